What follows belongs to an exercise in optimizing a design on an open flow for small area; a production flow would make more cautious choices.
Function was checked by simulation only, so behaviour that the tests miss may differ from the original.
Order is by start time. A run may have started before the one above it ended, and the first run may already hold edits.
Some runs may be left out. An edit can pass the tests and still lose a function that they never use.
No activity file was given, so power comes from the tool's default toggle rates.

### flow/run.sh
#!/bin/bash
# synth_recipe.tcl (not shown) runs the flow's synth.tcl, then flattens the netlist and writes it again
# the make line also repeats each setting of config.mk as NAME=value (left out here)
make -C /OpenROAD-flow-scripts/flow DESIGN_CONFIG=/design/flow/config.mk WORK_HOME=/design/flow/orfs CLKGATE_MAP_FILE= SYNTH_SCRIPT=/design/flow/synth_recipe.tcl finish
### flow/config.mk
export PLATFORM = sky130hd
export DESIGN_NAME = regfile
export DESIGN_NICKNAME = regfile
export VERILOG_FILES = /design/flow/design.v
export SDC_FILE = /design/flow/constraint.sdc
export NUM_CORES = 8
export LEC_CHECK = 0
export CAP_MARGIN = 20
export CORE_MARGIN = 2
export CORE_UTILIZATION = 40
export SETUP_SLACK_MARGIN = 0.4
export SLEW_MARGIN = 20
### flow/design.v
module regfile(
    input clk,  
    input rst_n,  
    input [4:0] rs1_id,  
    input [4:0] rs2_id,  
    output wire [31:0] rs1_data,  
    output wire [31:0] rs2_data,  
    input [4:0] rd_id,  
    input [31:0] rd_data  
    );
    reg [31:0] data[31:1];
    always @(posedge clk or negedge rst_n) begin
        if (!rst_n) begin
            for (int c = 1; c < 32; c++) begin
                data[c] <= 0;
            end
        end else begin
            if (rd_id != 0) begin
                data[rd_id] <= rd_data;
            end
        end
    end
    assign rs1_data = rs1_id == 0 ? 0 : data[rs1_id];
    assign rs2_data = rs2_id == 0 ? 0 : data[rs2_id];
endmodule
### flow/constraint.sdc
create_clock -name core_clock -period 6.0 [get_ports {clk}]
set_input_delay 1.2000 -clock core_clock [delete_from_list [all_inputs] [get_ports {clk}]]
set_output_delay 1.2000 -clock core_clock [all_outputs]
set_load 0.01 [all_outputs]
==> results of run 1 <==
-- layout make-up --
cell class,instances,area [sq um]
Antenna cell,23,57.56
Clock inverter,46,658.1
Fill cell,11600,67440
Inverter,11,41.29
Multi-Input combinational cell,2870,24690
Tap cell,1662,2079
Timing Repair Buffer,455,4369
Sequential cell,992,24820
Clock buffer,157,3193
-- routing by layer --
layer	part of all wire	wire [um]	GRT usage
met5	0.00043	125	0.002960
met4	0.093	26670	0.3084
met3	0.16	44960	0.1945
met2	0.39	110800	0.5684
met1	0.37	105200	0.5465
-- stage by stage --
step	util	cells	instance area [sq um]	total power, W
after floorplan	-	4293	51250	0.01154
after global placement	0.4395	5987	55980	0.01350
after detailed placement	0.4395	5987	55980	0.01359
after CTS	0.4701	6192	59860	0.02091
after global routing	0.4700	6194	59860	0.02166
final	0.4705	6216	59920	0.02114
-- cells by family (layout without fill, tap and decap cells) --
kind of cell,after synthesis,in the layout,synth area share
simple gates,656,656,0.07124
compound gates,1088,1088,0.1568
buf+inv,431,669,0.04243
other cells,0,23,0
mux,1126,1126,0.2451
flops,992,992,0.4844
-- cell usage in the layout (no fill, tap or decap), drive strengths merged, types with 13 or more instances in the layout --
cell / Yosys / layout
a2111oi: 13 / 13
a211oi: 13 / 13
a21oi: 136 / 136
a221oi: 63 / 63
a222oi: 27 / 27
a22o: 84 / 84
a22oi: 553 / 553
a31oi: 52 / 52
a32oi: 27 / 27
and3: 36 / 36
and4: 13 / 13
buf: 274 / 362
bufinv: 0 / 15
clkbuf: 146 / 158
clkdlybuf4s50: 0 / 92
clkinv: 0 / 21
dfrtp: 992 / 992
diode: 0 / 23
inv: 11 / 15
mux2: 1023 / 1023
mux2i: 102 / 102
nand2: 167 / 167
nand2b: 16 / 16
nand3: 36 / 36
nand3b: 13 / 13
nand4: 75 / 75
nor2: 148 / 148
nor2b: 25 / 25
nor3: 72 / 72
nor4: 20 / 20
o21ai: 44 / 44
o22ai: 18 / 18
-- where the power goes --
group | internal (W) | leakage (nW) | switching, W
combinational | 0.00190 | 10.8 | 0.00185
clock | 0.00434 | 1.88 | 0.00308
sequential | 0.00826 | 12.2 | 0.00172
total | 0.0145 | 24.9 | 0.00664
-- final timing paths --
check	start	to	slack (ns)	cells past startpoint
worst min-delay path	rst_n	data[1][24]	0.47	1
worst min register to register	data[20][19]	data[20][19]	0.52	1
max in group asynchronous	rst_n	data[21][17]	4.00	2
worst max-delay path	rs2_id[4]	rs2_data[27]	0.23	9
min in group core_clock	data[20][19]	data[20][19]	0.52	1
worst max register to register	data[28][27]	data[28][27]	5.08	1
-- repair_timing --
item | in CTS | in global routing
buffers inserted | 2 | 0
pin swaps | 1 | 0
gates resized for setup | 2 | 6
setup endpoints to repair | 6 | 9
==> flow_metrics.env, run 1 <==
export IMPL_cts_htree_levels=3
export IMPL_dpl_hpwl_um=182200
export IMPL_grt_pass1_vias=44090
export IMPL_final_nets=4489
export IMPL_clkLatencyLatePin_ns=0.77
export IMPL_via_per_inst=7.592
export IMPL_setup_viol=0
export IMPL_startpoint_type="primary input"
export IMPL_p_leak_nw=24.86
export IMPL_yosys_cell_types_count=77
export IMPL_path_buf_inv=4
export IMPL_pin_count=113
export IMPL_core_region_area_sq_mm=0.1274
export IMPL_clk_pin_slew_ns=0.06
export IMPL_fin_crit_sh=0.9620
export IMPL_yosysTopAreaCellShare=0.4844
export IMPL_slew_viol_final=0
export IMPL_rsz0062_at_grt="yes"
export IMPL_cp_required_ns=4.80
export IMPL_finClkSkew_ns=0
export IMPL_yosysMostFrequentCell="mux2_2"
export IMPL_syn_area_sq_mm=0.05125
export IMPL_first_pass_iters=8
export IMPL_grt_pass1_wl_um=385000
export IMPL_fin_crit_ns=5.772
export IMPL_wl_per_cell_um=46.29
export IMPL_rows=131
export IMPL_clock_sinks=992
export IMPL_slew_headroom=0.1698
export IMPL_largest_reg_flops=992
export IMPL_drtIter0Drc=8610
export IMPL_drc=0
export IMPL_worstPathArrival_ns=4.57
export IMPL_chipHeight_um=361.9
export IMPL_initial_core_util=0.4024
export IMPL_cpMaxStageDelayCell="o21ai_1"
export IMPL_gr_usage_all_layers=0.4290
export IMPL_outcome="timing/DRC/antenna clean"
export IMPL_setup_ws_ns=0.2280
export IMPL_antenna_found_initial=21
export IMPL_syn_inst=4293
export IMPL_seq_area_frac_synth=0.4844
export IMPL_clock_fmax_mhz=173.3
export IMPL_gp_congestion=1.072
export IMPL_cts_hold_buf=0
export IMPL_maxCapViolations=0
export IMPL_dr_total_vias=47190
export IMPL_area_delta_synth_final_pct=16.91
export IMPL_io_buffers=112
export IMPL_path_cells="clkbuf_4 > buf_4 > nor2b_2 > buf_4 > a22oi_1 > o21ai_1 > nor4_1 > a31oi_1 > clkdlybuf4s50_1"
export IMPL_largestRegisters="data (992)"
export IMPL_ant_nets=0
export IMPL_grt_ovfl_total=0
export IMPL_hold_class="primary input to async pin"
export IMPL_cts_buffers=110
export IMPL_synth_edff_count=0
export IMPL_crit_path_frequent_cell="buf_4"
export IMPL_hold_viol=0
export IMPL_clk_path_buf_depth=3
export IMPL_cts_tree="yes"
export IMPL_tns_ns=0
export IMPL_dpl_worst_slack_ns=0.2645
export IMPL_clockRootBuffer="clkbuf_16"
export IMPL_crit_path_end_kind="primary output"
export IMPL_synthFlopType="dfrtp_1"
export IMPL_top_register="data"
export IMPL_yosysTopAreaCell="dfrtp_1"
export IMPL_die_w_um=361.9
export IMPL_max_stage_delay_ns=0.64
export IMPL_whs_ns=0.4699
export IMPL_yosysWarningCount=2
export IMPL_drive_gt1_frac=0.3728
export IMPL_grt_max_degree=155
export IMPL_cp_max_fo=21
export IMPL_tightest_slew_ns=1.242
export IMPL_syn_avg_cell_area_sq_um=11.94
export IMPL_power_density_mw_per_mm2=352.9
export IMPL_synth_area_leaders="dfrtp_1, mux2_2, a22oi_1"
export IMPL_die_area_sq_mm=0.1310
export IMPL_synth_seq_cells=992
export IMPL_synth_common_cells="mux2_2, dfrtp_1, a22oi_1"
export IMPL_wirelength_um=287800
export IMPL_synthesis_nets=4342
export IMPL_async_reset_ff_frac=1.000
export IMPL_worst_path_dominant_cell_family="buffers and inverters"
export IMPL_ir_drop_mv=0.2386
export IMPL_path_class="primary input to primary output"
==> inputs of run 2 (changes only) <==
==> flow/design.v (replaced) <==
module regfile_aoi222(
    input a1, input a2, input b1, input b2, input c1, input c2,
    output y
    );
    assign y = ~((a1 & a2) | (b1 & b2) | (c1 & c2));
endmodule
module regfile_hold(
    input q, input keep, input we, input d,
    output y
    );
    assign y = (q & keep) | (we & d);
endmodule
module regfile_rdmux(
    input [31:1] sel,
    input [31:1] d,
    output y
    );
    wire [9:0] g;
    genvar j;
    generate
        for (j = 0; j < 10; j = j + 1) begin : g_grp
            regfile_aoi222 u(
                .a1(sel[3*j+1]), .a2(d[3*j+1]),
                .b1(sel[3*j+2]), .b2(d[3*j+2]),
                .c1(sel[3*j+3]), .c2(d[3*j+3]),
                .y(g[j]));
        end
    endgenerate
    wire g10 = ~(sel[31] & d[31]);
    assign y = ~(&{g, g10});
endmodule
module regfile(
    input clk,  
    input rst_n,  
    input [4:0] rs1_id,  
    input [4:0] rs2_id,  
    output wire [31:0] rs1_data,  
    output wire [31:0] rs2_data,  
    input [4:0] rd_id,  
    input [31:0] rd_data  
    );
    reg [31:0] data[31:1];
    reg [31:1] valid;
    wire [31:1] we, keep;
    genvar i, b;
    generate
        for (i = 1; i < 32; i = i + 1) begin : g_reg
            assign we[i] = (rd_id == i);
            assign keep[i] = (rd_id != i);
            wire [31:0] nxt;
            for (b = 0; b < 32; b = b + 1) begin : g_bit
                regfile_hold u(.q(data[i][b]), .keep(keep[i]), .we(we[i]),
                               .d(rd_data[b]), .y(nxt[b]));
            end
            always @(posedge clk) begin
                data[i] <= nxt;
            end
            always @(posedge clk or negedge rst_n) begin
                if (!rst_n)
                    valid[i] <= 1'b0;
                else if (we[i])
                    valid[i] <= 1'b1;
            end
        end
    endgenerate
    wire [31:1] sel1, sel2;
    generate
        for (i = 1; i < 32; i = i + 1) begin : g_sel
            assign sel1[i] = (rs1_id == i) & valid[i];
            assign sel2[i] = (rs2_id == i) & valid[i];
        end
    endgenerate
    generate
        for (b = 0; b < 32; b = b + 1) begin : g_rd
            wire [31:1] col;
            for (i = 1; i < 32; i = i + 1) begin : g_col
                assign col[i] = data[i][b];
            end
            regfile_rdmux u1(.sel(sel1), .d(col), .y(rs1_data[b]));
            regfile_rdmux u2(.sel(sel2), .d(col), .y(rs2_data[b]));
        end
    endgenerate
endmodule
--- a/flow/config.mk
+++ b/flow/config.mk
@@ -10,3 +10,4 @@
 export CORE_UTILIZATION = 40
 export SETUP_SLACK_MARGIN = 0.4
 export SLEW_MARGIN = 20
+export SYNTH_HIERARCHICAL = 1
==> flow_metrics.env, run 2 <==
export IMPL_wl_met3_um=36280
export IMPL_path_buf_inv=3
export IMPL_startpoint_type="primary input"
export IMPL_power_switching_w=0.005397
export IMPL_yosysTopAreaCellShare=0.5110
export IMPL_grt_pass1_vias=38790
export IMPL_final_cell_area_sq_mm=0.04748
export IMPL_tightest_slew_ns=1.234
export IMPL_cts_htree_levels=3
export IMPL_p_int_w=0.01418
export IMPL_synth_area_leaders="dfxtp_1, a22o_1, a222oi_1"
export IMPL_clock_fmax_mhz=182.2
export IMPL_rrSetupSlack_ns=5.25
export IMPL_cts_hold_buf=0
export IMPL_rows=114
export IMPL_synth_seq_cells=1023
export IMPL_combPwrFrac=0.149
export IMPL_top_register="data"
export IMPL_dr_max_layer_used="met5"
export IMPL_placed_area_sq_mm=0.04368
export IMPL_dpl_hpwl_um=112400
export IMPL_largestRegisters="data (992), valid (31)"
export IMPL_die_area_sq_mm=0.09967
export IMPL_grt_max_degree=33
export IMPL_met2_length_um=80010
export IMPL_worstPathArrival_ns=4.29
export IMPL_ir_drop_mv=0.2566
export IMPL_synth_edff_count=0
export IMPL_io_buffers=112
export IMPL_finClkSkew_ns=0
export IMPL_gr_usage_all_layers=0.3831
export IMPL_synth_common_cells="a22o_1, dfxtp_1, a222oi_1"
export IMPL_p_leak_nw=18.47
export IMPL_clk_path_buf_depth=3
export IMPL_path_cells="dlymetal6s2s_1 > nor3b_1 > and3_1 > buf_4 > a222oi_1 > nand4_1 > a2111o_1 > clkdlybuf4s50_1"
export IMPL_cp_max_fo=22
export IMPL_grt_pass1_wl_um=279000
export IMPL_drive_gt1_frac=0.1158
export IMPL_met1_length_um=70810
export IMPL_hold_path_end="valid[15]"
export IMPL_cts_tree="yes"
export IMPL_fin_crit_ns=5.489
export IMPL_cpMaxStageDelayCell="a2111o_1"
export IMPL_wirelength_um=200200
export IMPL_hold_class="register to register"
export IMPL_path_class="primary input to primary output"
export IMPL_yosysTopAreaCell="dfxtp_1"
export IMPL_cts_buffers=105
export IMPL_maxCapViolations=0
export IMPL_wl_per_cell_um=40.85
export IMPL_crit_path_end_kind="primary output"
export IMPL_chipHeight_um=315.7
export IMPL_clkPwrFrac=0.364
export IMPL_pin_count=113
export IMPL_slew_headroom=0.1757
export IMPL_initial_core_util=0.4031
export IMPL_swShare=0.2757
export IMPL_fin_crit_sh=0.9148
export IMPL_clock_sinks=1023
export IMPL_final_nets=3579
export IMPL_die_w_um=315.7
export IMPL_setup_viol=0
export IMPL_syn_area_sq_mm=0.03886
export IMPL_ant_nets=0
export IMPL_max_stage_delay_ns=0.57
export IMPL_grt_ovfl_total=0
export IMPL_drc=0
export IMPL_syn_inst=3135
export IMPL_largest_reg_flops=992
export IMPL_min_from="valid[15]"
export IMPL_gp_congestion=0.9385
export IMPL_ff2ff_path_depth=1
export IMPL_antenna_found_initial=17
export IMPL_area_delta_synth_final_pct=22.18
export IMPL_hold_viol=0
export IMPL_p_seq_frac=0.487
export IMPL_core_region_area_sq_mm=0.09642
export IMPL_r2r_end="data[31][13]"
export IMPL_dpl_worst_slack_ns=0.2642
export IMPL_layout_common_cells="a22o_1, dfxtp_1, a222oi_1, buf_4, nand4_1"
export IMPL_worst_path_dominant_cell_family="buffers and inverters"
export IMPL_clockRootBuffer="clkbuf_16"
export IMPL_holdPathStages=1
export IMPL_dr_total_vias=40470
export IMPL_setup_ws_ns=0.5114
export IMPL_first_pass_iters=14
export IMPL_outcome="timing/DRC/antenna clean"
export IMPL_fin_util=0.4925
export IMPL_drtIter0Drc=10010
export IMPL_cp_required_ns=4.80
export IMPL_tns_ns=0
export IMPL_clkLatencyLatePin_ns=0.68
export IMPL_synthesis_nets=3184
export IMPL_yosysWarningCount=9
export IMPL_async_reset_ff_frac=0.03030
export IMPL_slew_viol_final=0
export IMPL_synthFlopType="dfxtp_1"
export IMPL_clk_pin_slew_ns=0.06
export IMPL_yosys_cell_types_count=31
export IMPL_rsz0062_at_grt="no"
export IMPL_power_density_mw_per_mm2=412.2
export IMPL_syn_avg_cell_area_sq_um=12.40
export IMPL_rr_startpoint="data[31][13]"
export IMPL_fillers=8547
export IMPL_via_per_inst=8.257
export IMPL_seq_area_frac_synth=0.5310
==> run 2: timing repair <==
action	4_1_cts	5_1_grt
buffers inserted	0	0
pin swaps	10	11
resized for setup	7	16
endpoints found under the setup margin	23	34
==> run 2: per-stage QoR <==
step | total power [W] | std cells | hold slack, ns
global route | 0.02011 | 4895 | 0.4881
detailed placement | 0.01241 | 4698 | 0.4651
finish | 0.01958 | 4901 | 0.4751
global placement | 0.01218 | 4693 | 0.4490
floorplan | 0.01105 | 3135 | 0.4332
CTS | 0.01940 | 4894 | 0.4772
==> run 2: layout make-up <==
class | instances | area, sq um | area share
Sequential cell | 1023 | 20630 | 0.4346
Multi-Input combinational cell | 2095 | 18370 | 0.3868
Timing Repair Buffer | 305 | 3133 | 0.06598
Clock buffer | 150 | 3038 | 0.06398
Tap cell | 1276 | 1597 | 0.03362
Clock inverter | 46 | 701.9 | 0.01478
Antenna cell | 6 | 15.01 | 0.0003162
==> run 2: worst max-delay path by stage <==
stage              start      endpoint  slack (ns)  cells past startpoint
2_1_floorplan  rs2_id[2]   rs2_data[0]        2.06                      5
3_3_place_gp   rs2_id[0]  rs2_data[23]        0.29                      9
3_5_place_dp   rs1_id[1]  rs1_data[15]        0.26                      8
4_1_cts        rs1_id[2]  rs1_data[15]        0.38                      8
5_1_grt        rs1_id[2]  rs1_data[15]        0.43                      8
6_report       rs1_id[1]  rs1_data[15]        0.51                      8
==> run 2: modules after synthesis, one instance, submodules excluded <==
module          cell area [sq um]  flops+latches  times used  cells
regfile_aoi222              10.01              0         640      1
regfile_rdmux               27.53              0          64      4
regfile                     22010           1023           1   1247
regfile_hold                8.758              0         992      1
==> run 2: metal layers <==
metal / global-route usage / vias up
met5: 0.007576 / -
li1: - / 15490
met4: 0.1936 / 16
met2: 0.5406 / 4177
met3: 0.1801 / 1019
met1: 0.4862 / 19760
==> run 2: power by group through the flow <==
stage | registers, W | logic [W] | clock network (W)
global route | 0.00967 | 0.00304 | 0.00741
floorplan | 0.00922 | 0.00182 | 0
detailed placement | 0.00958 | 0.00283 | 0
CTS | 0.00945 | 0.00284 | 0.00711
global placement | 0.00946 | 0.00273 | 0
finish | 0.00953 | 0.00293 | 0.00712
==> run 2: logic make-up (layout without fill, tap and decap cells) <==
logic type / after synthesis / after routing / share of synthesized area
AOI/OAI and AO/OA: 1727 / 1727 / 0.4129
other: 0 / 6 / 0
buffers and inverters: 17 / 501 / 0.002672
and+or+nand+nor: 368 / 368 / 0.05344
DFF: 1023 / 1023 / 0.5310
==> inputs of run 3 (changes only) <==
--- a/flow/design.v
+++ b/flow/design.v
@@ -4,15 +4,28 @@
     );
     assign y = ~((a1 & a2) | (b1 & b2) | (c1 & c2));
 endmodule
-module regfile_hold(
-    input q, input keep, input we, input d,
+module regfile_ao2111(
+    input a1, input a2, input b1, input c1, input d1,
     output y
     );
-    assign y = (q & keep) | (we & d);
+    assign y = (a1 & a2) | b1 | c1 | d1;
+endmodule
+module regfile_xor(
+    input a, input b,
+    output y
+    );
+    assign y = a ^ b;
+endmodule
+module regfile_hold(
+    input q, input we, input dn, input keep,
+    output y
+    );
+    assign y = ~((q | we) & (dn | keep));
 endmodule
 module regfile_rdmux(
     input [31:1] sel,
     input [31:1] d,
+    input flip,
     output y
     );
     wire [9:0] g;
@@ -26,8 +39,12 @@
                 .y(g[j]));
         end
     endgenerate
-    wire g10 = ~(sel[31] & d[31]);
-    assign y = ~(&{g, g10});
+    wire h0 = ~(&g[3:0]);
+    wire h1 = ~(&g[7:4]);
+    wire h2 = ~(&g[9:8]);
+    wire m;
+    regfile_ao2111 u_or(.a1(sel[31]), .a2(d[31]), .b1(h0), .c1(h1), .d1(h2), .y(m));
+    regfile_xor u_x(.a(m), .b(flip), .y(y));
 endmodule
 module regfile(
     input clk,  
@@ -41,6 +58,14 @@
     );
     reg [31:0] data[31:1];
     reg [31:1] valid;
+    reg phase;
+    always @(posedge clk or negedge rst_n) begin
+        if (!rst_n)
+            phase <= 1'b0;
+        else
+            phase <= ~phase;
+    end
+    wire [31:0] dn = rd_data ^ {32{phase}};
     wire [31:1] we, keep;
     genvar i, b;
     generate
@@ -49,8 +74,8 @@
             assign keep[i] = (rd_id != i);
             wire [31:0] nxt;
             for (b = 0; b < 32; b = b + 1) begin : g_bit
-                regfile_hold u(.q(data[i][b]), .keep(keep[i]), .we(we[i]),
-                               .d(rd_data[b]), .y(nxt[b]));
+                regfile_hold u(.q(data[i][b]), .we(we[i]), .dn(dn[b]),
+                               .keep(keep[i]), .y(nxt[b]));
             end
             always @(posedge clk) begin
                 data[i] <= nxt;
@@ -70,14 +95,16 @@
             assign sel2[i] = (rs2_id == i) & valid[i];
         end
     endgenerate
+    wire flip1 = phase & (|sel1);
+    wire flip2 = phase & (|sel2);
     generate
         for (b = 0; b < 32; b = b + 1) begin : g_rd
             wire [31:1] col;
             for (i = 1; i < 32; i = i + 1) begin : g_col
                 assign col[i] = data[i][b];
             end
-            regfile_rdmux u1(.sel(sel1), .d(col), .y(rs1_data[b]));
-            regfile_rdmux u2(.sel(sel2), .d(col), .y(rs2_data[b]));
+            regfile_rdmux u1(.sel(sel1), .d(col), .flip(flip1), .y(rs1_data[b]));
+            regfile_rdmux u2(.sel(sel2), .d(col), .flip(flip2), .y(rs2_data[b]));
         end
     endgenerate
 endmodule
==> flow/flow/run.sh (new file) <==
#!/bin/bash
# The standard layout (standard.sh) with extra ORFS variables:
# - CTS without dummy loads, clkbuf_8 leaf buffers in clusters of up to 16 sinks
# - the smallest buffer cell for the port buffers
export CTS_ARGS="-sink_clustering_enable -repair_clock_nets -dont_use_dummy_load -buf_list sky130_fd_sc_hd__clkbuf_8 -sink_clustering_size 16 -sink_clustering_max_diameter 60"
export BUFFER_PORTS_ARGS="-buffer_cell sky130_fd_sc_hd__buf_1"
bash standard.sh > standard.log 2>&1
==> flow/standard.sh (new file) <==
#!/bin/bash
# synth_recipe.tcl (not shown) runs the flow's synth.tcl, then flattens the netlist and writes it again
# the make line also repeats each setting of config.mk as NAME=value (left out here)
make -C /OpenROAD-flow-scripts/flow DESIGN_CONFIG=/design/flow/config.mk WORK_HOME=/design/flow/orfs CLKGATE_MAP_FILE= SYNTH_SCRIPT=/design/flow/synth_recipe.tcl "${@:-finish}"
==> flow/config.mk (replaced) <==
export PLATFORM = sky130hd
export DESIGN_NAME = regfile
export DESIGN_NICKNAME = regfile
export VERILOG_FILES = /design/flow/design.v
export SDC_FILE = /design/flow/constraint.sdc
export NUM_CORES = 8
export LEC_CHECK = 0
export CAP_MARGIN = 10
export CORE_MARGIN = 2
export CORE_UTILIZATION = 45
export SETUP_SLACK_MARGIN = 0
export SLEW_MARGIN = 10
export SYNTH_HIERARCHICAL = 1
removed: flow/run.sh
==> flow_metrics.env, run 3 <==
export IMPL_cp_required_ns=4.80
export IMPL_io_buffers=112
export IMPL_initial_core_util=0.4560
export IMPL_top_register="data"
export IMPL_fillers=7286
export IMPL_chipHeight_um=292.7
export IMPL_clk_pin_slew_ns=0.06
export IMPL_post_cts_setup_buffer_count=0
export IMPL_clockRootBuffer="clkbuf_8"
export IMPL_outcome="timing/DRC/antenna clean"
export IMPL_grt_ovfl_total=0
export IMPL_synth_seq_cells=1024
export IMPL_rr_startpoint="phase"
export IMPL_tightest_slew_ns=1.157
export IMPL_gr_usage_all_layers=0.3997
export IMPL_finClkSkew_ns=0.08039
export IMPL_synthesis_nets=3331
export IMPL_hold_class="register to register"
export IMPL_startpoint="rs1_id[1]"
export IMPL_async_reset_ff_frac=0.03125
export IMPL_slew_viol_final=0
export IMPL_seq_area_sq_mm=0.02066
export IMPL_layout_common_cells="o22ai_1, dfxtp_1, a222oi_1, buf_4, nand4_1"
export IMPL_die_w_um=292.7
export IMPL_fin_crit_sh=0.9546
export IMPL_ant_nets=0
export IMPL_clkLatencyLatePin_ns=0.75
export IMPL_rsz0062_at_grt="no"
export IMPL_final_cell_area_sq_mm=0.04229
export IMPL_slew_headroom=0.2287
export IMPL_cts_tree="yes"
export IMPL_grt_pass1_wl_um=257300
export IMPL_synthFlopType="dfxtp_1"
export IMPL_maxCapViolations=0
export IMPL_fin_cells=4709
export IMPL_ir_drop_mv=0.2551
export IMPL_fin_util=0.5143
export IMPL_yosysWarningCount=9
export IMPL_yosysTopAreaCell="dfxtp_1"
export IMPL_wl_per_cell_um=38.25
export IMPL_cts_buffers=85
export IMPL_grt_max_degree=35
export IMPL_tns_ns=0
export IMPL_largestRegisters="data (992), valid (31), phase (1)"
export IMPL_setup_ws_ns=0.2727
export IMPL_synth_area_leaders="dfxtp_1, a222oi_1, o22ai_1"
export IMPL_antenna_found_initial=9
export IMPL_power_density_mw_per_mm2=393.1
export IMPL_first_pass_iters=13
export IMPL_seq_area_frac_synth=0.5509
export IMPL_clk_path_buf_depth=3
export IMPL_syn_inst=3282
export IMPL_syn_avg_cell_area_sq_um=11.43
export IMPL_worstPathArrival_ns=4.53
export IMPL_clock_sinks=1024
export IMPL_grt_pass1_vias=38470
export IMPL_dpl_worst_slack_ns=0.5251
export IMPL_pin_count=113
export IMPL_min_from="data[2][21]"
export IMPL_multi_input_area_sq_mm=0.01696
export IMPL_cp_max_fo=19
export IMPL_p_leak_nw=15.53
export IMPL_synth_common_cells="dfxtp_1, o22ai_1, a222oi_1"
export IMPL_cts_resized=0
export IMPL_numPlacedInstances=4620
export IMPL_crit_path_end_kind="primary output"
export IMPL_final_nets=3686
export IMPL_placed_area_sq_mm=0.04111
export IMPL_rows=105
export IMPL_drive_gt1_frac=0.09491
export IMPL_core_region_area_sq_mm=0.08224
export IMPL_drtIter0Drc=9191
export IMPL_drc=0
export IMPL_dpl_hpwl_um=104700
export IMPL_cts_hold_buf=0
export IMPL_dr_total_vias=39630
export IMPL_largest_reg_flops=992
export IMPL_via_per_inst=8.416
export IMPL_hold_viol=0
export IMPL_path_class="primary input to primary output"
export IMPL_cts_htree_levels=3
export IMPL_area_delta_synth_final_pct=12.78
export IMPL_fin_crit_ns=5.727
export IMPL_yosys_cell_types_count=52
export IMPL_setup_viol=0
export IMPL_syn_area_sq_mm=0.03750
export IMPL_gp_congestion=0.9805
export IMPL_die_area_sq_mm=0.08566
export IMPL_synth_edff_count=0
export IMPL_startpoint_type="primary input"
export IMPL_wirelength_um=180100
export IMPL_clock_fmax_mhz=174.6
export IMPL_yosysTopAreaCellShare=0.5296
[run 3: layer usage]
layer  GRT usage  share of wire
met4      0.2181          0.066
met1      0.4995           0.35
met2      0.5997           0.42
met5           0        0.00036
met3      0.1449           0.16
[run 3: final timing paths]
path	cells past startpoint	slack, ns	to
max	9	0.27	rs1_data[27]
min in group asynchronous	1	0.57	valid[2]
max in group asynchronous	1	4.68	phase
min reg2reg	1	0.47	data[2][21]
max reg2reg	4	3.71	data[12][3]
min	1	0.47	data[2][21]
[run 3: stage by stage]
step           total power [W]  hold WS [ns]
2_1_floorplan          0.01167        0.4399
3_3_place_gp           0.01278        0.4489
3_5_place_dp           0.01305        0.4592
4_1_cts                0.01644        0.4690
5_1_grt                0.01724        0.4870
6_report               0.01663        0.4723
[run 3: layout make-up]
class / instances / area share
multi-input combinational: 2205 / 0.4009
clock buffer: 85 / 0.02766
inverter: 33 / 0.002929
timing repair buffer: 288 / 0.04801
sequential: 1024 / 0.4886
tap: 1070 / 0.03165
antenna: 4 / 0.0002367
[run 3: logic make-up after synthesis]
group | count (synthesis) | share of synthesized area
AO/OA/AOI/OAI | 1719 | 0.3602
XOR/XNOR | 96 | 0.02242
buffers and inverters | 53 | 0.006573
flip-flops | 1024 | 0.5509
multiplexers | 5 | 0.001735
AND/OR/NAND/NOR | 385 | 0.05812
[run 3: per-module statistics from Yosys (local to each module, per instance)]
module          flops+latches  copies in the design
regfile_rdmux               0                    64
regfile_ao2111              0                    64
regfile_hold                0                   992
regfile_aoi222              0                   640
regfile                  1024                     1
regfile_xor                 0                    64
[run 3: worst max-delay path, cell delays in order]
cell      delay [ns]
buf_1           0.36
nor2b_1         0.73
and3_2          0.68
buf_4           0.43
a222oi_1        0.16
nand4_1         0.26
a2111o_1        0.21
xor2_1          0.28
buf_1           0.20
[run 3: power by group]
part	switching (W)	internal (W)	leakage [nW]	total [W]
Sequential	0.00143	0.00862	8.73	0.0101
Combinational	0.00171	0.00134	6.18	0.00304
Clock	0.00226	0.00127	0.611	0.00353
==> inputs of run 4 (changes only) <==
--- a/flow/config.mk
+++ b/flow/config.mk
@@ -5,9 +5,9 @@
 export SDC_FILE = /design/flow/constraint.sdc
 export NUM_CORES = 8
 export LEC_CHECK = 0
-export CAP_MARGIN = 10
+export CAP_MARGIN = 25
 export CORE_MARGIN = 2
 export CORE_UTILIZATION = 45
 export SETUP_SLACK_MARGIN = 0
-export SLEW_MARGIN = 10
+export SLEW_MARGIN = 15
 export SYNTH_HIERARCHICAL = 1
==> flow_metrics.env, run 4 <==
export IMPL_layout_common_cells="o22ai_1, dfxtp_1, a222oi_1, buf_4, nand4_1"
export IMPL_drive_gt1_frac=0.09491
export IMPL_yosysWarningCount=9
export IMPL_wirelength_um=180100
export IMPL_post_cts_setup_buffer_count=0
export IMPL_dr_total_vias=39630
export IMPL_io_buffers=112
export IMPL_clk_path_buf_depth=3
export IMPL_clock_fmax_mhz=174.6
export IMPL_max_stage_delay_ns=0.73
export IMPL_worst_path_dominant_cell_family="simple AND/OR/NAND/NOR gates"
export IMPL_grt_ovfl_total=0
export IMPL_maxCapViolations=0
export IMPL_die_area_sq_mm=0.08566
export IMPL_slew_viol_final=0
export IMPL_hold_class="register to register"
export IMPL_cts_buffers=85
export IMPL_pin_count=113
export IMPL_p_seq_frac=0.605
export IMPL_tns_ns=0
export IMPL_grt_pass1_wl_um=257300
export IMPL_dpl_hpwl_um=104700
export IMPL_setup_ws_ns=0.2727
export IMPL_yosysTopAreaCell="dfxtp_1"
export IMPL_path_buf_inv=3
export IMPL_clockRootBuffer="clkbuf_8"
export IMPL_die_w_um=292.7
export IMPL_grt_max_degree=35
export IMPL_syn_area_sq_mm=0.03750
export IMPL_power_switching_w=0.005399
export IMPL_cp_max_fo=19
export IMPL_chipHeight_um=292.7
export IMPL_dpl_worst_slack_ns=0.5251
export IMPL_p_int_w=0.01123
export IMPL_swShare=0.3247
export IMPL_area_delta_synth_final_pct=12.78
export IMPL_synthesis_nets=3331
export IMPL_rsz0062_at_grt="no"
export IMPL_drtIter0Drc=9191
export IMPL_synthFlopType="dfxtp_1"
export IMPL_worstPathArrival_ns=4.53
export IMPL_tightest_slew_ns=1.157
export IMPL_clkPwrFrac=0.212
export IMPL_antenna_found_initial=9
export IMPL_ant_nets=0
export IMPL_gp_congestion=0.9805
export IMPL_syn_inst=3282
export IMPL_cpMaxStageDelayCell="nor2b_1"
export IMPL_p_leak_nw=15.53
export IMPL_drc=0
export IMPL_outcome="timing/DRC/antenna clean"
export IMPL_crit_path_frequent_cell="buf_1"
export IMPL_async_reset_ff_frac=0.03125
export IMPL_largestRegisters="data (992), valid (31), phase (1)"
export IMPL_combPwrFrac=0.183
export IMPL_ir_drop_mv=0.2551
export IMPL_path_cells="buf_1 > nor2b_1 > and3_2 > buf_4 > a222oi_1 > nand4_1 > a2111o_1 > xor2_1 > buf_1"
export IMPL_startpoint_type="primary input"
export IMPL_syn_avg_cell_area_sq_um=11.43
export IMPL_setup_viol=0
export IMPL_first_pass_iters=13
export IMPL_grt_pass1_vias=38470
export IMPL_fin_crit_sh=0.9546
export IMPL_seq_area_frac_synth=0.5509
export IMPL_core_region_area_sq_mm=0.08224
export IMPL_cts_resized=0
export IMPL_yosysTopAreaCellShare=0.5296
export IMPL_synth_area_leaders="dfxtp_1, a222oi_1, o22ai_1"
export IMPL_synth_seq_cells=1024
export IMPL_largest_reg_flops=992
export IMPL_initial_core_util=0.4560
export IMPL_clk_pin_slew_ns=0.06
export IMPL_clock_sinks=1024
export IMPL_rows=105
export IMPL_clkLatencyLatePin_ns=0.75
export IMPL_top_register="data"
export IMPL_final_nets=3686
export IMPL_power_density_mw_per_mm2=393.1
export IMPL_crit_path_end_kind="primary output"
export IMPL_via_per_inst=8.416
export IMPL_synth_edff_count=0
export IMPL_fin_crit_ns=5.727
export IMPL_cts_htree_levels=3
export IMPL_synth_common_cells="dfxtp_1, o22ai_1, a222oi_1"
export IMPL_path_class="primary input to primary output"
export IMPL_cp_required_ns=4.80
export IMPL_slew_headroom=0.2287
export IMPL_hold_viol=0
export IMPL_cts_hold_buf=0
export IMPL_cts_tree="yes"
export IMPL_gr_usage_all_layers=0.3997
export IMPL_yosys_cell_types_count=52
export IMPL_wl_per_cell_um=38.25
export IMPL_finClkSkew_ns=0.08039
## run 4: metrics by stage
stage,hold slack [ns],total power (W),util,instances,instance area (sq um)
final,0.4723,0.01663,0.5143,4709,42290
after global routing,0.4870,0.01724,0.5142,4706,42290
after CTS,0.4690,0.01644,0.5141,4705,42280
after detailed placement,0.4592,0.01305,0.4999,4620,41110
after global placement,0.4489,0.01278,0.4999,4620,41110
after floorplan,0.4399,0.01167,-,3282,37510
## run 4: area by class of cell
| cell class | count | area, sq um |
|---|---|---|
| multi-input cells | 2205 | 16960 |
| well taps | 1070 | 1339 |
| clock buffers | 85 | 1170 |
| diodes | 4 | 10.01 |
| fillers | 7286 | 39950 |
| flip-flops and latches | 1024 | 20660 |
| repair buffers | 288 | 2031 |
| inverters | 33 | 123.9 |
## run 4: worst paths after layout
check	from	to	slack [ns]	cells after the start
min in group asynchronous	rst_n	valid[2]	0.57	1
worst max register to register	phase	data[12][3]	3.71	4
max in group asynchronous	rst_n	phase	4.68	1
worst min register to register	data[2][21]	data[2][21]	0.47	1
worst min-delay path	data[2][21]	data[2][21]	0.47	1
worst max-delay path	rs1_id[1]	rs1_data[27]	0.27	9
## run 4: power by group through the flow
stage	Combinational [W]	Sequential, W	Clock, W
2_1_floorplan	0.00192	0.00975	0
3_3_place_gp	0.00282	0.00996	0
3_5_place_dp	0.00293	0.0101	0
4_1_cts	0.00293	0.00997	0.00353
5_1_grt	0.00320	0.0103	0.00379
6_report	0.00304	0.0101	0.00353
## run 4: cells by family (layout without fill, tap and decap cells)
logic type,after synthesis,after routing,synth area share
AOI/OAI and AO/OA,1719,1719,0.3602
xor gates and xnor gates,96,96,0.02242
buffers and inverters,53,406,0.006573
DFF,1024,1024,0.5509
muxes,5,5,0.001735
other,0,4,0
and+or+nand+nor,385,385,0.05812
## run 4: Yosys stat by module, one instance, submodules excluded
module / area, sq um / cells / flip-flops and latches
regfile: 22570 / 1330 / 1024
regfile_xor: 8.758 / 1 / 0
regfile_rdmux: 16.27 / 3 / 0
regfile_aoi222: 10.01 / 1 / 0
regfile_ao2111: 11.26 / 1 / 0
regfile_hold: 6.256 / 1 / 0
## run 4: worst reg2reg max path, stage by stage (launching register included)
cell and delay [ns]:
dfrtp_4 0.67, buf_4 0.66, xor2_2 0.25, buf_4 0.45, o22ai_1 0.14
## run 4: per-layer routing
layer / GRT usage / up-vias / wire length [um]
met1: 0.4995 / 19280 / 63620
met4: 0.2181 / 10 / 11810
met5: 0 / - / 65
met2: 0.5997 / 3649 / 76410
met3: 0.1449 / 939 / 28210
li1: - / 15760 / -
==> inputs of run 5 (changes only) <==
--- a/flow/design.v
+++ b/flow/design.v
@@ -15,6 +15,24 @@
     output y
     );
     assign y = a ^ b;
+endmodule
+module regfile_inv(
+    input a,
+    output y
+    );
+    assign y = ~a;
+endmodule
+module regfile_nand2(
+    input a, input b,
+    output y
+    );
+    assign y = ~(a & b);
+endmodule
+module regfile_nand3(
+    input a, input b, input c,
+    output y
+    );
+    assign y = ~(a & b & c);
 endmodule
 module regfile_hold(
     input q, input we, input dn, input keep,
@@ -65,13 +83,30 @@
         else
             phase <= ~phase;
     end
-    wire [31:0] dn = rd_data ^ {32{phase}};
+    genvar i, b;
+    wire phase_n;
+    regfile_inv u_pn(.a(phase), .y(phase_n));
+    wire [31:0] dn;
+    generate
+        for (b = 0; b < 32; b = b + 1) begin : g_dn
+            wire x = rd_data[b] ^ phase_n;
+            regfile_inv u(.a(x), .y(dn[b]));
+        end
+    endgenerate
+    wire [3:0] wr_hi = 4'b1 << rd_id[4:3];
+    wire [7:0] wr_lo = 8'b1 << rd_id[2:0];
+    wire [3:0] r1_hi = 4'b1 << rs1_id[4:3];
+    wire [7:0] r1_lo = 8'b1 << rs1_id[2:0];
+    wire [3:0] r2_hi = 4'b1 << rs2_id[4:3];
+    wire [7:0] r2_lo = 8'b1 << rs2_id[2:0];
     wire [31:1] we, keep;
-    genvar i, b;
     generate
         for (i = 1; i < 32; i = i + 1) begin : g_reg
-            assign we[i] = (rd_id == i);
-            assign keep[i] = (rd_id != i);
+            wire a, an;
+            regfile_nand2 u_a(.a(wr_hi[i / 8]), .b(wr_lo[i % 8]), .y(a));
+            regfile_inv u_w(.a(a), .y(we[i]));
+            regfile_inv u_an(.a(a), .y(an));
+            regfile_inv u_k(.a(an), .y(keep[i]));
             wire [31:0] nxt;
             for (b = 0; b < 32; b = b + 1) begin : g_bit
                 regfile_hold u(.q(data[i][b]), .we(we[i]), .dn(dn[b]),
@@ -91,12 +126,18 @@
     wire [31:1] sel1, sel2;
     generate
         for (i = 1; i < 32; i = i + 1) begin : g_sel
-            assign sel1[i] = (rs1_id == i) & valid[i];
-            assign sel2[i] = (rs2_id == i) & valid[i];
+            wire n1, n2;
+            regfile_nand3 u_n1(.a(r1_hi[i / 8]), .b(r1_lo[i % 8]), .c(valid[i]), .y(n1));
+            regfile_nand3 u_n2(.a(r2_hi[i / 8]), .b(r2_lo[i % 8]), .c(valid[i]), .y(n2));
+            regfile_inv u_s1(.a(n1), .y(sel1[i]));
+            regfile_inv u_s2(.a(n2), .y(sel2[i]));
         end
     endgenerate
-    wire flip1 = phase & (|sel1);
-    wire flip2 = phase & (|sel2);
+    wire flip1, flip2;
+    wire nflip1 = ~(phase & (|sel1));
+    wire nflip2 = ~(phase & (|sel2));
+    regfile_inv u_f1(.a(nflip1), .y(flip1));
+    regfile_inv u_f2(.a(nflip2), .y(flip2));
     generate
         for (b = 0; b < 32; b = b + 1) begin : g_rd
             wire [31:1] col;
==> flow/flow/run.sh (replaced) <==
#!/bin/bash
# The standard layout (standard.sh) with extra ORFS variables:
# - CTS without dummy loads, clkbuf_8 leaf buffers in clusters of up to 18 sinks
# - the smallest buffer cell for the port buffers
# - the inverters that drive the long lines sized for their load before
#   repair_design (flow/presize.tcl), so that they are not buffered
export CTS_ARGS="-sink_clustering_enable -repair_clock_nets -dont_use_dummy_load -buf_list sky130_fd_sc_hd__clkbuf_8 -sink_clustering_size 18 -sink_clustering_max_diameter 55"
export BUFFER_PORTS_ARGS="-buffer_cell sky130_fd_sc_hd__buf_1"
export PRE_RESIZE_TCL=$PWD/flow/presize.tcl
bash standard.sh "$@" > standard.log 2>&1
==> flow/flow/presize.tcl (new file) <==
# Size the inverters that drive the long lines (PRE_RESIZE_TCL): pick the
# smallest inverter whose max capacitance covers the placed load with a
# margin, so that repair_design does not buffer these lines.
uplevel #0 {
  estimate_parasitics -placement
  set presize_scene [sta::cmd_scene]
  set presize_cells {
    {sky130_fd_sc_hd__inv_2 0.331}
    {sky130_fd_sc_hd__inv_4 0.563}
    {sky130_fd_sc_hd__inv_6 0.783}
    {sky130_fd_sc_hd__inv_8 1.035}
    {sky130_fd_sc_hd__inv_12 1.417}
  }
  set presize_n 0
  foreach inst [get_cells *] {
    set m [get_property $inst ref_name]
    if {$m ne "sky130_fd_sc_hd__inv_1" && $m ne "sky130_fd_sc_hd__inv_2"} continue
    set pin [get_pins -of_objects $inst -filter "direction==output"]
    set net [get_nets -of_objects $pin]
    set c [expr {[sta::Net_capacitance $net $presize_scene max] * 1e12}]
    foreach cand $presize_cells {
      lassign $cand cell cmax
      if {$c <= 0.75 * $cmax} {
        if {$cell ne $m} { replace_cell $inst $cell; incr presize_n }
        break
      }
    }
  }
  puts "presize: resized $presize_n inverters"
}
==> flow/config.mk (replaced) <==
export PLATFORM = sky130hd
export DESIGN_NAME = regfile
export DESIGN_NICKNAME = regfile
export VERILOG_FILES = /design/flow/design.v
export SDC_FILE = /design/flow/constraint.sdc
export NUM_CORES = 8
export LEC_CHECK = 0
export CAP_MARGIN = 10
export CORE_MARGIN = 2
export CORE_UTILIZATION = 50
export GPL_TIMING_DRIVEN = 0
export PLACE_DENSITY = 0.85
export SETUP_SLACK_MARGIN = 0
export SLEW_MARGIN = 10
export SYNTH_HIERARCHICAL = 1
==> flow_metrics.env, run 5 <==
export IMPL_grt_pass1_wl_um=231100
export IMPL_rows=100
export IMPL_finClkSkew_ns=0.04678
export IMPL_syn_inst=3387
export IMPL_p_leak_nw=15.01
export IMPL_pin_count=113
export IMPL_slew_viol_final=0
export IMPL_syn_area_sq_mm=0.03764
export IMPL_cp_max_fo=33
export IMPL_synth_edff_count=0
export IMPL_clk_path_buf_depth=3
export IMPL_clkLatencyLatePin_ns=0.75
export IMPL_largest_reg_flops=992
export IMPL_ant_nets=0
export IMPL_cts_buffers=69
export IMPL_synthesis_nets=3436
export IMPL_wl_per_cell_um=35.45
export IMPL_initial_core_util=0.5056
export IMPL_rsz0062_at_grt="no"
export IMPL_gr_usage_all_layers=0.3905
export IMPL_clk_pin_slew_ns=0.09
export IMPL_clockRootBuffer="clkbuf_8"
export IMPL_async_reset_ff_frac=0.03125
export IMPL_crit_path_end_kind="primary output"
export IMPL_path_class="primary input to primary output"
export IMPL_via_per_inst=8.780
export IMPL_largestRegisters="data (992), valid (31), phase (1)"
export IMPL_gp_congestion=1.002
export IMPL_cts_tree="yes"
export IMPL_rrSetupSlack_ns=3.70
export IMPL_synth_common_cells="dfxtp_1, o22ai_1, a222oi_1"
export IMPL_so_faults="setup timing"
export IMPL_clock_fmax_mhz=165.5
export IMPL_seq_area_frac_synth=0.5488
export IMPL_cp_required_ns=4.80
export IMPL_setup_viol=2
export IMPL_drive_gt1_frac=0.08520
export IMPL_layout_common_cells="o22ai_1, dfxtp_1, a222oi_1, inv_2, nand4_1"
export IMPL_synth_area_leaders="dfxtp_1, a222oi_1, o22ai_1"
export IMPL_cts_htree_levels=3
export IMPL_ir_drop_mv=0.1629
export IMPL_tightest_slew_ns=1.163
export IMPL_clock_sinks=1024
export IMPL_area_delta_synth_final_pct=7.017
export IMPL_die_area_sq_mm=0.07750
export IMPL_final_nets=3619
export IMPL_yosysWarningCount=9
export IMPL_first_pass_iters=15
export IMPL_hold_class="register to register"
export IMPL_top_register="data"
export IMPL_antenna_found_initial=8
export IMPL_setup_ws_ns=-0.04396
export IMPL_outcome="complete, but fails checks"
export IMPL_grt_ovfl_total=0
export IMPL_syn_avg_cell_area_sq_um=11.11
export IMPL_final_cell_area_sq_mm=0.04028
export IMPL_synth_seq_cells=1024
export IMPL_chipHeight_um=278.4
export IMPL_whs_ns=0.4745
export IMPL_yosysTopAreaCellShare=0.5276
export IMPL_worstPathArrival_ns=4.84
export IMPL_fin_crit_ns=6.044
export IMPL_die_w_um=278.4
export IMPL_drc=0
export IMPL_slew_headroom=0.2247
export IMPL_fin_cells=4543
export IMPL_drtIter0Drc=10640
export IMPL_core_region_area_sq_mm=0.07445
export IMPL_fillers=6367
export IMPL_yosysTopAreaCell="dfxtp_1"
export IMPL_numPlacedInstances=4468
export IMPL_dpl_worst_slack_ns=-0.1644
export IMPL_yosys_cell_types_count=23
export IMPL_dpl_hpwl_um=86580
export IMPL_maxCapViolations=0
export IMPL_wirelength_um=161100
export IMPL_dr_total_vias=39890
export IMPL_placed_area_sq_mm=0.03928
export IMPL_power_density_mw_per_mm2=400.7
export IMPL_grt_max_degree=34
export IMPL_io_buffers=112
export IMPL_hold_viol=0
export IMPL_cts_hold_buf=0
export IMPL_synthFlopType="dfxtp_1"
export IMPL_startpoint_type="primary input"
export IMPL_fin_crit_sh=1.007
export IMPL_grt_pass1_vias=37320
[run 5: cell count changes after synthesis, sizes merged, moves of 6 or more]
cell / before / now
or2: 11 / 31
and3: 60 / 3
nand3: 9 / 62
nor2b: 12 / 6
inv: 33 / 191
nand2b: 22 / 0
nor2: 16 / 5
clkbuf: 12 / 0
nor4: 6 / 14
[run 5: Yosys stat by module, one instance, submodules excluded]
| module | flops+latches | cell area [sq um] | copies in the design | cells inside |
|---|---|---|---|---|
| regfile | 1024 | 21570 | 1 | 1152 |
| regfile_nand3 | 0 | 5.005 | 62 | 1 |
| regfile_inv | 0 | 3.754 | 190 | 1 |
| regfile_xor | 0 | 8.758 | 64 | 1 |
| regfile_hold | 0 | 6.256 | 992 | 1 |
| regfile_rdmux | 0 | 16.27 | 64 | 3 |
| regfile_nand2 | 0 | 3.754 | 31 | 1 |
| regfile_aoi222 | 0 | 10.01 | 640 | 1 |
| regfile_ao2111 | 0 | 11.26 | 64 | 1 |
[run 5: final cells by class]
| class | instances | area (sq um) | share of cell area |
|---|---|---|---|
| antenna | 6 | 15.01 | 0.0003727 |
| buffer | 4 | 41.29 | 0.001025 |
| clock buffer | 69 | 949.7 | 0.02357 |
| inverter | 191 | 729.5 | 0.01811 |
| multi-input combinational | 2168 | 16260 | 0.4035 |
| sequential | 1024 | 20660 | 0.5128 |
| tap | 969 | 1212 | 0.03010 |
| timing repair buffer | 112 | 421.7 | 0.01047 |
[run 5: cell families (layout without fill, tap and decap cells)]
kind of cell	after synthesis	after routing	synth area share
AO/OA/AOI/OAI	1698	1698	0.3545
flip-flops	1024	1024	0.5488
AND/OR/NAND/NOR	374	374	0.05424
buffers and inverters	195	376	0.02014
XOR/XNOR	96	96	0.02234
other	0	6	0
[run 5: per-stage QoR]
step	power, W	util	TNS (ns)
after floorplan	0.01163	-	0
after global placement	0.01259	0.5276	-62.94
after detailed placement	0.01284	0.5276	-2.331
after CTS	0.01580	0.5404	0
after global routing	0.01665	0.5410	0
final	0.01614	0.5411	-0.05218
[run 5: power breakdown]
part           switching [W]  total (W)  leakage (nW)  internal (W)
registers            0.00138     0.0100          8.73       0.00862
logic                0.00169    0.00295          5.78       0.00125
clock network        0.00215    0.00319         0.496       0.00104
[run 5: worst max-delay path: stages]
cell and delay, ns:
buf_1 0.26, nor3b_2 0.61, nand3_1 0.17, inv_2 0.73, nor3_1 0.18, nand4_1 0.24, o21ai_1 0.13, inv_4 0.50
xor2_1 0.57, buf_1 0.23
[run 5: path summary, 6_finish.rpt]
path	start	to	cells after the start
max	rs1_id[1]	rs1_data[19]	10
min	data[17][25]	data[17][25]	1
max reg2reg	phase	data[15][9]	6
min reg2reg	data[17][25]	data[17][25]	1
max in group asynchronous	rst_n	valid[14]	1
min in group asynchronous	rst_n	valid[10]	1
[run 5: metal layers]
| metal | track usage | part of all wire | vias to the layer above |
|---|---|---|---|
| met4 | 0.2693 | 0.090 | 8 |
| met3 | 0.1914 | 0.19 | 1334 |
| met1 | 0.4638 | 0.32 | 18620 |
| li1 | - | - | 15600 |
| met5 | 0.0006254 | 0.00050 | - |
| met2 | 0.5512 | 0.40 | 4330 |
[run 5: timing repair]
item / in CTS / in global routing
setup endpoints to repair: 22 / 22
buffers inserted: 0 / 0
gates resized for setup: 2 / 12
==> inputs of run 6 (changes only) <==
--- a/flow/design.v
+++ b/flow/design.v
@@ -33,6 +33,30 @@
     output y
     );
     assign y = ~(a & b & c);
+endmodule
+module regfile_predec(
+    input [4:0] id,
+    output [3:0] hi,
+    output [7:0] lo
+    );
+    wire [4:0] idn;
+    genvar k;
+    generate
+        for (k = 0; k < 5; k = k + 1) begin : g_n
+            regfile_inv u(.a(id[k]), .y(idn[k]));
+        end
+        for (k = 0; k < 4; k = k + 1) begin : g_hi
+            wire n;
+            regfile_nand2 u_n(.a(k[0] ? id[3] : idn[3]), .b(k[1] ? id[4] : idn[4]), .y(n));
+            regfile_inv u_i(.a(n), .y(hi[k]));
+        end
+        for (k = 0; k < 8; k = k + 1) begin : g_lo
+            wire n;
+            regfile_nand3 u_n(.a(k[0] ? id[0] : idn[0]), .b(k[1] ? id[1] : idn[1]),
+                              .c(k[2] ? id[2] : idn[2]), .y(n));
+            regfile_inv u_i(.a(n), .y(lo[k]));
+        end
+    endgenerate
 endmodule
 module regfile_hold(
     input q, input we, input dn, input keep,
@@ -89,24 +113,22 @@
     wire [31:0] dn;
     generate
         for (b = 0; b < 32; b = b + 1) begin : g_dn
-            wire x = rd_data[b] ^ phase_n;
+            wire x;
+            regfile_xor u_x(.a(rd_data[b]), .b(phase_n), .y(x));
             regfile_inv u(.a(x), .y(dn[b]));
         end
     endgenerate
     wire [3:0] wr_hi = 4'b1 << rd_id[4:3];
     wire [7:0] wr_lo = 8'b1 << rd_id[2:0];
-    wire [3:0] r1_hi = 4'b1 << rs1_id[4:3];
-    wire [7:0] r1_lo = 8'b1 << rs1_id[2:0];
-    wire [3:0] r2_hi = 4'b1 << rs2_id[4:3];
-    wire [7:0] r2_lo = 8'b1 << rs2_id[2:0];
+    wire [3:0] r1_hi, r2_hi;
+    wire [7:0] r1_lo, r2_lo;
+    regfile_predec u_pd1(.id(rs1_id), .hi(r1_hi), .lo(r1_lo));
+    regfile_predec u_pd2(.id(rs2_id), .hi(r2_hi), .lo(r2_lo));
     wire [31:1] we, keep;
     generate
         for (i = 1; i < 32; i = i + 1) begin : g_reg
-            wire a, an;
-            regfile_nand2 u_a(.a(wr_hi[i / 8]), .b(wr_lo[i % 8]), .y(a));
-            regfile_inv u_w(.a(a), .y(we[i]));
-            regfile_inv u_an(.a(a), .y(an));
-            regfile_inv u_k(.a(an), .y(keep[i]));
+            regfile_nand2 u_k(.a(wr_hi[i / 8]), .b(wr_lo[i % 8]), .y(keep[i]));
+            regfile_inv u_w(.a(keep[i]), .y(we[i]));
             wire [31:0] nxt;
             for (b = 0; b < 32; b = b + 1) begin : g_bit
                 regfile_hold u(.q(data[i][b]), .we(we[i]), .dn(dn[b]),
@@ -124,18 +146,18 @@
         end
     endgenerate
     wire [31:1] sel1, sel2;
+    wire [31:1] nsel1, nsel2;
     generate
         for (i = 1; i < 32; i = i + 1) begin : g_sel
-            wire n1, n2;
-            regfile_nand3 u_n1(.a(r1_hi[i / 8]), .b(r1_lo[i % 8]), .c(valid[i]), .y(n1));
-            regfile_nand3 u_n2(.a(r2_hi[i / 8]), .b(r2_lo[i % 8]), .c(valid[i]), .y(n2));
-            regfile_inv u_s1(.a(n1), .y(sel1[i]));
-            regfile_inv u_s2(.a(n2), .y(sel2[i]));
+            regfile_nand3 u_n1(.a(r1_hi[i / 8]), .b(r1_lo[i % 8]), .c(valid[i]), .y(nsel1[i]));
+            regfile_nand3 u_n2(.a(r2_hi[i / 8]), .b(r2_lo[i % 8]), .c(valid[i]), .y(nsel2[i]));
+            regfile_inv u_s1(.a(nsel1[i]), .y(sel1[i]));
+            regfile_inv u_s2(.a(nsel2[i]), .y(sel2[i]));
         end
     endgenerate
     wire flip1, flip2;
-    wire nflip1 = ~(phase & (|sel1));
-    wire nflip2 = ~(phase & (|sel2));
+    wire nflip1 = ~(phase & ~(&nsel1));
+    wire nflip2 = ~(phase & ~(&nsel2));
     regfile_inv u_f1(.a(nflip1), .y(flip1));
     regfile_inv u_f2(.a(nflip2), .y(flip2));
     generate
==> flow/flow/presize.tcl (replaced) <==
# Size the inverters and nand2s that drive the long lines (PRE_RESIZE_TCL):
# pick the smallest cell of the same kind whose max capacitance covers the
# placed load with a margin, so that repair_design does not buffer them.
uplevel #0 {
  estimate_parasitics -placement
  set presize_scene [sta::cmd_scene]
  set presize_cells(inv) {
    {sky130_fd_sc_hd__inv_2 0.331}
    {sky130_fd_sc_hd__inv_4 0.563}
    {sky130_fd_sc_hd__inv_6 0.783}
    {sky130_fd_sc_hd__inv_8 1.035}
    {sky130_fd_sc_hd__inv_12 1.417}
  }
  set presize_cells(nand2) {
    {sky130_fd_sc_hd__nand2_1 0.167}
    {sky130_fd_sc_hd__nand2_2 0.296}
    {sky130_fd_sc_hd__nand2_4 0.530}
    {sky130_fd_sc_hd__nand2_8 0.934}
  }
  set presize_n 0
  foreach inst [get_cells *] {
    set m [get_property $inst ref_name]
    if {$m eq "sky130_fd_sc_hd__inv_1" || $m eq "sky130_fd_sc_hd__inv_2"} {
      set kind inv
    } elseif {$m eq "sky130_fd_sc_hd__nand2_1"} {
      set kind nand2
    } else {
      continue
    }
    set pin [get_pins -of_objects $inst -filter "direction==output"]
    set net [get_nets -of_objects $pin]
    set c [expr {[sta::Net_capacitance $net $presize_scene max] * 1e12}]
    foreach cand $presize_cells($kind) {
      lassign $cand cell cmax
      if {$c <= 0.75 * $cmax} {
        if {$cell ne $m} { replace_cell $inst $cell; incr presize_n }
        break
      }
    }
  }
  puts "presize: resized $presize_n drivers"
}
--- a/flow/config.mk
+++ b/flow/config.mk
@@ -10,6 +10,6 @@
 export CORE_UTILIZATION = 50
 export GPL_TIMING_DRIVEN = 0
 export PLACE_DENSITY = 0.85
-export SETUP_SLACK_MARGIN = 0
+export SETUP_SLACK_MARGIN = 0.25
 export SLEW_MARGIN = 10
 export SYNTH_HIERARCHICAL = 1
==> flow_metrics.env, run 6 <==
export IMPL_multi_input_area_sq_mm=0.01624
export IMPL_grt_ovfl_total=0
export IMPL_initial_core_util=0.5037
export IMPL_p_leak_nw=14.98
export IMPL_syn_inst=3354
export IMPL_worstPathArrival_ns=4.41
export IMPL_final_nets=3588
export IMPL_io_buffers=112
export IMPL_ant_nets=0
export IMPL_syn_area_sq_mm=0.03744
export IMPL_gp_congestion=0.9603
export IMPL_tightest_slew_ns=1.216
export IMPL_path_class="primary input to primary output"
export IMPL_clk_path_buf_depth=3
export IMPL_max_stage_delay_ns=0.54
export IMPL_cp_max_fo=32
export IMPL_area_delta_synth_final_pct=7.222
export IMPL_via_per_inst=8.840
export IMPL_ff2ff_path_depth=4
export IMPL_swShare=0.3249
export IMPL_drtIter0Drc=11370
export IMPL_dr_total_vias=39890
export IMPL_p_seq_frac=0.618
export IMPL_cts_buffers=71
export IMPL_synth_edff_count=0
export IMPL_clock_fmax_mhz=178.2
export IMPL_r2r_end="data[13][31]"
export IMPL_yosysTopAreaCell="dfxtp_1"
export IMPL_chipHeight_um=277.6
export IMPL_holdPathStages=1
export IMPL_ir_drop_mv=0.2144
export IMPL_grt_pass1_vias=37300
export IMPL_yosysWarningCount=9
export IMPL_p_int_w=0.01095
export IMPL_rrSetupSlack_ns=3.57
export IMPL_finClkSkew_ns=0.09447
export IMPL_slew_headroom=0.1868
export IMPL_power_switching_w=0.005269
export IMPL_outcome="timing/DRC/antenna clean"
export IMPL_grt_pass1_wl_um=231400
export IMPL_core_region_area_sq_mm=0.07432
export IMPL_top_register="data"
export IMPL_synth_seq_cells=1024
export IMPL_startpoint_type="primary input"
export IMPL_yosysTopAreaCellShare=0.5305
export IMPL_drc=0
export IMPL_cpMaxStageDelayCell="a222oi_1"
export IMPL_slew_viol_final=0
export IMPL_hold_viol=0
export IMPL_clkLatencyLatePin_ns=0.76
export IMPL_cts_hold_buf=0
export IMPL_pin_count=113
export IMPL_tns_ns=0
export IMPL_dpl_hpwl_um=86700
export IMPL_synth_area_leaders="dfxtp_1, a222oi_1, o22ai_1"
export IMPL_largestRegisters="data (992), valid (31), phase (1)"
export IMPL_fin_util=0.5401
export IMPL_crit_path_frequent_cell="inv_2"
export IMPL_layout_common_cells="o22ai_1, dfxtp_1, a222oi_1, inv_2, nand4_1"
export IMPL_power_density_mw_per_mm2=404.0
export IMPL_async_reset_ff_frac=0.03125
export IMPL_clock_sinks=1024
export IMPL_first_pass_iters=13
export IMPL_fin_crit_sh=0.9352
export IMPL_rsz0062_at_grt="no"
export IMPL_die_area_sq_mm=0.07708
export IMPL_cts_resized=0
export IMPL_syn_avg_cell_area_sq_um=11.16
export IMPL_wl_per_cell_um=35.59
export IMPL_hold_path_end="data[9][7]"
export IMPL_wirelength_um=160600
export IMPL_path_cells="buf_1 > inv_2 > nand3_1 > inv_2 > nand3_1 > inv_2 > a222oi_1 > nand4_1 > a2111o_1 > xor2_1 > buf_1"
export IMPL_cts_htree_levels=3
export IMPL_setup_viol=0
export IMPL_grt_max_degree=34
export IMPL_fin_crit_ns=5.611
export IMPL_rows=100
export IMPL_clk_pin_slew_ns=0.04
export IMPL_crit_path_end_kind="primary output"
export IMPL_gr_usage_all_layers=0.3904
export IMPL_seq_area_sq_mm=0.02066
export IMPL_min_from="data[9][7]"
export IMPL_synth_common_cells="dfxtp_1, o22ai_1, a222oi_1"
export IMPL_fillers=6510
export IMPL_antenna_found_initial=13
export IMPL_die_w_um=277.6
export IMPL_cp_required_ns=4.80
export IMPL_synthesis_nets=3403
export IMPL_rr_startpoint="phase"
export IMPL_drive_gt1_frac=0.08397
export IMPL_clockRootBuffer="clkbuf_8"
export IMPL_clkPwrFrac=0.199
export IMPL_cts_tree="yes"
export IMPL_maxCapViolations=0
export IMPL_largest_reg_flops=992
export IMPL_post_cts_setup_buffer_count=0
export IMPL_combPwrFrac=0.183
export IMPL_yosys_cell_types_count=20
export IMPL_hold_class="register to register"
export IMPL_seq_area_frac_synth=0.5519
export IMPL_synthFlopType="dfxtp_1"
run 6: cell types whose count changed in the layout (fill, tap and decap cells not counted), sizes merged, moves of 6 or more:
cell,delta
clkinv,-6
inv,-22
nand2,+7
nand3,+18
nand4,+10
nor3b,-6
nor4,-14
run 6: critical path, delay by kind of cell:
| kind | cells | cell delay [ns] |
|---|---|---|
| xor gates and xnor gates | 1 | 0.49 |
| buffers and inverters | 5 | 1.00 |
| and+or+nand+nor | 3 | 0.65 |
| AOI/OAI and AO/OA | 2 | 1.03 |
run 6: cells by family (layout without fill, tap and decap cells):
group | Yosys count | after routing | synth area share
buffers and inverters | 163 | 346 | 0.01634
flip-flops | 1024 | 1024 | 0.5519
other | 0 | 6 | 0
XOR/XNOR | 96 | 96 | 0.02246
AO/OA/AOI/OAI | 1698 | 1698 | 0.3564
AND/OR/NAND/NOR | 373 | 373 | 0.05291
run 6: layer usage:
metal	GRT usage	routed length [um]
met5	0	133
met4	0.2462	13810
met3	0.1942	31500
met2	0.5560	63550
met1	0.4668	51590
run 6: worst max path at each step:
stage / from / end / slack, ns / cells after the start
after floorplan: rs1_id[4] / rs1_data[0] / 1.67 / 9
after global placement: rs1_id[1] / rs1_data[10] / 0.25 / 11
after detailed placement: rs1_id[0] / rs1_data[10] / 0.74 / 11
after CTS: rs2_id[1] / rs2_data[14] / 0.73 / 11
after global routing: rs1_id[1] / rs1_data[26] / 0.39 / 11
final: rs1_id[1] / rs1_data[26] / 0.39 / 11
run 6: Yosys stat by module (local to each module, per instance), a selection:
| module | flops+latches | cell area [sq um] | cells inside |
|---|---|---|---|
| regfile | 1024 | 21080 | 1091 |
| regfile_nand2 | 0 | 3.754 | 1 |
| regfile_ao2111 | 0 | 11.26 | 1 |
| regfile_xor | 0 | 8.758 | 1 |
| regfile_hold | 0 | 6.256 | 1 |
| regfile_rdmux | 0 | 16.27 | 3 |
| regfile_inv | 0 | 3.754 | 1 |
| regfile_nand3 | 0 | 5.005 | 1 |
| regfile_aoi222 | 0 | 10.01 | 1 |
run 6: cell type report:
| class | count | share of cell area |
|---|---|---|
| antenna | 6 | 0.0003741 |
| clock buffer | 71 | 0.02434 |
| multi-input combinational | 2167 | 0.4046 |
| timing repair buffer | 112 | 0.01050 |
| sequential | 1024 | 0.5147 |
| tap | 969 | 0.03020 |
| inverter | 163 | 0.01524 |
run 6: power by group through the flow:
stage               registers (W)  clock network (W)  logic (W)
detailed placement         0.0101                  0    0.00278
floorplan                 0.00974                  0    0.00188
CTS                       0.00994            0.00316    0.00277
global route               0.0102            0.00343    0.00307
global placement          0.00995                  0    0.00265
finish                     0.0100            0.00323    0.00297
run 6: per-stage QoR:
| step | power (W) | worst slack, ns | area, sq um | hold slack, ns | instances |
|---|---|---|---|---|---|
| after floorplan | 0.01163 | 1.671 | 37440 | 0.4300 | 3354 |
| after global placement | 0.01260 | 0.2497 | 39070 | 0.4489 | 4435 |
| after detailed placement | 0.01285 | 0.7406 | 39150 | 0.4586 | 4435 |
| after CTS | 0.01587 | 0.7343 | 40120 | 0.4702 | 4506 |
| after global routing | 0.01671 | 0.3855 | 40120 | 0.4858 | 4506 |
| final | 0.01622 | 0.3890 | 40140 | 0.4722 | 4512 |
==> inputs of run 7 (changes only) <==
==> flow/flow/run.sh (replaced) <==
#!/bin/bash
# The standard layout (standard.sh) with extra ORFS variables:
# - CTS without dummy loads, clkbuf_8 leaf buffers in clusters of up to 17 sinks,
#   clkbuf_4 at the root
# - the smallest buffer cell for the port buffers
# - the inverters that drive the long lines sized for their load before
#   repair_design (flow/presize.tcl), so that they are not buffered
export CTS_ARGS="-sink_clustering_enable -repair_clock_nets -dont_use_dummy_load -buf_list sky130_fd_sc_hd__clkbuf_8 -root_buf sky130_fd_sc_hd__clkbuf_4 -sink_clustering_size 17 -sink_clustering_max_diameter 60"
export BUFFER_PORTS_ARGS="-buffer_cell sky130_fd_sc_hd__buf_1"
export PRE_RESIZE_TCL=$PWD/flow/presize.tcl
bash standard.sh "$@" > standard.log 2>&1
==> flow_metrics.env, run 7 <==
export IMPL_via_per_inst=8.809
export IMPL_syn_area_sq_mm=0.03744
export IMPL_slew_headroom=0.1961
export IMPL_maxCapViolations=0
export IMPL_worst_path_dominant_cell_family="compound AO/OA/AOI/OAI gates"
export IMPL_worstPathArrival_ns=4.47
export IMPL_grt_max_degree=34
export IMPL_drive_gt1_frac=0.08397
export IMPL_rsz0062_at_grt="no"
export IMPL_synthFlopType="dfxtp_1"
export IMPL_yosysTopAreaCell="dfxtp_1"
export IMPL_synth_area_leaders="dfxtp_1, a222oi_1, o22ai_1"
export IMPL_clkLatencyLatePin_ns=0.95
export IMPL_top_register="data"
export IMPL_path_cells="buf_1 > inv_2 > nand3_1 > inv_2 > nand3_1 > inv_2 > a222oi_1 > nand4_1 > a2111o_1 > xor2_1 > buf_1"
export IMPL_path_buf_inv=5
export IMPL_hold_viol=0
export IMPL_crit_path_frequent_cell="inv_2"
export IMPL_cpMaxStageDelayCell="a222oi_1"
export IMPL_gr_usage_all_layers=0.3878
export IMPL_p_leak_nw=14.96
export IMPL_wl_per_cell_um=35.41
export IMPL_tns_ns=0
export IMPL_finClkSkew_ns=0.03770
export IMPL_ant_nets=0
export IMPL_path_class="primary input to primary output"
export IMPL_core_region_area_sq_mm=0.07432
export IMPL_layout_common_cells="o22ai_1, dfxtp_1, a222oi_1, inv_2, nand4_1"
export IMPL_io_buffers=112
export IMPL_clock_fmax_mhz=176.5
export IMPL_setup_viol=0
export IMPL_first_pass_iters=15
export IMPL_fin_crit_sh=0.9445
export IMPL_dpl_hpwl_um=86700
export IMPL_cts_hold_buf=0
export IMPL_max_stage_delay_ns=0.65
export IMPL_grt_pass1_vias=37280
export IMPL_clockRootBuffer="clkbuf_4"
export IMPL_ir_drop_mv=0.1483
export IMPL_cts_htree_levels=3
export IMPL_hold_class="primary input to async pin"
export IMPL_syn_inst=3354
export IMPL_fin_crit_ns=5.667
export IMPL_seq_area_frac_synth=0.5519
export IMPL_post_cts_setup_buffer_count=0
export IMPL_antenna_found_initial=17
export IMPL_startpoint_type="primary input"
export IMPL_die_w_um=277.6
export IMPL_cts_resized=0
export IMPL_grt_pass1_wl_um=230200
export IMPL_drtIter0Drc=10980
export IMPL_power_w=0.01609
export IMPL_synth_seq_cells=1024
export IMPL_final_nets=3588
export IMPL_seq_area_sq_mm=0.02066
export IMPL_multi_input_area_sq_mm=0.01624
export IMPL_dpl_worst_slack_ns=0.7406
export IMPL_slew_viol_final=0
export IMPL_initial_core_util=0.5037
export IMPL_largestRegisters="data (992), valid (31), phase (1)"
export IMPL_syn_avg_cell_area_sq_um=11.16
export IMPL_async_reset_ff_frac=0.03125
export IMPL_fillers=6529
export IMPL_cts_buffers=71
export IMPL_cts_tree="yes"
export IMPL_outcome="timing/DRC/antenna clean"
export IMPL_synth_common_cells="dfxtp_1, o22ai_1, a222oi_1"
export IMPL_crit_path_end_kind="primary output"
export IMPL_cp_required_ns=4.80
export IMPL_die_area_sq_mm=0.07708
export IMPL_dr_total_vias=39760
export IMPL_grt_ovfl_total=0
export IMPL_chipHeight_um=277.6
export IMPL_tightest_slew_ns=1.202
export IMPL_clk_pin_slew_ns=0.11
export IMPL_setup_ws_ns=0.3331
export IMPL_cp_max_fo=32
export IMPL_yosysTopAreaCellShare=0.5305
export IMPL_gp_congestion=0.9603
export IMPL_wirelength_um=159800
export IMPL_pin_count=113
export IMPL_drc=0
export IMPL_synth_edff_count=0
export IMPL_clk_path_buf_depth=3
export IMPL_rows=100
export IMPL_synthesis_nets=3403
export IMPL_largest_reg_flops=992
export IMPL_power_density_mw_per_mm2=401.4
export IMPL_yosysWarningCount=9
export IMPL_yosys_cell_types_count=20
export IMPL_area_delta_synth_final_pct=7.079
export IMPL_clock_sinks=1024
## run 7: cell count changes in the layout (fill, tap and decap cells not counted)
cell	before	now
clkbuf_4	0	9
diode_2	6	7
clkbuf_8	71	62
## run 7: cell families (layout without fill, tap and decap cells)
| group | Yosys count | count (layout) | synth area share |
|---|---|---|---|
| xor+xnor | 96 | 96 | 0.02246 |
| flops | 1024 | 1024 | 0.5519 |
| buf+inv | 163 | 346 | 0.01634 |
| compound gates | 1698 | 1698 | 0.3564 |
| other cells | 0 | 7 | 0 |
| simple gates | 373 | 373 | 0.05291 |
## run 7: final cells by class
type / count / share of cell area
Tap cell: 969 / 0.03025
Multi-Input combinational cell: 2167 / 0.4052
Sequential cell: 1024 / 0.5154
Clock buffer: 71 / 0.02297
Inverter: 163 / 0.01526
Antenna cell: 7 / 0.0004370
Timing Repair Buffer: 112 / 0.01052
## run 7: worst reg2reg max path: stages, from the launching register on
cell	delay, ns
dfrtp_1	0.45
inv_2	0.68
xor2_1	0.54
inv_2	0.44
o22ai_1	0.27
## run 7: through the flow
step	hold slack (ns)	area [sq um]	util	std cells
2_1_floorplan	0.4300	37440	-	3354
3_3_place_gp	0.4489	39070	0.5257	4435
3_5_place_dp	0.4586	39150	0.5267	4435
4_1_cts	0.3300	40070	0.5391	4506
5_1_grt	0.3687	40080	0.5393	4510
6_report	0.3262	40090	0.5394	4513
## run 7: worst paths after layout
check,to,slack (ns),cells after the start,from
max,rs1_data[10],0.33,11,rs1_id[1]
min,valid[5],0.33,1,rst_n
max reg2reg,data[30][31],3.55,4,phase
min reg2reg,data[2][7],0.47,1,data[2][7]
max in group asynchronous,valid[29],5.13,1,rst_n
min in group core_clock,data[2][7],0.47,1,data[2][7]
## run 7: routing by layer
layer	part of all wire	vias to the layer above	track usage	wire (um)
met5	0.00098	-	0.002502	157
met4	0.085	24	0.2391	13650
met3	0.19	1307	0.1858	30870
met2	0.40	4354	0.5547	63280
met1	0.32	18540	0.4682	51860
li1	-	15540	-	-
## run 7: power by group
group	internal (W)	switching (W)	total, W
clock network	0.000989	0.00213	0.00312
logic	0.00125	0.00171	0.00297
registers	0.00863	0.00138	0.0100
## run 7: per-module statistics from Yosys, one instance, submodules excluded, excerpt
module | area (sq um) | flops+latches
regfile_rdmux | 16.27 | 0
regfile_aoi222 | 10.01 | 0
regfile_xor | 8.758 | 0
regfile_ao2111 | 11.26 | 0
regfile_hold | 6.256 | 0
regfile_nand2 | 3.754 | 0
==> inputs of run 8 (changes only) <==
--- a/flow/config.mk
+++ b/flow/config.mk
@@ -7,9 +7,9 @@
 export LEC_CHECK = 0
 export CAP_MARGIN = 10
 export CORE_MARGIN = 2
-export CORE_UTILIZATION = 50
+export CORE_UTILIZATION = 55
 export GPL_TIMING_DRIVEN = 0
-export PLACE_DENSITY = 0.85
+export PLACE_DENSITY = 0.9
 export SETUP_SLACK_MARGIN = 0.25
 export SLEW_MARGIN = 10
 export SYNTH_HIERARCHICAL = 1
==> flow_metrics.env, run 8 <==
export IMPL_rsz0062_at_grt="no"
export IMPL_fin_crit_ns=5.524
export IMPL_clk_pin_slew_ns=0.10
export IMPL_clock_sinks=1024
export IMPL_chipHeight_um=264.9
export IMPL_worst_path_dominant_cell_family="compound AO/OA/AOI/OAI gates"
export IMPL_gp_congestion=1.014
export IMPL_setup_viol=0
export IMPL_grt_pass1_vias=38200
export IMPL_path_buf_inv=5
export IMPL_yosysWarningCount=9
export IMPL_dr_total_vias=40200
export IMPL_swShare=0.3248
export IMPL_final_nets=3588
export IMPL_post_cts_setup_buffer_count=0
export IMPL_via_per_inst=9.103
export IMPL_power_switching_w=0.005226
export IMPL_cts_tree="yes"
export IMPL_syn_avg_cell_area_sq_um=11.16
export IMPL_cp_depth=11
export IMPL_layout_common_cells="o22ai_1, dfxtp_1, a222oi_1, inv_2, nand4_1"
export IMPL_rrSetupSlack_ns=3.59
export IMPL_crit_path_frequent_cell="inv_2"
export IMPL_tns_ns=0
export IMPL_clockRootBuffer="clkbuf_4"
export IMPL_largestRegisters="data (992), valid (31), phase (1)"
export IMPL_synthFlopType="dfxtp_1"
export IMPL_fin_crit_sh=0.9206
export IMPL_pin_count=113
export IMPL_cpMaxStageDelayCell="a222oi_1"
export IMPL_drtIter0Drc=12470
export IMPL_ir_drop_mv=0.1537
export IMPL_dpl_hpwl_um=85820
export IMPL_clock_fmax_mhz=181.0
export IMPL_seq_area_sq_mm=0.02066
export IMPL_slew_headroom=0.1748
export IMPL_wl_per_cell_um=35.75
export IMPL_yosysTopAreaCell="dfxtp_1"
export IMPL_ant_nets=0
export IMPL_cts_buffers=71
export IMPL_die_w_um=264.9
export IMPL_slew_viol_final=0
export IMPL_maxCapViolations=0
export IMPL_hold_viol=0
export IMPL_finClkSkew_ns=0.05825
export IMPL_synth_fa_ha_area_frac=0
export IMPL_wirelength_um=157900
export IMPL_yosys_mux_area_fraction=0
export IMPL_antenna_found_initial=11
export IMPL_cts_htree_levels=3
export IMPL_rows=95
export IMPL_largest_reg_flops=992
export IMPL_first_pass_iters=21
export IMPL_synth_common_cells="dfxtp_1, o22ai_1, a222oi_1"
export IMPL_grt_max_degree=34
export IMPL_startpoint_type="primary input"
export IMPL_crit_path_end_kind="primary output"
export IMPL_fin_util=0.5940
export IMPL_cp_required_ns=4.80
export IMPL_p_leak_nw=14.96
export IMPL_drive_gt1_frac=0.08397
export IMPL_multi_input_area_sq_mm=0.01624
export IMPL_drc=0
export IMPL_gr_usage_all_layers=0.4242
export IMPL_outcome="timing/DRC/antenna clean"
export IMPL_synth_xor_area_frac=0.02246
export IMPL_async_reset_ff_frac=0.03125
export IMPL_p_int_w=0.01087
export IMPL_io_buffers=112
export IMPL_top_register="data"
export IMPL_p_seq_frac=0.624
export IMPL_seq_area_frac_synth=0.5519
export IMPL_syn_area_sq_mm=0.03744
export IMPL_tightest_slew_ns=1.233
export IMPL_core_region_area_sq_mm=0.06728
export IMPL_area_delta_synth_final_pct=6.751
export IMPL_cp_max_fo=32
export IMPL_synth_seq_cells=1024
export IMPL_max_stage_delay_ns=0.54
export IMPL_synth_compound_area_frac=0.3564
export IMPL_yosys_cell_types_count=20
export IMPL_synthesis_nets=3403
export IMPL_rr_startpoint="phase"
export IMPL_die_area_sq_mm=0.07017
export IMPL_synth_simple_gate_area_share=0.05291
export IMPL_ff2ff_path_depth=4
export IMPL_hold_class="primary input to async pin"
export IMPL_r2r_end="data[12][20]"
export IMPL_path_cells="buf_1 > inv_2 > nand3_1 > inv_2 > nand3_1 > inv_2 > a222oi_1 > nand4_1 > a2111o_1 > xor2_1 > buf_1"
export IMPL_yosysTopAreaCellShare=0.5305
export IMPL_clkLatencyLatePin_ns=0.95
export IMPL_power_density_mw_per_mm2=402.7
export IMPL_cts_hold_buf=0
export IMPL_syn_inst=3354
export IMPL_synth_edff_count=0
export IMPL_combPwrFrac=0.182
export IMPL_synth_area_leaders="dfxtp_1, a222oi_1, o22ai_1"
export IMPL_grt_pass1_wl_um=228000
export IMPL_path_class="primary input to primary output"
export IMPL_worstPathArrival_ns=4.32
export IMPL_cts_resized=0
export IMPL_grt_ovfl_total=0
export IMPL_initial_core_util=0.5564
export IMPL_clkPwrFrac=0.194
export IMPL_synth_top_family_by_area="compound AO/OA/AOI/OAI gates"
export IMPL_clk_path_buf_depth=3
export IMPL_fillers=5518
## run 8: changes by cell type in the layout (fill, tap and decap cells not counted)
cell / before / now
diode_2: 7 / 6
## run 8: layout make-up
class	count	share of cell area
timing repair buffer	112	0.01055
inverter	163	0.01531
sequential	1024	0.5170
tap	873	0.02733
clock buffer	71	0.02304
antenna	6	0.0003757
multi-input combinational	2167	0.4064
## run 8: cells by family after synthesis
kind of cell,count (synthesis)
buffers and inverters,163
flip-flops,1024
AND/OR/NAND/NOR,373
AO/OA/AOI/OAI,1698
XOR/XNOR,96
## run 8: worst max-delay path by stage
stage               from           end  slack [ns]
2_1_floorplan  rs1_id[4]   rs1_data[0]        1.67
3_3_place_gp   rs2_id[1]  rs2_data[25]        0.40
3_5_place_dp   rs1_id[1]   rs1_data[3]        0.84
4_1_cts        rs1_id[1]   rs1_data[3]        0.82
5_1_grt        rs1_id[0]  rs1_data[25]        0.55
6_report       rs2_id[2]  rs2_data[25]        0.48
## run 8: power groups by stage
stage	combinational [W]	sequential [W]	clock (W)
after floorplan	0.00188	0.00974	0
after global placement	0.00260	0.00995	0
after detailed placement	0.00274	0.0101	0
after CTS	0.00274	0.00995	0.00304
after global routing	0.00303	0.0102	0.00329
final	0.00294	0.0100	0.00312
## run 8: worst reg2reg max path, delay by kind of cell (launching register included)
| family | cells | cell delay [ns] |
|---|---|---|
| buffers and inverters | 2 | 1.24 |
| DFF | 1 | 0.43 |
| xor gates and xnor gates | 1 | 0.40 |
| AOI/OAI and AO/OA | 1 | 0.18 |
## run 8: through the flow
step	hold WS, ns	setup slack [ns]	instance area, sq um	power (W)	instances
6_report	0.3549	0.4765	39960	0.01609	4416
5_1_grt	0.4201	0.5454	39960	0.01654	4416
4_1_cts	0.3411	0.8181	39950	0.01573	4410
3_5_place_dp	0.4589	0.8367	39030	0.01283	4339
3_3_place_gp	0.4487	0.4013	38950	0.01255	4339
2_1_floorplan	0.4300	1.671	37440	0.01163	3354
## run 8: modules after synthesis (local to each module, per instance), excerpt
module          cells  copies in the design
regfile_hold        1                   992
regfile_ao2111      1                    64
regfile_xor         1                    96
regfile_rdmux       3                    64
regfile_inv         1                   162
regfile          1091                     1
regfile_aoi222      1                   640
regfile_nand3       1                    78
regfile_nand2       1                    39
## run 8: metal layers
metal	routed length [um]	GRT usage
met1	48550	0.4964
met2	62360	0.5984
met3	31040	0.2142
met4	15690	0.3025
met5	237	0.008316

re-timing with driven ports:
No port has a modelled driver above. Below, the same layouts with a new extraction and two added sets of constraints. Step 1 sets driving cells, clkbuf_16 on the clock port and buf_2 on the other inputs (assumed; they add their load-dependent delay and slew). Step 2 times the ports against the registers' clock, not the clock port: input delays grow and output delays shrink by t, the midpoint of the rising clock arrivals with the driver on. Slacks: ideal / step 1 / step 2; pairs: ideal / step 1.
run	t, ns	setup WS [ns]	worst setup path at the end	latest minus earliest clock arrival (ns)	slew at the worst register clock pin (ns)
run 1	0.841	0.228 / 0.180 / 0.180	input to output	0.049 / 0.049	0.07 / 0.07
run 2	0.764	0.511 / 0.397 / 0.397	input to output	0.039 / 0.039	0.07 / 0.07
run 3	0.780	0.273 / 0.243 / 0.243	input to output	0.081 / 0.081	0.11 / 0.11
run 4	0.780	0.273 / 0.243 / 0.243	input to output	0.081 / 0.081	0.11 / 0.11
run 5	0.798	-0.044 / -0.076 / -0.076	input to output	0.066 / 0.067	0.12 / 0.12
run 6	0.765	0.389 / 0.358 / 0.358	input to output	0.110 / 0.110	0.12 / 0.12
run 7	0.983	0.333 / 0.302 / 0.302	input to output	0.066 / 0.067	0.11 / 0.11
run 8	0.962	0.476 / 0.443 / 0.443	input to output	0.099 / 0.098	0.11 / 0.11
For run 2, which loses most, drivers alone change the setup slack by -0.114 ns; drivers and shift together by -0.114 ns.
